Background: an optimization exercise with open tools, aiming at small area, a short achievable clock period and few clock cycles per item. Do not read the settings as production practice.
At most, simulation tests tie the RTL to the original design; equivalence was not proved.
Runs are listed by start time; runs that overlapped did not see each other's results, and the first one shown may already differ from the original design.
The series may have gaps, and a smaller design here may also do less where the tests do not look.
No functional check of the RTL was part of runs 2 to 13.
The flow treats the clock pin as an ideal source, which a real chip does not have.
Power and IR drop assume default switching activity.

### design/flow/run.sh
#!/bin/bash
# synth_recipe.tcl (not shown) runs the flow's synth.tcl, then flattens the netlist and writes it again
# the make line also repeats each setting of config.mk as NAME=value (left out here)
make -C /OpenROAD-flow-scripts/flow DESIGN_CONFIG=/design/flow/config.mk WORK_HOME=/design/flow/orfs CLKGATE_MAP_FILE= SYNTH_SCRIPT=/design/flow/synth_recipe.tcl finish
### design/flow/config.mk
export PLATFORM = sky130hd
export DESIGN_NAME = top
export DESIGN_NICKNAME = top
export VERILOG_FILES = /design/flow/design.v
export SDC_FILE = /design/flow/constraint.sdc
export NUM_CORES = 4
export LEC_CHECK = 0
export CAP_MARGIN = 20
export CORE_MARGIN = 2
export CORE_UTILIZATION = 40
export PLACE_DENSITY = 0.6
export SLEW_MARGIN = 20
### design/flow/constraint.sdc
create_clock -name core_clock -period 13.0 [get_ports {clk}]
set_input_delay 2.6000 -clock core_clock [delete_from_list [all_inputs] [get_ports {clk}]]
set_output_delay 2.6000 -clock core_clock [all_outputs]
set_load 0.01 [all_outputs]
### design/flow/design.v
module divider(
    input logic [15:0]  dividend,
    output logic [15:0] quotient,
    output logic [15:0] remainder
);
    localparam logic[15:0] MAGIC = 16'h000047AF;
    logic [31:0]           temp;
    logic [31:0]           q;
    logic [15:0]           diff, t;
    assign temp = MAGIC * dividend[14:0];
    assign q = temp[31:16];
    assign diff = (dividend[14:0] - q) >> 1;
    assign t = diff + q;
    assign quotient = t >> 6;
    assign remainder[14:0] = dividend[14:0] - ((quotient << 6) + (quotient << 5) + (quotient << 2));
    assign remainder[15] = dividend[15];
endmodule
module input_circuit(
    input logic clk,
    input logic rst_n,
    input logic init_i,
    input logic stop_i,
    input logic [15:0] data_i,
    input logic valid_1,
    output logic ready_1,
    output logic [15:0] data_o,
    output logic valid_2,
    input  logic ready_2,
    output logic[15:0] total_num_turns_o
);
    logic[15:0] skid_buffer;
    logic       skid_buffer_empty;
    logic       r_init;
    logic       t1_done, t2_done;
    assign t1_done = ready_1 && valid_1;
    assign t2_done = ready_2 && valid_2;
    always_ff @(posedge clk) begin
        if(!rst_n) begin
            ready_1 <= 0;
        end
        else begin
            if(r_init)
              ready_1 <= !t1_done;
            else begin
                if(!stop_i) begin
                    if(skid_buffer_empty) begin
                        if((!valid_2) || t2_done)
                          ready_1 <= 1;
                        else ready_1 <= 0;
                    end else ready_1 <= 0;
                end
                else
                    ready_1 <= 0;
            end
        end
    end
    always_ff @(posedge clk) begin
        if(!rst_n) begin
            valid_2 <= 0;
        end
        else begin
            if(r_init)
              valid_2 <= 0;
            else begin
                if(t2_done) begin
                    if(skid_buffer_empty) begin
                        if(t1_done) begin
                            data_o <= data_i;
                            valid_2 <= 1;
                        end
                        else begin
                            valid_2 <= 0;
                        end
                    end
                    else begin
                        data_o <= skid_buffer;
                        valid_2 <= 1;
                    end
                end
                else if(!valid_2) begin
                    if(t1_done) begin
                        data_o <= data_i;
                        valid_2 <= 1;
                    end
                end
            end
        end
    end
    always_ff @(posedge clk) begin
        if(!rst_n) begin
            r_init <= 0;
            skid_buffer_empty <= 1;
        end
        else begin
            if(r_init) begin
                if(t1_done) begin
                    r_init <= 0;
                    total_num_turns_o <= data_i;
                end
            end
            else begin
                if(init_i)
                    r_init <= 1;
                if(t1_done && valid_2 && !t2_done) begin
                    skid_buffer <= data_i;
                    skid_buffer_empty <= 0;
                end
                else if(!t1_done && t2_done && !skid_buffer_empty) begin
                    skid_buffer_empty <= 1;
                end
            end
        end
    end
endmodule
module dial_solver(
        input logic [15:0] val,
        input logic        valid_i,
        input logic        clk,
        input logic        rst_n,
        input logic [15:0] full_turns,
        output logic       ready,
        output logic       valid,
        output logic [31:0] password
);
    logic signed[31:0] dial;
    logic signed[31:0] old_dial;
    logic [15:0] rval;
    typedef enum logic {
        LEFT = 0,
        RIGHT = 1
    } turn_t;
    typedef enum logic[2:0]{
        IDLE,
        READY,
        CHECK_TURN,
        R_END,
        L_END
    }state_t;
    logic turn;
    state_t state;
    assign turn = rval[15];
    always_ff @(posedge clk) begin
        if(!rst_n) begin
            ready <= 0;
            password <= 0;
            dial <= 50;
            state <= IDLE;
        end
        else begin
            unique case(state)
                IDLE: begin
                    ready <= 1;
                    state <= READY;
                end
                READY: begin
                    if(valid_i) begin
                      old_dial <= dial;
                      password <= password + full_turns;
                      rval <= val;
                      state <= CHECK_TURN;
                      ready <= 0;
                    end
                end
                CHECK_TURN: begin
                    if(turn == RIGHT) begin
                      dial <= dial + rval[14:0];
                      state <= R_END;
                    end
                    else begin
                      dial <= dial - rval[14:0];
                      state <= L_END;
                    end
                end
                R_END: begin
                    if(dial > 99) begin
                        dial <= dial - 100;
                        password <= password + 1;
                    end
                    state <= READY;
                    ready <= 1;
                end
                L_END: begin
                    if(dial < 0) begin
                      dial <= dial + 100;
                    end
                    if((dial < 0 || dial == 0) && old_dial != 0)
                        password <= password + 1;
                    state <= READY;
                    ready <= 1;
                end
            endcase
        end
    end
endmodule
module top(input logic [15:0]  data_i,
           input logic         valid_i,
           input logic         clk,
           input logic         rst_n,
           output logic        ready_o,
           output logic valid_o,
           output logic [31:0] password_o);
    logic [15:0] dividend;
    logic [15:0] quotient;
    logic [15:0] remainder;
    logic        init;
    logic        stop;
    logic [31:0] turns;
    logic        ready1;
    logic        valid2, ready2;
    logic        valid3;
    logic [15:0] cnt;
    logic [15:0] total_num_turns;
    typedef enum logic[2:0] {
        IDLE,
        CHECK_TOTAL_CNT,
        ACTIVE,
        WAIT1,
        WAIT2,
        DONE
    }state_t;
    state_t state;
    always_ff @(posedge clk) begin
        if(!rst_n) begin
            state <= IDLE;
            valid_o <= 0;
            init <= 1;
            stop <= 1;
            cnt <= 0;
        end
        else begin
            unique case(state)
                IDLE: begin
                    if(valid_i && ready_o) begin
                        init <= 0;
                        state <= CHECK_TOTAL_CNT;
                    end
                end
                CHECK_TOTAL_CNT: begin
                    if(cnt == total_num_turns) begin
                        state <= DONE;
                    end
                    else begin
                        state <= ACTIVE;
                        stop <= 0;
                        init <= 0;
                    end
                end
                ACTIVE:begin
                    if(ready_o && valid_i) begin
                        cnt <= cnt + 1;
                        if(cnt + 1 == total_num_turns) begin
                            state <= WAIT1;
                            stop <= 1;
                        end
                    end
                end
                WAIT1: begin
                    state <= WAIT2;
                end
                WAIT2: begin
                    if(ready2 && !valid2) begin
                        valid_o <= 1;
                        state <= DONE;
                    end
                end
                DONE:begin
                    valid_o <= 0;
                    stop <= 1;
                    init <= 1;
                    state <= IDLE;
                end
            endcase
        end
    end
    input_circuit ic (
        .clk (clk),
        .rst_n (rst_n),
        .data_i (data_i),
        .valid_1 (valid_i),
        .ready_1 (ready_o),
        .data_o (dividend),
        .valid_2 (valid2),
        .ready_2 (ready2),
        .total_num_turns_o (total_num_turns),
        .init_i (init),
        .stop_i (stop));
    divider d(.dividend (dividend),
              .quotient (quotient),
              .remainder (remainder));
    dial_solver ds(.val (remainder),
                  .valid_i (valid2),
                  .clk (clk),
                  .rst_n (rst_n),
                  .ready (ready2),
                  .valid (valid_3),
                  .password (password_o),
                  .full_turns (quotient));
endmodule
==> flow_summary.ini, run 1 <==
[setup_path]
startpoint_type = register
reg2reg_depth = 49
arrival_ns = 12.49
worst_setup_path_end_kind = register
r2r_end = ds.rval[14]
worst-setup-path-type = reg2reg
crit_path_frequent_cell = fa_1
ff2ff_setup_slack_ns = 0.70
cp.required_ns = 13.18
r2r-start = ic.data_o[1]
cp_slowest_cell = fa_1
slowest_delay_ns = 0.53
path_max_fanout = 6

[logic_synthesis]
synth_top_cells_by_count = ha_1, inv_1, nor2_1
synthSimpleGateAreaFrac = 0.1511
synth.most_common_cell = ha_1
synth_top_area_cell = edfxtp_1
synthTopCellsByArea = edfxtp_1, ha_1, dfxtp_1
synth_top_family_by_area = adder cells
seq_area_frac_synth = 0.2678
synth_xor_area_frac = 0.09423
synth_top_area_frac = 0.1620
syn_area_sq_um = 17790
ys_seq_elements = 190
ys_warn_count = 4
synth_ff_type = edfxtp_1
async_flop_share = 0
synth_cell_types = 90
synthAdderAreaFrac = 0.2603
synthMuxAreaShare = 0.01512
avgSynthCellArea_sq_um = 9.124
synth_edf_count = 96
synthCells = 1950
synth_compound_area_frac = 0.1611

[global_routing]
track_usage = 0.1877
grt_pass1_wl_mm = 71.17
antenna_found_initial = 0
grt_max_degree = 70
grt_pass1_vias = 14120
grt-ovfl-total = 0

[place]
hpwl_mm = 33.94
place_congestion = 0.8703
io_buffers = 52
dp_slack_ns = 0.3798

[detailed_routing]
finalWirelength_mm = 42.28
routedWlPerCell_microns = 16.10
dr.pass1.iters = 5
num_vias = 13930
drtAntennaViolNets = 0
vias_per_cell = 5.305
drt_iter0_drc = 694
drc_errors = 0

[min_path]
hold_depth = 0
holdCritStartpoint = ic.data_o[15]
worstHoldPathType = reg2reg
min_to = ds.rval[15]

[clock_tree]
cts_tree = done
cts-buffers-inserted = 17
root_buffer = clkbuf_16
holdBufCountCts = 0
htree_levels = 4
cts.path.max_buffers = 2
clk_pin_slew_ns = 0.08
numClockSinks = 190
clkLatencyLatePin_ns = 0.45

[timing]
finClkSkew_ns = 0.01367
fin_ws_ns = 0.6968
relSlewSlack = 0.2734
clock.fmax_mhz = 81.28
final.period_utilization = 0.9464
min_period_ns = 12.30
drv_slew = 0
tightest_slew_ns = 1.082
setup_viol = 0
hold_viol = 0

[die]
core_sq_um = 44030
start_util = 0.4041
ios = 53
die_width_microns = 214.9
die_area_sq_um = 46180
num_rows = 77
fp.dieH_microns = 214.9

[layout]
fillers = 4268
drive_above_1_share = 0.06883
n_antenna_cell = 0
syn2layout_area_growth_pct = 11.68
post-route-util = 0.4513
layout.nets = 2350
multi_input_area_sq_um = 12210
regArea_sq_um = 4765

[status]
status = timing/DRC/antenna clean

[job]
maxCapViolCount = 0
==> cell usage in the layout, fill, tap and decap left out, types with 17 or more instances in the layout <==
master / synthesis / layout
o21bai_1: 19 / 19
clkbuf_16: 0 / 17
xor2_1: 83 / 81
nand2b_1: 23 / 23
o211ai_1: 21 / 21
nor3_1: 50 / 50
nor2_1: 185 / 184
ha_1: 221 / 221
and3_1: 21 / 21
nand2_1: 106 / 104
buf_4: 1 / 43
xnor2_1: 101 / 99
nand3_1: 33 / 33
nand4_1: 22 / 22
nor4_1: 22 / 21
mux2i_1: 21 / 21
a21o_1: 29 / 29
a21oi_1: 148 / 145
edfxtp_1: 96 / 96
o21a_1: 20 / 20
and2_1: 23 / 23
inv_1: 190 / 188
clkdlybuf4s50_1: 0 / 52
dfxtp_1: 94 / 94
o21ai_0: 85 / 84
fa_1: 89 / 88
nor2b_1: 17 / 17
==> registers in the layout, summed over array words and instances, names as in the netlist, 16 cells and up <==
register / flops
cnt: 16
ds.dial: 32
ds.old_dial: 32
ds.password: 32
ds.rval: 16
ic.data_o: 16
ic.skid_buffer: 16
ic.total_num_turns_o: 16
==> layout make-up <==
class | instances | area share
Inverter | 192 | 0.03627
Tap cell | 592 | 0.03728
Multi-Input combinational cell | 1525 | 0.6145
Clock inverter | 14 | 0.008123
Sequential cell | 190 | 0.2398
Clock buffer | 18 | 0.02160
Timing Repair Buffer | 95 | 0.04244
==> worst max-delay path by stage <==
stage	startpoint	to	slack, ns	cells past startpoint
global route	ic.data_o[1]	ds.rval[14]	-0.03	48
detailed placement	ic.data_o[1]	ds.rval[14]	0.38	48
global placement	ic.data_o[1]	ds.rval[14]	0.56	48
CTS	ic.data_o[1]	ds.rval[14]	0.31	48
floorplan	ic.data_o[5]	ds.rval[14]	1.13	47
finish	ic.data_o[1]	ds.rval[14]	0.70	49
==> repair_timing <==
item,4_1_cts,5_1_grt
endpoints found under the setup margin,0,11
buffers inserted,0,12
gates resized for setup,0,13
hold endpoints to repair,0,0
==> metrics by stage <==
step | setup TNS (ns) | instance area, sq um | instances | hold WS [ns]
final | 0 | 19870 | 2626 | 0.4726
after global routing | -0.02680 | 19870 | 2626 | 0.4895
after CTS | 0 | 19730 | 2614 | 0.4741
after detailed placement | 0 | 19140 | 2582 | 0.4557
after global placement | 0 | 19140 | 2582 | 0.4452
after floorplan | 0 | 17790 | 1950 | 0.4261
==> cell families (layout without fill, tap and decap cells) <==
kind of cell	Yosys count	count (layout)
xor+xnor	188	188
buf+inv	235	319
flops	190	190
fa+ha+maj	318	318
mux	26	26
simple gates	554	554
compound gates	439	439
==> per-layer routing <==
layer	up-vias	global-route usage	wire, microns
met5	-	0	0
met4	0	0.05301	876
met3	55	0.02166	994
met2	175	0.3351	21010
met1	6661	0.2384	19400
li1	7040	-	-
==> worst max-delay path: cells and delay by family, from the launching register on <==
kind                       cells  cell delay [ns]
xor gates and xnor gates       6             0.98
adders and majority gates     16             6.50
buffers and inverters          5             0.48
and+or+nand+nor               11             1.46
DFF                            1             0.49
AOI/OAI and AO/OA             11             2.15
Testbench counts, summed over its fixed seeds: cycles 33,144, items 10,920.
Power of run 1 is left out: the tool's default activity adds up to more than one toggle a clock period on the data nets, which glitch-free logic cannot reach.
==> inputs of run 2 (changes only) <==
==> design/flow/design.v (replaced) <==
module top(input  logic [15:0] data_i,
           input  logic        valid_i,
           input  logic        clk,
           input  logic        rst_n,
           output logic        ready_o,
           output logic        valid_o,
           output logic [31:0] password_o);
    localparam int PW = 25;
    logic        got_n;    
    logic        pend;     
    logic [15:0] cnt;      
    logic        drain;    
    logic        mv;       
    logic        big;      
    assign ready_o = !pend;
    assign mv  = valid_i & got_n & !pend & rst_n;
    assign big = (data_i[14:12] != 3'd0) || (data_i[11:0] >= 12'd3200);
    logic [11:0] x;
    logic        xv;       
    logic        xdir;
    logic [4:0]  low;      
    logic [4:0]  q_h;
    logic [6:0]  r_h;
    always_comb begin
        logic [11:0] t;
        t = x;
        for (int i = 4; i >= 0; i--) begin
            q_h[i] = t >= (12'd100 << i);
            if (q_h[i]) t = t - (12'd100 << i);
        end
        r_h = t[6:0];
    end
    always_ff @(posedge clk) begin
        got_n <= rst_n & (got_n | valid_i);
        pend  <= mv & big;
        xv    <= (mv & !big) | (rst_n & pend);
        if (pend)     x <= {r_h, low};
        else if (big) x <= {2'd0, data_i[14:5]};
        else          x <= data_i[11:0];
        if (!pend) xdir <= data_i[15];
        low <= data_i[4:0];
    end
    logic [4:0] q1;
    logic [6:0] r1;
    logic       d1, v1, h1;
    always_ff @(posedge clk) begin
        q1 <= q_h;
        r1 <= r_h;
        d1 <= xdir;
        v1 <= rst_n & xv;
        h1 <= rst_n & pend;
    end
    logic [6:0] dial;
    logic [6:0] r;
    logic [7:0] sr, sl;
    logic       hit, hit1;
    logic [6:0] ndial;
    assign r  = v1 ? r1 : 7'd0;
    assign sr = {1'b0, dial} + {1'b0, r};
    assign sl = {1'b0, dial} - {1'b0, r};
    always_comb begin
        if (d1) begin
            hit   = sr >= 8'd100;
            ndial = hit ? 7'(sr - 8'd100) : sr[6:0];
        end else begin
            hit   = (sl[7] || sl == 8'd0) && dial != 7'd0;
            ndial = sl[7] ? 7'(sl + 8'd100) : sl[6:0];
        end
    end
    logic [PW-1:0] pw;
    logic [9:0]    addend;
    assign addend = v1 ? {5'd0, q1} : h1 ? {q1, 5'd0} : 10'd0;
    always_ff @(posedge clk) begin
        if (!got_n) begin
            dial <= 7'd50;
            hit1 <= 1'b0;
            pw   <= '0;
        end else begin
            dial <= ndial;
            hit1 <= hit;
            pw   <= pw + PW'(addend) + PW'(hit1);
        end
    end
    always_ff @(posedge clk) begin
        if (!got_n) cnt <= data_i;
        else        cnt <= cnt - {15'd0, mv | drain};
        drain   <= got_n & (drain | (cnt == 16'd0 && !pend));
        valid_o <= rst_n & got_n & drain & (cnt[1:0] == 2'd3);
    end
    assign password_o = {{(32 - PW){1'b0}}, pw};
endmodule
--- a/design/flow/config.mk
+++ b/design/flow/config.mk
@@ -7,2 +7,3 @@
 export LEC_CHECK = 0
+export ABC_AREA = 1
 export CAP_MARGIN = 20
==> flow_summary.ini, run 2 <==
[layout]
post-route-util = 0.4651
final_common_cell = nand2_1
drive_above_1_share = 0.08611
n_antenna_cell = 0
layout.nets = 927
largest_register_ffs = 25
fillers = 1463
largestRegisters = pw x25, cnt x16, x x12
final_cell_mix = nand2_1, inv_1, dfxtp_1
syn2layout_area_growth_pct = 15.11
regMostFlops = pw

[logic_synthesis]
synth_top_area_cell = dfxtp_1
synth_ff_type = dfxtp_1
synth_top_area_frac = 0.2966
synth_cell_types = 47
avgSynthCellArea_sq_um = 7.037
synthCells = 825
synthTopCellsByArea = dfxtp_1, nand2_1, ha_1
seq_area_frac_synth = 0.3017
synth.most_common_cell = nand2_1
async_flop_share = 0
ys_warn_count = 1
synth_edf_count = 1
syn_area_sq_um = 5806
synth_top_cells_by_count = nand2_1, inv_1, dfxtp_1
ys_seq_elements = 87

[clock_tree]
holdBufCountCts = 0
numClockSinks = 87
clkLatencyLatePin_ns = 0.33
cts_setup_buffers = 0
cts-buffers-inserted = 9
root_buffer = clkbuf_16
post_cts_resized = 0
clk_pin_slew_ns = 0.06
cts.path.max_buffers = 2
htree_levels = 3
cts_tree = done

[setup_path]
reg2reg_depth = 39
worst_setup_path_end_kind = register
arrival_ns = 5.16
path_max_fanout = 5
r2r-start = x[6]
startpoint_type = input pin
r2r_end = x[10]
ff2ff_setup_slack_ns = 8.29
worst-setup-path-type = in2reg
cp.required_ns = 13.27

[min_path]
hold_depth = 0
min_to = d1
holdCritStartpoint = xdir
worstHoldPathType = reg2reg

[global_routing]
track_usage = 0.1659
met3_usage = 0.03265
grt_pass1_vias = 4551
grt-ovfl-total = 0
antenna_found_initial = 0
grt_pass1_wl_mm = 21.74
grt_busiest_layer = met2
grt_max_degree = 39
grt_use_met2 = 0.2674
met1_usage = 0.2337

[place]
dp_slack_ns = 7.806
hpwl_mm = 10.09
io_buffers = 45
place_congestion = 0.7893

[detailed_routing]
num_vias = 5094
dr.pass1.iters = 4
drtAntennaViolNets = 0
drc_errors = 0
drt_iter0_drc = 181
routedWlPerCell_microns = 12.26
vias_per_cell = 4.828
finalWirelength_mm = 12.93

[timing]
hold_viol = 0
min_period_ns = 4.884
final.period_utilization = 0.3757
finClkSkew_ns = 0.005918
holdWs_ns = 0.3478
tightest_slew_ns = 1.010
clock.fmax_mhz = 204.7
rsz0062_at_grt = no
drv_slew = 0
setup_tns_ns = 0
fin_ws_ns = 8.116
relSlewSlack = 0.3227
setup_viol = 0

[job]
maxCapViolCount = 0

[die]
die_area_sq_um = 15490
num_rows = 44
start_util = 0.4040
core_sq_um = 14370
die_width_microns = 124.5
ios = 53
fp.dieH_microns = 124.5

[status]
status = timing/DRC/antenna clean
-- run 2: metal layers --
metal | part of all wire | vias up
li1 | - | 2748
met1 | 0.51 | 2267
met2 | 0.45 | 69
met3 | 0.028 | 10
met4 | 0.0099 | 0
met5 | 0 | -
-- run 2: layout make-up --
type | instances | area (sq um) | share of cell area
tap | 184 | 230.2 | 0.03445
clock buffer | 11 | 232.7 | 0.03482
multi-input combinational | 612 | 3546 | 0.5306
inverter | 111 | 416.7 | 0.06235
timing repair buffer | 46 | 457.9 | 0.06853
clock inverter | 4 | 47.55 | 0.007115
sequential | 87 | 1752 | 0.2621
-- run 2: through the flow --
step / cell area, sq um / cells
after floorplan: 5828 / 831
after global placement: 6402 / 1040
after detailed placement: 6402 / 1040
after CTS: 6683 / 1055
after global routing: 6683 / 1055
final: 6683 / 1055
-- run 2: cells by family after synthesis --
| logic type | count (synthesis) | synth area share |
|---|---|---|
| AOI/OAI and AO/OA | 125 | 0.1196 |
| xor gates and xnor gates | 28 | 0.04224 |
| adders and majority gates | 41 | 0.09353 |
| buffers and inverters | 132 | 0.09138 |
| DFF | 87 | 0.3017 |
| other | 1 | 0.0006459 |
| and+or+nand+nor | 411 | 0.3509 |
-- run 2: how the worst max path moves through the flow --
stage,start,to,slack [ns],cells past startpoint
6_report,rst_n,cnt[15],8.12,12
2_1_floorplan,rst_n,cnt[15],8.60,11
4_1_cts,rst_n,cnt[15],8.15,12
3_5_place_dp,rst_n,cnt[15],7.81,12
5_1_grt,x[6],x[10],7.73,39
3_3_place_gp,rst_n,cnt[15],7.85,12
-- run 2: critical path: stages --
cell and delay [ns]:
clkdlybuf4s50_1 0.56, nand4_1 0.16, nand2_1 0.11, ha_1 0.16, nand3_1 0.13, nor4_1 0.34
nand2_1 0.17, or3_1 0.39, nor4_1 0.25, xor2_1 0.17, nand2_1 0.06, nand2_1 0.06
Power of run 2 is not shown: the default activity estimate is doubtful for this run.
==> inputs of run 3 (changes only) <==
==> design/flow/design.v (replaced) <==
module top(input  logic [15:0] data_i,
           input  logic        valid_i,
           input  logic        clk,
           input  logic        rst_n,
           output logic        ready_o,
           output logic        valid_o,
           output logic [31:0] password_o);
    localparam int PW = 25;
    localparam int LO = 6;
    logic        got_n;    
    logic        rdy;      
    logic        tk;       
    logic [15:0] cnt;      
    logic        drain;    
    logic [15:0] x;        
    logic        xv;       
    logic        mv;       
    logic        big;      
    logic        big_in;   
    logic        big_nx;   
    assign ready_o = rdy;
    assign mv      = valid_i & got_n & rdy & rst_n;
    assign big     = xv & ((x[14:12] != 3'd0) || (x[11:0] >= 12'd3200));
    assign big_in  = (data_i[14:12] != 3'd0) || (data_i[11:0] >= 12'd3200);
    assign big_nx  = x[14:0] >= 15'd6400;
    always_ff @(posedge clk) begin
        got_n <= rst_n & (got_n | valid_i);
        tk    <= mv;
        if (big) begin
            x[14:7] <= x[14:7] - 8'd25;
        end else begin
            x  <= data_i;
        end
        xv  <= rst_n & (big | mv);
        rdy <= !rst_n | (big ? !big_nx : !(mv & big_in));
    end
    logic [4:0]  q_h;
    logic [6:0]  r_h;
    always_comb begin
        logic [11:0] t;
        t = x[11:0];
        for (int i = 4; i >= 0; i--) begin
            q_h[i] = t >= (12'd100 << i);
            if (q_h[i]) t = t - (12'd100 << i);
        end
        r_h = t[6:0];
    end
    logic [4:0] q1;
    logic [6:0] r1;
    logic       d1, v1, i1;
    always_ff @(posedge clk) begin
        q1 <= q_h;
        r1 <= r_h;
        d1 <= x[15];
        v1 <= rst_n & xv & !big;
        i1 <= rst_n & big;
    end
    logic [6:0] dial;
    logic [6:0] r;
    logic [7:0] sr, sl;
    logic       hit, hit1;
    logic [6:0] ndial;
    assign r  = v1 ? r1 : 7'd0;
    assign sr = {1'b0, dial} + {1'b0, r};
    assign sl = {1'b0, dial} - {1'b0, r};
    always_comb begin
        if (d1) begin
            hit   = sr >= 8'd100;
            ndial = hit ? 7'(sr - 8'd100) : sr[6:0];
        end else begin
            hit   = (sl[7] || sl == 8'd0) && dial != 7'd0;
            ndial = sl[7] ? 7'(sl + 8'd100) : sl[6:0];
        end
    end
    logic [PW-1:0] pw;
    logic [LO:0]   lo;
    logic          cy;
    logic [PW-LO-1:0] hi_n;
    assign lo = {1'b0, pw[LO-1:0]} + (LO+1)'({i1, v1 ? q1 : 5'd0}) + (LO+1)'(hit1);
    always_comb
        for (int i = 0; i < PW - LO; i++)
            hi_n[i] = pw[LO + i] ^ (cy & &(pw[PW-1:LO] | ~((PW-LO)'((1 << i) - 1))));
    always_ff @(posedge clk) begin
        if (!got_n) begin
            dial <= 7'd50;
            hit1 <= 1'b0;
            cy   <= 1'b0;
            pw   <= '0;
        end else begin
            dial <= ndial;
            hit1 <= hit;
            cy   <= lo[LO];
            pw   <= {hi_n, lo[LO-1:0]};
        end
    end
    always_ff @(posedge clk) begin
        if (!got_n) cnt <= data_i;
        else        cnt <= cnt - {15'd0, tk | drain};
        drain   <= got_n & (drain | (cnt == 16'd0 && !xv));
        valid_o <= rst_n & got_n & drain & (cnt[1:0] == 2'd3);
    end
    assign password_o = {{(32 - PW){1'b0}}, pw};
endmodule
==> flow_summary.ini, run 3 <==
[setup_path]
r2r_end = r1[2]
cp_slowest_cell = edfxtp_1
crit_path_frequent_cell = nand2_1
worst-setup-path-type = reg2reg
ff2ff_setup_slack_ns = 8.56
path_max_fanout = 9
r2r-start = x[6]
reg2reg_depth = 36
worst_setup_path_end_kind = register
arrival_ns = 4.67
cp.required_ns = 13.23
slowest_delay_ns = 0.45
startpoint_type = register

[clock_tree]
post_cts_resized = 0
htree_levels = 3
cts-buffers-inserted = 9
root_buffer = clkbuf_16
cts_setup_buffers = 0
clkLatencyLatePin_ns = 0.34
numClockSinks = 87
cts_tree = done
clk_pin_slew_ns = 0.06
cts.path.max_buffers = 2
holdBufCountCts = 0

[logic_synthesis]
synth_edf_count = 8
synth_cell_types = 47
avgSynthCellArea_sq_um = 7.219
syn_area_sq_um = 5739
synthTopCellsByArea = dfxtp_1, nand2_1, ha_1
ys_seq_elements = 87
seq_area_frac_synth = 0.3174
ys_warn_count = 1
synth_top_area_cell = dfxtp_1
synth_top_area_frac = 0.2756
synthCells = 795
synth.most_common_cell = nand2_1
synth_ff_type = dfxtp_1
synth_top_cells_by_count = nand2_1, inv_1, dfxtp_1
async_flop_share = 0

[layout]
post-route-cell-area_sq_um = 6636
drive_above_1_share = 0.1019
layout.nets = 900
fillers = 1425
largestRegisters = pw x25, cnt x16, x x16
n_antenna_cell = 0
final_common_cell = nand2_1
regArea_sq_um = 1822
final_cell_mix = nand2_1, inv_1, dfxtp_1
largest_register_ffs = 25
post-route-util = 0.4763
multi_input_area_sq_um = 3372
fin_cells = 1024
regMostFlops = pw
syn2layout_area_growth_pct = 15.63

[timing]
final.period_utilization = 0.3413
drv_slew = 0
rsz0062_at_grt = no
setup_tns_ns = 0
hold_viol = 0
tightest_slew_ns = 0.7327
finClkSkew_ns = 0.009150
setup_viol = 0
relSlewSlack = 0.5085
min_period_ns = 4.437
clock.fmax_mhz = 225.4
fin_ws_ns = 8.563

[global_routing]
track_usage = 0.1652
grt_pass1_vias = 4433
grt_max_degree = 43
grt_pass1_wl_mm = 20.38
antenna_found_initial = 0
grt-ovfl-total = 0

[place]
post-place-cells = 1008
io_buffers = 45
place_congestion = 0.8013
hpwl_mm = 9.264
dp_slack_ns = 8.588
post_dp_cell_area_sq_um = 6345

[pwr]
ir_drop_uv = 73.42
total_leakage_power_nw = 3.193
powerDensity_nw_per_um2 = 194.2

[die]
die_area_sq_um = 15320
num_rows = 43
die_width_microns = 123.8
fp.dieH_microns = 123.8
ios = 53
core_sq_um = 13930
start_util = 0.4119

[status]
status = timing/DRC/antenna clean

[detailed_routing]
drt_iter0_drc = 193
drc_errors = 0
top_layer = met4
routedWlPerCell_microns = 11.57
drtAntennaViolNets = 0
met1Wirelength_mm = 5.876
dr.pass1.iters = 5
wl_met3_microns = 273
vias_per_cell = 4.679
num_vias = 4791
wl_met2_mm = 5.600
finalWirelength_mm = 11.84

[min_path]
hold_depth = 0
worstHoldPathType = reg2reg
min_to = r1[0]
holdCritStartpoint = x[0]

[job]
maxCapViolCount = 0
[run 3: worst max-delay path, delay by kind of cell (launching register included)]
family | cells | cell delay [ns]
compound gates | 1 | 0.18
fa+ha+maj | 4 | 0.76
buf+inv | 5 | 0.44
flops | 1 | 0.45
simple gates | 26 | 2.49
[run 3: power breakdown]
group	leakage, nW	total [mW]	internal (mW)	switching (mW)
sequential	0.735	0.337	0.311	0.0262
combinational	2.31	0.702	0.242	0.460
clock	0.148	0.250	0.142	0.108
[run 3: cell families (layout without fill, tap and decap cells)]
family / count (synthesis) / after routing / share of synthesized area
buf+inv: 142 / 185 / 0.09898
simple gates: 375 / 375 / 0.3242
fa+ha+maj: 42 / 42 / 0.09680
flops: 87 / 87 / 0.3174
other cells: 1 / 7 / 0.0006534
compound gates: 117 / 117 / 0.1147
xor+xnor: 31 / 31 / 0.04731
[run 3: cell type report]
| type | count | area share |
|---|---|---|
| clock buffers | 11 | 0.03808 |
| clock inverters | 5 | 0.005845 |
| repair buffers | 47 | 0.07014 |
| flip-flops and latches | 87 | 0.2745 |
| inverters | 122 | 0.06938 |
| well taps | 180 | 0.03394 |
| multi-input cells | 572 | 0.5081 |
[run 3: worst max-delay path by stage]
stage               endpoint  start  cells after the start  slack (ns)
CTS                    r1[2]   x[6]                     36        8.55
global route           r1[3]   x[6]                     36        8.07
floorplan              r1[4]   x[6]                     36        9.01
global placement       r1[6]   x[6]                     36        8.69
detailed placement     r1[3]   x[6]                     36        8.59
finish                 r1[2]   x[6]                     36        8.56
[run 3: metal layers]
| metal | vias up | global-route usage |
|---|---|---|
| met3 | 9 | 0.03205 |
| met5 | - | 0 |
| met2 | 51 | 0.2709 |
| li1 | 2627 | - |
| met4 | 0 | 0.03835 |
| met1 | 2104 | 0.2245 |
[run 3: stage by stage]
stage          total power, mW  hold WS [ns]
6_report                 1.289        0.3663
5_1_grt                  1.412        0.3877
4_1_cts                  1.301        0.3681
3_5_place_dp             1.047        0.3538
3_3_place_gp             1.042        0.3538
2_1_floorplan           0.9194        0.3233
==> inputs of run 4 (changes only) <==
--- a/design/flow/design.v
+++ b/design/flow/design.v
@@ -8,3 +8,3 @@
     localparam int PW = 25;
-    localparam int LO = 6;
+    localparam int LO = 5;
     logic        got_n;    
@@ -22,5 +22,5 @@
     assign mv      = valid_i & got_n & rdy & rst_n;
-    assign big     = xv & ((x[14:12] != 3'd0) || (x[11:0] >= 12'd3200));
-    assign big_in  = (data_i[14:12] != 3'd0) || (data_i[11:0] >= 12'd3200);
-    assign big_nx  = x[14:0] >= 15'd6400;
+    assign big     = xv & ((x[14:11] != 4'd0) || (x[10:0] >= 11'd1600));
+    assign big_in  = (data_i[14:11] != 4'd0) || (data_i[10:0] >= 11'd1600);
+    assign big_nx  = x[14:0] >= 15'd3200;
     always_ff @(posedge clk) begin
@@ -29,3 +29,3 @@
         if (big) begin
-            x[14:7] <= x[14:7] - 8'd25;
+            x[14:6] <= x[14:6] - 9'd25;
         end else begin
@@ -36,10 +36,10 @@
     end
-    logic [4:0]  q_h;
+    logic [3:0]  q_h;
     logic [6:0]  r_h;
     always_comb begin
-        logic [11:0] t;
-        t = x[11:0];
-        for (int i = 4; i >= 0; i--) begin
-            q_h[i] = t >= (12'd100 << i);
-            if (q_h[i]) t = t - (12'd100 << i);
+        logic [10:0] t;
+        t = x[10:0];
+        for (int i = 3; i >= 0; i--) begin
+            q_h[i] = t >= (11'd100 << i);
+            if (q_h[i]) t = t - (11'd100 << i);
         end
@@ -47,3 +47,3 @@
     end
-    logic [4:0] q1;
+    logic [3:0] q1;
     logic [6:0] r1;
@@ -78,3 +78,3 @@
     logic [PW-LO-1:0] hi_n;
-    assign lo = {1'b0, pw[LO-1:0]} + (LO+1)'({i1, v1 ? q1 : 5'd0}) + (LO+1)'(hit1);
+    assign lo = {1'b0, pw[LO-1:0]} + (LO+1)'({i1, v1 ? q1 : 4'd0}) + (LO+1)'(hit1);
     always_comb
==> flow_summary.ini, run 4 <==
[logic_synthesis]
synthTopCellsByArea = dfxtp_1, nand2_1, ha_1
synth_cell_types = 43
async_flop_share = 0
avgSynthCellArea_sq_um = 7.408
synth_ff_type = dfxtp_1
synth_top_cells_by_count = nand2_1, inv_1, dfxtp_1
ys_seq_elements = 86
syn_area_sq_um = 5067
seq_area_frac_synth = 0.3536
synth_top_area_cell = dfxtp_1
synthCells = 684
synth_top_area_frac = 0.3121
ys_warn_count = 1
synth.most_common_cell = nand2_1
synth_edf_count = 7

[layout]
regMostFlops = pw
layout.nets = 785
syn2layout_area_growth_pct = 18.20
drive_above_1_share = 0.08856
final_common_cell = nand2_1
fin_cells = 906
post-route-util = 0.4785
final_cell_mix = nand2_1, inv_1, dfxtp_1
post-route-cell-area_sq_um = 5989
largest_register_ffs = 25
largestRegisters = pw x25, cnt x16, x x16
n_antenna_cell = 0

[die]
die_area_sq_um = 13590
start_util = 0.4048
fp.dieH_microns = 116.6
core_sq_um = 12520
ios = 53
die_width_microns = 116.6
num_rows = 41

[place]
dp_slack_ns = 9.299
post_dp_cell_area_sq_um = 5673
post-place-cells = 890
hpwl_mm = 8.467
io_buffers = 45
place_congestion = 0.8653

[pwr]
ir_drop_uv = 74.39
powerDensity_nw_per_um2 = 147.2
total_leakage_power_nw = 2.759
power.total_mw = 0.8816

[clock_tree]
numClockSinks = 86
root_buffer = clkbuf_16
post_cts_resized = 0
cts_tree = done
cts-buffers-inserted = 9
htree_levels = 3
cts.path.max_buffers = 2
cts_setup_buffers = 0
holdBufCountCts = 0
clkLatencyLatePin_ns = 0.34
clk_pin_slew_ns = 0.06

[job]
maxCapViolCount = 0

[timing]
setup_viol = 0
relSlewSlack = 0.5801
holdWs_ns = 0.3454
clock.fmax_mhz = 257.7
hold_viol = 0
tightest_slew_ns = 0.6284
rsz0062_at_grt = no
fin_ws_ns = 9.119
final.period_utilization = 0.2985
drv_slew = 0
setup_tns_ns = 0
min_period_ns = 3.881
finClkSkew_ns = 0.009680

[status]
status = timing/DRC/antenna clean

[setup_path]
crit_chain = clkdlybuf4s50_1
worst_setup_path_end_kind = output port
worst-setup-path-type = reg2out
crit_family = buffers and inverters
cp.required_ns = 10.40
path_max_fanout = 3
arrival_ns = 1.28
cp_num_buf_inv = 1
cp_slowest_cell = clkdlybuf4s50_1
startpoint_type = register
ff2ff_setup_slack_ns = 9.71
slowest_delay_ns = 0.56

[global_routing]
grt_pass1_wl_mm = 18.17
antenna_found_initial = 0
grt_max_degree = 31
grt_pass1_vias = 4025
track_usage = 0.1683
grt-ovfl-total = 0

[min_path]
worstHoldPathType = reg2reg

[detailed_routing]
num_vias = 4255
drtAntennaViolNets = 0
vias_per_cell = 4.696
dr.pass1.iters = 4
finalWirelength_mm = 10.76
drc_errors = 0
routedWlPerCell_microns = 11.88
drt_iter0_drc = 190
[run 4: changes by cell type after synthesis, moves of 5 or more]
cell     before  now
a31oi_1      10    3
nand2_2      23   12
ha_1         38   33
o21ai_0      52   43
nand4_1      13    7
nor3_1       10   16
nor2_1       76   66
nand3_1      44   37
inv_1       108   93
nand3_2       5    0
nand2_1     165  139
[run 4: logic make-up after synthesis]
family | Yosys count | share of synthesized area
compound gates | 101 | 0.1158
xor+xnor | 30 | 0.05185
fa+ha+maj | 37 | 0.09729
buf+inv | 120 | 0.09407
flops | 86 | 0.3536
other cells | 1 | 0.0007400
simple gates | 309 | 0.2867
[run 4: path summary, 6_finish.rpt]
path | from | end | cells past startpoint
hold reg to reg | x[15] | d1 | 0
setup reg to reg | x[5] | r1[4] | 23
hold / removal | x[15] | d1 | 0
setup / recovery | pw[1] | password_o[1] | 1
[run 4: cell type report]
class                      count  area, sq um
fill                        1261         6528
clock inverter                 5        62.56
multi-input combinational    484         2821
tap                          172        215.2
clock buffer                  11        254.0
timing repair buffer          47        465.4
sequential                    86         1792
inverter                     101        379.1
[run 4: routing by layer]
layer	track usage	wire length [microns]	vias up
met4	0.03451	109	0
met2	0.2957	5216	66
li1	-	-	2269
met5	0	0	-
met3	0.04411	396	9
met1	0.2089	5036	1911
[run 4: power by group]
group	total, mW	internal, mW	switching, mW
Sequential	0.323	0.300	0.0224
Clock	0.270	0.162	0.108
Combinational	0.289	0.105	0.184
Total	0.882	0.567	0.314
==> inputs of run 5 (changes only) <==
--- a/design/flow/design.v
+++ b/design/flow/design.v
@@ -48,9 +48,10 @@
     logic [3:0] q1;
-    logic [6:0] r1;
-    logic       d1, v1, i1;
+    logic [6:0] a1;
+    logic       d1, i1;
+    logic       xm;        
+    assign xm = rst_n & xv & !big;
     always_ff @(posedge clk) begin
-        q1 <= q_h;
-        r1 <= r_h;
-        d1 <= x[15];
-        v1 <= rst_n & xv & !big;
+        q1 <= xm ? q_h : 4'd0;
+        a1 <= !xm ? 7'd0 : x[15] ? r_h : 7'(7'd100 - r_h);
+        d1 <= x[15] | !xm;
         i1 <= rst_n & big;
@@ -58,18 +59,20 @@
     logic [6:0] dial;
-    logic [6:0] r;
-    logic [7:0] sr, sl;
-    logic       hit, hit1;
+    logic [7:0] a;
+    logic       ge, le, hit, hit1;
     logic [6:0] ndial;
-    assign r  = v1 ? r1 : 7'd0;
-    assign sr = {1'b0, dial} + {1'b0, r};
-    assign sl = {1'b0, dial} - {1'b0, r};
     always_comb begin
-        if (d1) begin
-            hit   = sr >= 8'd100;
-            ndial = hit ? 7'(sr - 8'd100) : sr[6:0];
-        end else begin
-            hit   = (sl[7] || sl == 8'd0) && dial != 7'd0;
-            ndial = sl[7] ? 7'(sl + 8'd100) : sl[6:0];
+        logic       c;
+        logic [6:0] b;
+        b = a1;
+        c = 1'b0;
+        for (int i = 0; i < 7; i++) begin
+            a[i] = dial[i] ^ b[i] ^ c;
+            c = (dial[i] & b[i]) | (c & (dial[i] ^ b[i]));
         end
+        a[7] = c;
     end
+    assign ge    = a[7] | (a[6] & a[5] & (a[4] | a[3] | a[2]));
+    assign le    = !ge | (a == 8'd100);
+    assign hit   = d1 ? ge : (le && dial != 7'd0);
+    assign ndial = ge ? 7'(a - 8'd100) : a[6:0];
     logic [PW-1:0] pw;
@@ -78,3 +81,3 @@
     logic [PW-LO-1:0] hi_n;
-    assign lo = {1'b0, pw[LO-1:0]} + (LO+1)'({i1, v1 ? q1 : 4'd0}) + (LO+1)'(hit1);
+    assign lo = {1'b0, pw[LO-1:0]} + (LO+1)'({i1, q1}) + (LO+1)'(hit1);
     always_comb
==> flow_summary.ini, run 5 <==
[layout]
final_common_cell = nand2_1
syn2layout_area_growth_pct = 17.74
final_cell_mix = nand2_1, inv_1, nor2_1
fillers = 1187
n_antenna_cell = 0
largest_register_ffs = 25
post-route-cell-area_sq_um = 5729
regMostFlops = pw
drive_above_1_share = 0.08815
multi_input_area_sq_um = 2635
layout.nets = 767
largestRegisters = pw x25, cnt x16, x x16
regArea_sq_um = 1772

[global_routing]
grt_pass1_vias = 4015
grt_pass1_wl_mm = 18.02
antenna_found_initial = 0
grt_max_degree = 40
track_usage = 0.1707
grt-ovfl-total = 0

[logic_synthesis]
synth_top_cells_by_count = nand2_1, inv_1, nor2_1
synth_ff_type = dfxtp_1
async_flop_share = 0
synthTopCellsByArea = dfxtp_1, nand2_1, inv_1
synth_top_area_frac = 0.3209
synth_edf_count = 7
syn_area_sq_um = 4866
synth_cell_types = 38
synth.most_common_cell = nand2_1
synth_top_area_cell = dfxtp_1
ys_seq_elements = 85
ys_warn_count = 1
synthCells = 676
avgSynthCellArea_sq_um = 7.198
seq_area_frac_synth = 0.3641

[timing]
rsz0062_at_grt = no
min_period_ns = 4.002
holdWs_ns = 0.4614
hold_viol = 0
relSlewSlack = 0.3554
tightest_slew_ns = 0.9659
drv_slew = 0
final.period_utilization = 0.3079
finClkSkew_ns = 0.009752
setup_tns_ns = 0
setup_viol = 0
clock.fmax_mhz = 249.9

[clock_tree]
clk_pin_slew_ns = 0.06
numClockSinks = 85
holdBufCountCts = 0
cts_setup_buffers = 0
cts-buffers-inserted = 9
htree_levels = 3
post_cts_resized = 0
root_buffer = clkbuf_16
cts.path.max_buffers = 2
cts_tree = done
clkLatencyLatePin_ns = 0.33

[detailed_routing]
num_vias = 4221
vias_per_cell = 4.835
dr.pass1.iters = 5
finalWirelength_mm = 10.56
drt_iter0_drc = 158
drtAntennaViolNets = 0
drc_errors = 0
routedWlPerCell_microns = 12.09

[pwr]
switching_power_mw = 0.3797
total_leakage_power_nw = 2.546
powerDensity_nw_per_um2 = 169.5
comb_power_share = 0.423
seq_power_share = 0.316
pwr-share-clk = 0.262
p_int_mw = 0.5914
switching_share = 0.3910
ir_drop_uv = 78.64

[place]
io_buffers = 45
post_dp_cell_area_sq_um = 5431
place_congestion = 0.8514
hpwl_mm = 8.200

[setup_path]
crit_path_frequent_cell = nand2_1
arrival_ns = 4.22
startpoint_type = register
cp.required_ns = 13.22
cp_slowest_cell = edfxtp_1
worst_setup_path_end_kind = register
slowest_delay_ns = 0.35
path_max_fanout = 7
worst-setup-path-type = reg2reg

[min_path]
worstHoldPathType = reg2reg

[die]
ios = 53
core_sq_um = 11960
fp.dieH_microns = 114.3
num_rows = 40
die_area_sq_um = 13060
start_util = 0.4068
die_width_microns = 114.3

[status]
status = timing/DRC/antenna clean

[job]
maxCapViolCount = 0
[run 5: cell count changes in the layout (fill, tap and decap cells not counted), sizes merged, moves of 5 or more]
| cell | change |
|---|---|
| o21ai | -9 |
| a21oi | -5 |
| nand2 | +8 |
| ha | -14 |
| xor2 | -7 |
| a31oi | +5 |
| nand3 | +16 |
| nor3 | -6 |
| xnor2 | -6 |
| nor2 | +21 |
[run 5: worst max-delay path: cells and delay by family, from the launching register on]
| kind | cells | cell delay [ns] |
|---|---|---|
| buffers and inverters | 3 | 0.41 |
| and+or+nand+nor | 22 | 2.39 |
| adders and majority gates | 2 | 0.47 |
| AOI/OAI and AO/OA | 1 | 0.26 |
| DFF | 1 | 0.35 |
[run 5: layout make-up]
type                    instances  area share
clock buffers                  15     0.04674
clock inverters                 1    0.005241
inverters                     102     0.06683
multi-input cells             477      0.4599
flip-flops and latches         85      0.3092
well taps                     147     0.03210
repair buffers                 46     0.07993
[run 5: power by group through the flow]
stage	Combinational (mW)	Clock (mW)	Sequential, mW
6_report	0.410	0.254	0.307
5_1_grt	0.468	0.271	0.310
4_1_cts	0.410	0.261	0.307
3_5_place_dp	0.408	0	0.313
3_3_place_gp	0.397	0	0.312
2_1_floorplan	0.332	0	0.308
[run 5: routing by layer]
layer | wire [microns] | global-route usage | vias up | share of wire
li1 | - | - | 2232 | -
met1 | 5001 | 0.2177 | 1921 | 0.47
met2 | 5142 | 0.2940 | 58 | 0.49
met3 | 316 | 0.03441 | 10 | 0.030
met4 | 95 | 0.04715 | 0 | 0.0090
met5 | 0 | 0 | - | 0
[run 5: cell families (layout without fill, tap and decap cells)]
logic type | count (synthesis) | after routing | synth area share
AO/OA/AOI/OAI | 87 | 87 | 0.09822
XOR/XNOR | 17 | 17 | 0.03060
adder cells (fa/ha/maj) | 27 | 27 | 0.08177
buffers and inverters | 120 | 164 | 0.09900
AND/OR/NAND/NOR | 339 | 339 | 0.3255
flip-flops | 85 | 85 | 0.3641
other | 1 | 7 | 0.0007707
[run 5: metrics by stage]
| step | utilization | setup slack [ns] | power [mW] | std cells |
|---|---|---|---|---|
| after floorplan | - | 9.535 | 0.6397 | 682 |
| after CTS | 0.4790 | 9.017 | 0.9783 | 873 |
| final | 0.4790 | 8.998 | 0.9711 | 873 |
| after global routing | 0.4790 | 8.574 | 1.050 | 873 |
| after global placement | 0.4541 | 8.923 | 0.7095 | 857 |
| after detailed placement | 0.4541 | 8.870 | 0.7204 | 857 |
[run 5: path summary, 6_finish.rpt]
| kind | start | endpoint | slack [ns] | cells after the start |
|---|---|---|---|---|
| max | x[1] | a1[6] | 9.00 | 28 |
| min | pw[15] | pw[15] | 0.46 | 2 |
| max reg2reg | x[1] | a1[6] | 9.00 | 28 |
| min reg2reg | pw[15] | pw[15] | 0.46 | 2 |
==> inputs of run 6 (changes only) <==
--- a/design/flow/design.v
+++ b/design/flow/design.v
@@ -48,10 +48,9 @@
     logic [3:0] q1;
-    logic [6:0] a1;
-    logic       d1, i1;
-    logic       xm;        
-    assign xm = rst_n & xv & !big;
+    logic [6:0] r1;
+    logic       d1, v1, i1;
     always_ff @(posedge clk) begin
-        q1 <= xm ? q_h : 4'd0;
-        a1 <= !xm ? 7'd0 : x[15] ? r_h : 7'(7'd100 - r_h);
-        d1 <= x[15] | !xm;
+        q1 <= q_h;
+        r1 <= r_h;
+        d1 <= x[15];
+        v1 <= rst_n & xv & !big;
         i1 <= rst_n & big;
@@ -59,20 +58,18 @@
     logic [6:0] dial;
-    logic [7:0] a;
-    logic       ge, le, hit, hit1;
+    logic [6:0] r;
+    logic [7:0] sr, sl;
+    logic       hit, hit1;
     logic [6:0] ndial;
+    assign r  = v1 ? r1 : 7'd0;
+    assign sr = {1'b0, dial} + {1'b0, r};
+    assign sl = {1'b0, dial} - {1'b0, r};
     always_comb begin
-        logic       c;
-        logic [6:0] b;
-        b = a1;
-        c = 1'b0;
-        for (int i = 0; i < 7; i++) begin
-            a[i] = dial[i] ^ b[i] ^ c;
-            c = (dial[i] & b[i]) | (c & (dial[i] ^ b[i]));
+        if (d1) begin
+            hit   = sr >= 8'd100;
+            ndial = hit ? 7'(sr - 8'd100) : sr[6:0];
+        end else begin
+            hit   = (sl[7] || sl == 8'd0) && dial != 7'd0;
+            ndial = sl[7] ? 7'(sl + 8'd100) : sl[6:0];
         end
-        a[7] = c;
     end
-    assign ge    = a[7] | (a[6] & a[5] & (a[4] | a[3] | a[2]));
-    assign le    = !ge | (a == 8'd100);
-    assign hit   = d1 ? ge : (le && dial != 7'd0);
-    assign ndial = ge ? 7'(a - 8'd100) : a[6:0];
     logic [PW-1:0] pw;
@@ -81,3 +78,3 @@
     logic [PW-LO-1:0] hi_n;
-    assign lo = {1'b0, pw[LO-1:0]} + (LO+1)'({i1, q1}) + (LO+1)'(hit1);
+    assign lo = {1'b0, pw[LO-1:0]} + (LO+1)'({i1, v1 ? q1 : 4'd0}) + (LO+1)'(hit1);
     always_comb
--- a/design/flow/config.mk
+++ b/design/flow/config.mk
@@ -11,2 +11,4 @@
 export CORE_UTILIZATION = 40
+export CTS_CLUSTER_DIAMETER = 100
+export CTS_CLUSTER_SIZE = 30
 export PLACE_DENSITY = 0.6
==> flow_summary.ini, run 6 <==
[setup_path]
cp_slowest_cell = clkdlybuf4s50_1
cp_num_buf_inv = 1
crit_family = buffers and inverters
path_max_fanout = 3
worst_setup_path_end_kind = output port
crit_chain = clkdlybuf4s50_1
worst-setup-path-type = reg2out
startpoint_type = register
cp.required_ns = 10.40
arrival_ns = 1.28
slowest_delay_ns = 0.56

[global_routing]
track_usage = 0.1683
grt_pass1_wl_mm = 18.17
antenna_found_initial = 0
grt_pass1_vias = 4025
grt-ovfl-total = 0
grt_max_degree = 31

[layout]
post-route-util = 0.4785
regMostFlops = pw
fillers = 1261
fin_cells = 906
post-route-cell-area_sq_um = 5989
largest_register_ffs = 25
regArea_sq_um = 1792
final_common_cell = nand2_1
drive_above_1_share = 0.08856
final_cell_mix = nand2_1, inv_1, dfxtp_1
n_antenna_cell = 0
largestRegisters = pw x25, cnt x16, x x16
layout.nets = 785
syn2layout_area_growth_pct = 18.20
multi_input_area_sq_um = 2821

[clock_tree]
post_cts_resized = 0
htree_levels = 3
holdBufCountCts = 0
clk_pin_slew_ns = 0.06
clkLatencyLatePin_ns = 0.34
cts_tree = done
cts.path.max_buffers = 2
numClockSinks = 86
root_buffer = clkbuf_16
cts_setup_buffers = 0
cts-buffers-inserted = 9

[status]
status = timing/DRC/antenna clean

[logic_synthesis]
synth_edf_count = 7
synth_ff_type = dfxtp_1
synth_cell_types = 43
synth_top_area_cell = dfxtp_1
synth_top_area_frac = 0.3121
ys_warn_count = 1
seq_area_frac_synth = 0.3536
synth.most_common_cell = nand2_1
ys_seq_elements = 86
syn_area_sq_um = 5067
synthCells = 684
synth_top_cells_by_count = nand2_1, inv_1, dfxtp_1
avgSynthCellArea_sq_um = 7.408
synthTopCellsByArea = dfxtp_1, nand2_1, ha_1
async_flop_share = 0

[timing]
setup_viol = 0
rsz0062_at_grt = no
fin_ws_ns = 9.119
finClkSkew_ns = 0.009680
holdWs_ns = 0.3454
drv_slew = 0
tightest_slew_ns = 0.6284
hold_viol = 0
relSlewSlack = 0.5801
setup_tns_ns = 0
clock.fmax_mhz = 257.7
min_period_ns = 3.881
final.period_utilization = 0.2985

[pwr]
powerDensity_nw_per_um2 = 147.2
total_leakage_power_nw = 2.759
ir_drop_uv = 74.39
power.total_mw = 0.8816

[die]
num_rows = 41
start_util = 0.4048
die_width_microns = 116.6
fp.dieH_microns = 116.6
core_sq_um = 12520
die_area_sq_um = 13590
ios = 53

[detailed_routing]
routedWlPerCell_microns = 11.88
wl_met3_microns = 396
num_vias = 4255
finalWirelength_mm = 10.76
dr.pass1.iters = 4
vias_per_cell = 4.696
drtAntennaViolNets = 0
met1Wirelength_mm = 5.036
wl_met2_mm = 5.216
drt_iter0_drc = 190
top_layer = met4
drc_errors = 0

[place]
dp_slack_ns = 9.299
post-place-cells = 890
post_dp_cell_area_sq_um = 5673
place_congestion = 0.8653
io_buffers = 45
hpwl_mm = 8.467

[job]
maxCapViolCount = 0

[min_path]
worstHoldPathType = reg2reg
run 6: cell types whose count changed after synthesis, sizes merged, moves of 7 or more:
cell	change
nand3	-16
nor2	-21
nand2	-8
o21ai	+9
xor2	+7
ha	+14
run 6: logic make-up after synthesis:
logic type	Yosys count	synth area share
AO/OA/AOI/OAI	101	0.1158
XOR/XNOR	30	0.05185
adder cells (fa/ha/maj)	37	0.09729
buffers and inverters	120	0.09407
flip-flops	86	0.3536
other	1	0.0007400
AND/OR/NAND/NOR	309	0.2867
run 6: worst paths after layout:
path	startpoint	endpoint	slack (ns)	cells past startpoint
worst max-delay path	pw[1]	password_o[1]	9.12	1
worst max register to register	x[5]	r1[4]	9.71	23
worst min register to register	x[15]	d1	0.35	0
worst min-delay path	x[15]	d1	0.35	0
run 6: per-layer routing:
layer,up-vias,track usage
met3,9,0.04411
met5,-,0
met4,0,0.03451
met2,66,0.2957
met1,1911,0.2089
li1,2269,-
run 6: power by group:
part           internal (mW)  switching, mW
Sequential             0.300         0.0224
Clock                  0.162          0.108
Combinational          0.105          0.184
run 6: layout make-up:
cell class,count,share of cell area
Clock buffer,11,0.04241
Clock inverter,5,0.01044
Inverter,101,0.06330
Multi-Input combinational cell,484,0.4711
Sequential cell,86,0.2991
Tap cell,172,0.03593
Timing Repair Buffer,47,0.07771
==> inputs of run 7 (changes only) <==
--- a/design/flow/design.v
+++ b/design/flow/design.v
@@ -22,3 +22,3 @@
     assign mv      = valid_i & got_n & rdy & rst_n;
-    assign big     = xv & ((x[14:11] != 4'd0) || (x[10:0] >= 11'd1600));
+    assign big     = xv & !rdy;
     assign big_in  = (data_i[14:11] != 4'd0) || (data_i[10:0] >= 11'd1600);
@@ -48,9 +48,10 @@
     logic [3:0] q1;
-    logic [6:0] r1;
-    logic       d1, v1, i1;
+    logic [6:0] a1;
+    logic       d1, i1;
+    logic       xm;        
+    assign xm = rst_n & xv & rdy;
     always_ff @(posedge clk) begin
-        q1 <= q_h;
-        r1 <= r_h;
-        d1 <= x[15];
-        v1 <= rst_n & xv & !big;
+        q1 <= xm ? q_h : 4'd0;
+        a1 <= !xm ? 7'd0 : x[15] ? r_h : 7'(7'd100 - r_h);
+        d1 <= x[15] | !xm;
         i1 <= rst_n & big;
@@ -58,18 +59,20 @@
     logic [6:0] dial;
-    logic [6:0] r;
-    logic [7:0] sr, sl;
-    logic       hit, hit1;
+    logic [7:0] a;
+    logic       ge, le, hit, hit1;
     logic [6:0] ndial;
-    assign r  = v1 ? r1 : 7'd0;
-    assign sr = {1'b0, dial} + {1'b0, r};
-    assign sl = {1'b0, dial} - {1'b0, r};
     always_comb begin
-        if (d1) begin
-            hit   = sr >= 8'd100;
-            ndial = hit ? 7'(sr - 8'd100) : sr[6:0];
-        end else begin
-            hit   = (sl[7] || sl == 8'd0) && dial != 7'd0;
-            ndial = sl[7] ? 7'(sl + 8'd100) : sl[6:0];
+        logic       c;
+        logic [6:0] b;
+        b = a1;
+        c = 1'b0;
+        for (int i = 0; i < 7; i++) begin
+            a[i] = dial[i] ^ b[i] ^ c;
+            c = (dial[i] & b[i]) | (c & (dial[i] ^ b[i]));
         end
+        a[7] = c;
     end
+    assign ge    = a[7] | (a[6] & a[5] & (a[4] | a[3] | a[2]));
+    assign le    = !ge | (a == 8'd100);
+    assign hit   = d1 ? ge : (le && dial != 7'd0);
+    assign ndial = ge ? 7'(a - 8'd100) : a[6:0];
     logic [PW-1:0] pw;
@@ -78,3 +81,3 @@
     logic [PW-LO-1:0] hi_n;
-    assign lo = {1'b0, pw[LO-1:0]} + (LO+1)'({i1, v1 ? q1 : 4'd0}) + (LO+1)'(hit1);
+    assign lo = {1'b0, pw[LO-1:0]} + (LO+1)'({i1, q1}) + (LO+1)'(hit1);
     always_comb
--- a/design/flow/config.mk
+++ b/design/flow/config.mk
@@ -11,4 +11,2 @@
 export CORE_UTILIZATION = 40
-export CTS_CLUSTER_DIAMETER = 100
-export CTS_CLUSTER_SIZE = 30
 export PLACE_DENSITY = 0.6
==> flow_summary.ini, run 7 <==
[status]
status = timing/DRC/antenna clean

[global_routing]
grt_max_degree = 41
grt-ovfl-total = 0
grt_pass1_vias = 3810
grt_pass1_wl_mm = 16.96
track_usage = 0.1658
antenna_found_initial = 0

[clock_tree]
cts.path.max_buffers = 2
post_cts_resized = 0
root_buffer = clkbuf_16
cts_setup_buffers = 0
clk_pin_slew_ns = 0.06
cts_tree = done
holdBufCountCts = 0
htree_levels = 3
clkLatencyLatePin_ns = 0.34
cts-buffers-inserted = 9
numClockSinks = 85

[place]
io_buffers = 45
place_congestion = 0.8079
hpwl_mm = 7.591
post_dp_cell_area_sq_um = 5230
dp_slack_ns = 8.679

[layout]
regMostFlops = pw
fillers = 1124
largest_register_ffs = 25
drive_above_1_share = 0.1187
n_antenna_cell = 0
final_common_cell = nand2_1
layout.nets = 714
regArea_sq_um = 1772
largestRegisters = pw x25, cnt x16, x x16
multi_input_area_sq_um = 2446
final_cell_mix = nand2_1, inv_1, dfxtp_1
post-route-cell-area_sq_um = 5489
syn2layout_area_growth_pct = 17.96

[logic_synthesis]
synth_top_area_cell = dfxtp_1
synthAdderAreaFrac = 0.08282
synthTopCellsByArea = dfxtp_1, nand2_1, inv_1
ys_warn_count = 1
synth_top_cells_by_count = nand2_1, inv_1, dfxtp_1
synth.most_common_cell = nand2_1
synth_cell_types = 42
synthMuxAreaShare = 0
syn_area_sq_um = 4653
synth_compound_area_frac = 0.1199
synth_xor_area_frac = 0.02823
async_flop_share = 0
synth_top_area_frac = 0.3356
seq_area_frac_synth = 0.3807
ys_seq_elements = 85
synthSimpleGateAreaFrac = 0.2891
synth_edf_count = 7
synthCells = 621
synth_ff_type = dfxtp_1
synth_top_family_by_area = simple AND/OR/NAND/NOR gates
avgSynthCellArea_sq_um = 7.493

[timing]
drv_slew = 0
rsz0062_at_grt = no
finClkSkew_ns = 0.005033
clock.fmax_mhz = 250.5
fin_ws_ns = 9.007
final.period_utilization = 0.3071
hold_viol = 0
min_period_ns = 3.993
setup_viol = 0
relSlewSlack = 0.3637
setup_tns_ns = 0
tightest_slew_ns = 0.9533

[detailed_routing]
dr.pass1.iters = 4
drt_iter0_drc = 106
drc_errors = 0
routedWlPerCell_microns = 11.82
num_vias = 3906
finalWirelength_mm = 9.657
drtAntennaViolNets = 0
vias_per_cell = 4.781

[setup_path]
cp_slowest_cell = nor3_1
cp.required_ns = 13.25
crit_chain = clkdlybuf4s50_1 > inv_1 > nor3_1 > inv_1 > nor3_1
worst_setup_path_end_kind = register
worst-setup-path-type = in2reg
startpoint_type = input pin
cp_num_buf_inv = 3
path_max_fanout = 7
crit_family = buffers and inverters
slowest_delay_ns = 0.56
arrival_ns = 4.24

[die]
die_area_sq_um = 12510
fp.dieH_microns = 111.9
start_util = 0.4093
die_width_microns = 111.9
core_sq_um = 11370
num_rows = 39
ios = 53

[min_path]
worstHoldPathType = reg2reg

[pwr]
power.total_mw = 0.7049
total_leakage_power_nw = 2.445
ir_drop_uv = 59.90
powerDensity_nw_per_um2 = 128.4

[job]
maxCapViolCount = 0
run 7: kinds of logic (layout without fill, tap and decap cells):
kind of cell,count (synthesis),after routing
XOR/XNOR,15,15
flip-flops,85,85
AND/OR/NAND/NOR,279,279
AO/OA/AOI/OAI,100,100
other,1,7
adder cells (fa/ha/maj),26,26
buffers and inverters,115,162
run 7: worst paths after layout:
check	start	slack, ns	depth (start not counted)	end
worst max-delay path	rst_n	9.01	5	a1[2]
worst min-delay path	d1	0.46	2	hit1
worst max register to register	x[5]	9.12	28	a1[6]
worst min register to register	d1	0.46	2	hit1
run 7: through the flow:
stage	utilization	instances	hold WS (ns)
after floorplan	-	627	0.4289
after global placement	0.4600	801	0.4530
after detailed placement	0.4600	801	0.4624
after CTS	0.4828	817	0.4701
after global routing	0.4828	817	0.4916
final	0.4828	817	0.4641
run 7: power breakdown:
| part | internal (mW) | switching, mW | leakage (nW) |
|---|---|---|---|
| registers | 0.279 | 0.0109 | 0.713 |
| clock network | 0.127 | 0.0975 | 0.136 |
| logic | 0.0675 | 0.122 | 1.60 |
run 7: layer usage:
metal  GRT usage  vias up  wire length (microns)  share of wire
met5           0        -                      0              0
met4     0.06831        0                    206          0.021
met3     0.04083       18                    301          0.031
met2      0.2873       52                   4848           0.50
met1      0.1965     1774                   4301           0.45
li1            -     2062                      -              -
run 7: worst reg2reg max path: cells and delay by family (launching register included):
family | cells | cell delay (ns)
AO/OA/AOI/OAI | 3 | 0.67
adder cells (fa/ha/maj) | 2 | 0.38
buffers and inverters | 3 | 0.28
AND/OR/NAND/NOR | 19 | 1.85
flip-flops | 1 | 0.43
XOR/XNOR | 1 | 0.16
run 7: cell type report:
| class | instances | area share |
|---|---|---|
| inverters | 100 | 0.06838 |
| repair buffers | 46 | 0.08343 |
| clock inverters | 6 | 0.005471 |
| clock buffers | 10 | 0.04171 |
| well taps | 143 | 0.03260 |
| flip-flops and latches | 85 | 0.3228 |
| multi-input cells | 427 | 0.4456 |
==> inputs of run 8 (changes only) <==
--- a/design/flow/design.v
+++ b/design/flow/design.v
@@ -36,13 +36,42 @@
     end
+    logic [3:0]  qh;
+    logic [6:0]  rh;
+    always_comb begin
+        case (x[10:6])
+            5'd0: begin qh = 4'd0; rh = 7'd0; end
+            5'd1: begin qh = 4'd0; rh = 7'd64; end
+            5'd2: begin qh = 4'd1; rh = 7'd28; end
+            5'd3: begin qh = 4'd1; rh = 7'd92; end
+            5'd4: begin qh = 4'd2; rh = 7'd56; end
+            5'd5: begin qh = 4'd3; rh = 7'd20; end
+            5'd6: begin qh = 4'd3; rh = 7'd84; end
+            5'd7: begin qh = 4'd4; rh = 7'd48; end
+            5'd8: begin qh = 4'd5; rh = 7'd12; end
+            5'd9: begin qh = 4'd5; rh = 7'd76; end
+            5'd10: begin qh = 4'd6; rh = 7'd40; end
+            5'd11: begin qh = 4'd7; rh = 7'd4; end
+            5'd12: begin qh = 4'd7; rh = 7'd68; end
+            5'd13: begin qh = 4'd8; rh = 7'd32; end
+            5'd14: begin qh = 4'd8; rh = 7'd96; end
+            5'd15: begin qh = 4'd9; rh = 7'd60; end
+            5'd16: begin qh = 4'd10; rh = 7'd24; end
+            5'd17: begin qh = 4'd10; rh = 7'd88; end
+            5'd18: begin qh = 4'd11; rh = 7'd52; end
+            5'd19: begin qh = 4'd12; rh = 7'd16; end
+            5'd20: begin qh = 4'd12; rh = 7'd80; end
+            5'd21: begin qh = 4'd13; rh = 7'd44; end
+            5'd22: begin qh = 4'd14; rh = 7'd8; end
+            5'd23: begin qh = 4'd14; rh = 7'd72; end
+            5'd24: begin qh = 4'd15; rh = 7'd36; end
+            default: begin qh = 4'd0; rh = 7'd0; end
+        endcase
+    end
+    logic [7:0]  hs;
+    logic        hge;
     logic [3:0]  q_h;
     logic [6:0]  r_h;
-    always_comb begin
-        logic [10:0] t;
-        t = x[10:0];
-        for (int i = 3; i >= 0; i--) begin
-            q_h[i] = t >= (11'd100 << i);
-            if (q_h[i]) t = t - (11'd100 << i);
-        end
-        r_h = t[6:0];
-    end
+    assign hs  = {1'b0, rh} + {2'b0, x[5:0]};
+    assign hge = hs >= 8'd100;
+    assign r_h = hge ? 7'(hs - 8'd100) : hs[6:0];
+    assign q_h = qh + {3'd0, hge};
     logic [3:0] q1;
==> flow_summary.ini, run 8 <==
[clock_tree]
holdBufCountCts = 0
cts-buffers-inserted = 9
post_cts_resized = 0
htree_levels = 3
clk_pin_slew_ns = 0.06
clkLatencyLatePin_ns = 0.34
cts.path.max_buffers = 2
numClockSinks = 93
cts_setup_buffers = 0
cts_tree = done
root_buffer = clkbuf_16

[timing]
drv_slew = 0
setup_tns_ns = 0
rsz0062_at_grt = no
setup_viol = 0
final.period_utilization = 0.3391
holdWs_ns = 0.4551
hold_viol = 0
finClkSkew_ns = 0.006743
tightest_slew_ns = 0.8630
relSlewSlack = 0.4186
clock.fmax_mhz = 226.8
min_period_ns = 4.409

[layout]
regMostFlops = pw
post-route-cell-area_sq_um = 5704
layout.nets = 728
largest_register_ffs = 25
post-route-util = 0.4932
final_common_cell = nand2_1
n_antenna_cell = 0
syn2layout_area_growth_pct = 19.22
final_cell_mix = nand2_1, inv_1, dfxtp_1
drive_above_1_share = 0.05605
largestRegisters = pw x25, cnt x16, x x16

[setup_path]
worst_setup_path_end_kind = register
arrival_ns = 4.63
r2r-start = dial[0]
crit_start = data_i[7]
path_max_fanout = 8
startpoint_type = input pin
cp.required_ns = 13.22
reg2reg_depth = 16
worst-setup-path-type = in2reg

[detailed_routing]
routedWlPerCell_microns = 11.95
num_vias = 3913
vias_per_cell = 4.766
dr.pass1.iters = 4
drt_iter0_drc = 249
finalWirelength_mm = 9.813
drc_errors = 0
drtAntennaViolNets = 0

[global_routing]
grt-ovfl-total = 0
met3_usage = 0.03401
grt_pass1_wl_mm = 17.24
met1_usage = 0.2003
grt_busiest_layer = met2
grt_use_met2 = 0.2890
track_usage = 0.1644
grt_max_degree = 36
grt_pass1_vias = 3920
antenna_found_initial = 0

[logic_synthesis]
synth_top_area_frac = 0.3598
avgSynthCellArea_sq_um = 7.655
async_flop_share = 0
synth_ff_type = dfxtp_1
synthCells = 625
ys_seq_elements = 93
synth_edf_count = 7
synth.most_common_cell = nand2_1
synth_cell_types = 38
synthTopCellsByArea = dfxtp_1, nand2_1, inv_1
seq_area_frac_synth = 0.4038
syn_area_sq_um = 4785
synth_top_cells_by_count = nand2_1, inv_1, dfxtp_1
ys_warn_count = 1
synth_top_area_cell = dfxtp_1

[die]
die_area_sq_um = 12850
fp.dieH_microns = 113.4
core_sq_um = 11560
die_width_microns = 113.4
num_rows = 39
ios = 53
start_util = 0.4137

[place]
io_buffers = 45
hpwl_mm = 7.454
place_congestion = 0.8635
post_dp_cell_area_sq_um = 5365

[job]
maxCapViolCount = 0

[pwr]
powerDensity_nw_per_um2 = 129.2
total_leakage_power_nw = 2.522
ir_drop_uv = 59.74

[min_path]
hold_depth = 2
worstHoldPathType = reg2reg
holdCritStartpoint = d1

[status]
status = timing/DRC/antenna clean
[run 8: cell types whose count changed after synthesis, moves of 5 or more]
| cell | change |
|---|---|
| dfxtp_1 | +8 |
| ha_1 | +9 |
| inv_2 | -10 |
| nand2_2 | -21 |
| nand2_4 | -7 |
| nor2_1 | +6 |
| nor2_4 | -6 |
| or2_2 | +5 |
| xnor2_1 | +6 |
[run 8: worst max-delay path, stage by stage]
cell and delay (ns):
clkdlybuf4s50_1 0.51, nand2_1 0.06, o21ai_0 0.36, inv_1 0.21, ha_1 0.28, inv_1 0.06, nor2_1 0.03, o21ai_0 0.25
inv_1 0.09, o21ai_0 0.11, nand2_1 0.08
[run 8: final cells by class]
type                            count  area [sq um]
Clock buffer                       10         229.0
Clock inverter                      6         110.1
Fill cell                        1169          5861
Inverter                           95         356.6
Multi-Input combinational cell    427          2432
Sequential cell                    93          1932
Tap cell                          143         178.9
Timing Repair Buffer               47         465.4
[run 8: per-layer routing]
metal / vias up / wire length, microns
met5: - / 0
met1: 1743 / 4527
met2: 63 / 4818
li1: 2098 / -
met3: 9 / 360
met4: 0 / 106
[run 8: cell families after synthesis]
group,synth area share
buffers and inverters,0.09257
AND/OR/NAND/NOR,0.2479
other,0.0007838
XOR/XNOR,0.03635
AO/OA/AOI/OAI,0.1104
adder cells (fa/ha/maj),0.1083
flip-flops,0.4038
[run 8: final timing paths]
| kind | to | slack [ns] |
|---|---|---|
| min | hit1 | 0.46 |
| min reg2reg | hit1 | 0.46 |
| max | rh[5] | 8.59 |
| max reg2reg | dial[6] | 9.52 |
[run 8: stage by stage]
stage                     worst slack, ns  cells  total power, mW
after global placement              8.104    805           0.4428
after floorplan                     9.077    631           0.4165
final                               8.591    821           0.7369
after CTS                           8.367    821           0.7453
after detailed placement            8.003    805           0.4458
after global routing                8.357    821           0.7786
[run 8: power by group]
group / internal (mW) / leakage [nW] / switching [mW]
Clock: 0.188 / 0.161 / 0.109
Sequential: 0.305 / 0.781 / 0.0121
Combinational: 0.0480 / 1.58 / 0.0745
Total: 0.541 / 2.52 / 0.196
==> inputs of run 9 (changes only) <==
--- a/design/flow/design.v
+++ b/design/flow/design.v
@@ -38,32 +38,13 @@
     logic [6:0]  rh;
-    always_comb begin
-        case (x[10:6])
-            5'd0: begin qh = 4'd0; rh = 7'd0; end
-            5'd1: begin qh = 4'd0; rh = 7'd64; end
-            5'd2: begin qh = 4'd1; rh = 7'd28; end
-            5'd3: begin qh = 4'd1; rh = 7'd92; end
-            5'd4: begin qh = 4'd2; rh = 7'd56; end
-            5'd5: begin qh = 4'd3; rh = 7'd20; end
-            5'd6: begin qh = 4'd3; rh = 7'd84; end
-            5'd7: begin qh = 4'd4; rh = 7'd48; end
-            5'd8: begin qh = 4'd5; rh = 7'd12; end
-            5'd9: begin qh = 4'd5; rh = 7'd76; end
-            5'd10: begin qh = 4'd6; rh = 7'd40; end
-            5'd11: begin qh = 4'd7; rh = 7'd4; end
-            5'd12: begin qh = 4'd7; rh = 7'd68; end
-            5'd13: begin qh = 4'd8; rh = 7'd32; end
-            5'd14: begin qh = 4'd8; rh = 7'd96; end
-            5'd15: begin qh = 4'd9; rh = 7'd60; end
-            5'd16: begin qh = 4'd10; rh = 7'd24; end
-            5'd17: begin qh = 4'd10; rh = 7'd88; end
-            5'd18: begin qh = 4'd11; rh = 7'd52; end
-            5'd19: begin qh = 4'd12; rh = 7'd16; end
-            5'd20: begin qh = 4'd12; rh = 7'd80; end
-            5'd21: begin qh = 4'd13; rh = 7'd44; end
-            5'd22: begin qh = 4'd14; rh = 7'd8; end
-            5'd23: begin qh = 4'd14; rh = 7'd72; end
-            5'd24: begin qh = 4'd15; rh = 7'd36; end
-            default: begin qh = 4'd0; rh = 7'd0; end
-        endcase
-    end
+    assign qh[0] = (x[10:6] == 5'd2) | (x[10:6] == 5'd3) | (x[10:6] == 5'd5) | (x[10:6] == 5'd6) | (x[10:6] == 5'd8) | (x[10:6] == 5'd9) | (x[10:6] == 5'd11) | (x[10:6] == 5'd12) | (x[10:6] == 5'd15) | (x[10:6] == 5'd18) | (x[10:6] == 5'd21) | (x[10:6] == 5'd24);
+    assign qh[1] = (x[10:6] == 5'd4) | (x[10:6] == 5'd5) | (x[10:6] == 5'd6) | (x[10:6] == 5'd10) | (x[10:6] == 5'd11) | (x[10:6] == 5'd12) | (x[10:6] == 5'd16) | (x[10:6] == 5'd17) | (x[10:6] == 5'd18) | (x[10:6] == 5'd22) | (x[10:6] == 5'd23) | (x[10:6] == 5'd24);
+    assign qh[2] = (x[10:6] == 5'd7) | (x[10:6] == 5'd8) | (x[10:6] == 5'd9) | (x[10:6] == 5'd10) | (x[10:6] == 5'd11) | (x[10:6] == 5'd12) | (x[10:6] == 5'd19) | (x[10:6] == 5'd20) | (x[10:6] == 5'd21) | (x[10:6] == 5'd22) | (x[10:6] == 5'd23) | (x[10:6] == 5'd24);
+    assign qh[3] = (x[10:6] == 5'd13) | (x[10:6] == 5'd14) | (x[10:6] == 5'd15) | (x[10:6] == 5'd16) | (x[10:6] == 5'd17) | (x[10:6] == 5'd18) | (x[10:6] == 5'd19) | (x[10:6] == 5'd20) | (x[10:6] == 5'd21) | (x[10:6] == 5'd22) | (x[10:6] == 5'd23) | (x[10:6] == 5'd24);
+    assign rh[0] = 1'b0;
+    assign rh[1] = 1'b0;
+    assign rh[2] = (x[10:6] == 5'd2) | (x[10:6] == 5'd3) | (x[10:6] == 5'd5) | (x[10:6] == 5'd6) | (x[10:6] == 5'd8) | (x[10:6] == 5'd9) | (x[10:6] == 5'd11) | (x[10:6] == 5'd12) | (x[10:6] == 5'd15) | (x[10:6] == 5'd18) | (x[10:6] == 5'd21) | (x[10:6] == 5'd24);
+    assign rh[3] = (x[10:6] == 5'd2) | (x[10:6] == 5'd3) | (x[10:6] == 5'd4) | (x[10:6] == 5'd8) | (x[10:6] == 5'd9) | (x[10:6] == 5'd10) | (x[10:6] == 5'd15) | (x[10:6] == 5'd16) | (x[10:6] == 5'd17) | (x[10:6] == 5'd21) | (x[10:6] == 5'd22) | (x[10:6] == 5'd23);
+    assign rh[4] = (x[10:6] == 5'd2) | (x[10:6] == 5'd3) | (x[10:6] == 5'd4) | (x[10:6] == 5'd5) | (x[10:6] == 5'd6) | (x[10:6] == 5'd7) | (x[10:6] == 5'd15) | (x[10:6] == 5'd16) | (x[10:6] == 5'd17) | (x[10:6] == 5'd18) | (x[10:6] == 5'd19) | (x[10:6] == 5'd20);
+    assign rh[5] = (x[10:6] == 5'd4) | (x[10:6] == 5'd7) | (x[10:6] == 5'd10) | (x[10:6] == 5'd13) | (x[10:6] == 5'd14) | (x[10:6] == 5'd15) | (x[10:6] == 5'd18) | (x[10:6] == 5'd21) | (x[10:6] == 5'd24);
+    assign rh[6] = (x[10:6] == 5'd1) | (x[10:6] == 5'd3) | (x[10:6] == 5'd6) | (x[10:6] == 5'd9) | (x[10:6] == 5'd12) | (x[10:6] == 5'd14) | (x[10:6] == 5'd17) | (x[10:6] == 5'd20) | (x[10:6] == 5'd23);
     logic [7:0]  hs;
@@ -72,2 +53,3 @@
     logic [6:0]  r_h;
+    logic [6:0]  a_h;      
     assign hs  = {1'b0, rh} + {2'b0, x[5:0]};
@@ -76,2 +58,3 @@
     assign q_h = qh + {3'd0, hge};
+    assign a_h = x[15] ? r_h : 7'(7'd100 - r_h);
     logic [3:0] q1;
@@ -80,8 +63,8 @@
     logic       xm;        
-    assign xm = rst_n & xv & rdy;
+    assign xm = xv & rdy;
     always_ff @(posedge clk) begin
         q1 <= xm ? q_h : 4'd0;
-        a1 <= !xm ? 7'd0 : x[15] ? r_h : 7'(7'd100 - r_h);
+        a1 <= xm ? a_h : 7'd0;
         d1 <= x[15] | !xm;
-        i1 <= rst_n & big;
+        i1 <= big;
     end
@@ -91,13 +74,3 @@
     logic [6:0] ndial;
-    always_comb begin
-        logic       c;
-        logic [6:0] b;
-        b = a1;
-        c = 1'b0;
-        for (int i = 0; i < 7; i++) begin
-            a[i] = dial[i] ^ b[i] ^ c;
-            c = (dial[i] & b[i]) | (c & (dial[i] ^ b[i]));
-        end
-        a[7] = c;
-    end
+    assign a = {1'b0, dial} + {1'b0, a1};
     assign ge    = a[7] | (a[6] & a[5] & (a[4] | a[3] | a[2]));
==> design/flow/flow/run.sh (new file) <==
#!/bin/bash
# The standard layout (standard.sh: ORFS synthesis to final layout),
# with: port buffers of sky130_fd_sc_hd__buf_2 cells instead of the slower
# delay buffers buffer_ports picks on its own; a clock tree of clkbuf_8 cells
# without dummy loads; and ORFS's timing repair aiming for 9.25 ns of setup
# slack (a 3.75 ns cycle) instead of 0.
set -euo pipefail
bash standard.sh BUFFER_PORTS_ARGS="-buffer_cell sky130_fd_sc_hd__buf_2" \
    CTS_ARGS="-sink_clustering_enable -repair_clock_nets -dont_use_dummy_load -buf_list sky130_fd_sc_hd__clkbuf_8 -sink_clustering_size 30 -sink_clustering_max_diameter 100" \
    SETUP_SLACK_MARGIN=9.25 \
    finish > standard.log 2>&1
==> design/flow/standard.sh (new file) <==
#!/bin/bash
# synth_recipe.tcl (not shown) runs the flow's synth.tcl, then flattens the netlist and writes it again
# the make line also repeats each setting of config.mk as NAME=value (left out here)
make -C /OpenROAD-flow-scripts/flow DESIGN_CONFIG=/design/flow/config.mk WORK_HOME=/design/flow/orfs CLKGATE_MAP_FILE= SYNTH_SCRIPT=/design/flow/synth_recipe.tcl "${@:-finish}"
removed: design/flow/run.sh
==> flow_summary.ini, run 9 <==
[pwr]
seq_power_share = 0.489
comb_power_share = 0.271
pwr-share-clk = 0.240
switching_share = 0.3336
ir_drop_uv = 53.10
powerDensity_nw_per_um2 = 113.5
p_int_mw = 0.4041
power.total_mw = 0.6064
total_leakage_power_nw = 2.595
switching_power_mw = 0.2023

[logic_synthesis]
synthCells = 657
ys_warn_count = 1
synth_top_area_cell = dfxtp_1
synthAdderAreaFrac = 0.09737
synthTopCellsByArea = dfxtp_1, nand2_1, ha_1
synth.most_common_cell = nand2_1
synth_compound_area_frac = 0.1244
synth_cell_types = 40
seq_area_frac_synth = 0.3687
synth_xor_area_frac = 0.03463
synth_edf_count = 7
ys_seq_elements = 85
synth_top_family_by_area = simple AND/OR/NAND/NOR gates
synth_top_cells_by_count = nand2_1, inv_1, dfxtp_1, nor2_1, a21oi_1
async_flop_share = 0
syn_area_sq_um = 4806
synthSimpleGateAreaFrac = 0.2773
synthMuxAreaShare = 0
synth_ff_type = dfxtp_1
avgSynthCellArea_sq_um = 7.315
synth_top_area_frac = 0.3249

[layout]
regArea_sq_um = 1777
multi_input_area_sq_um = 2649
largest_register_ffs = 25
largestRegisters = pw x25, cnt x16, x x16
layout.nets = 758
fillers = 1218
final_cell_mix = nand2_1, inv_1, nor2_1
post-route-cell-area_sq_um = 5341
drive_above_1_share = 0.1396
final_common_cell = nand2_1
fin_cells = 849
regMostFlops = pw
syn2layout_area_growth_pct = 11.14
n_antenna_cell = 0

[detailed_routing]
finalWirelength_mm = 10.86
met1Wirelength_mm = 4.978
dr.pass1.iters = 4
num_vias = 4234
wl_met2_mm = 5.493
routedWlPerCell_microns = 12.80
drtAntennaViolNets = 0
vias_per_cell = 4.987
drc_errors = 0
top_layer = met4
drt_iter0_drc = 214
wl_met3_microns = 243

[place]
dp_slack_ns = 9.368
io_buffers = 45
post-place-cells = 839
place_congestion = 0.8146
hpwl_mm = 8.573
post_dp_cell_area_sq_um = 5147

[timing]
hold_viol = 0
setup_tns_ns = 0
tightest_slew_ns = 1.027
clock.fmax_mhz = 278.7
setup_viol = 0
fin_ws_ns = 9.412
rsz0062_at_grt = no
finClkSkew_ns = 0.01649
final.period_utilization = 0.2760
relSlewSlack = 0.3143
drv_slew = 0
min_period_ns = 3.588

[min_path]
holdCritStartpoint = pw[20]
worstHoldPathType = reg2reg

[setup_path]
cp.required_ns = 10.40
ff2ff_setup_slack_ns = 9.51
worst-setup-path-type = reg2out
cp.depth = 1
startpoint_type = register
path_max_fanout = 5
cp_slowest_cell = dfxtp_1
arrival_ns = 0.99
crit_chain = buf_2
crit_family = flip-flops
worst_setup_path_end_kind = output port
cp_num_buf_inv = 1
critPathCapture = password_o[15]
reg2reg_depth = 22
slowest_delay_ns = 0.44
r2r_end = a1[3]
r2r-start = x[6]
crit_start = pw[15]

[global_routing]
track_usage = 0.1786
grt_pass1_wl_mm = 18.56
antenna_found_initial = 0
grt-ovfl-total = 0
grt_pass1_vias = 4084
grt_max_degree = 39

[die]
core_sq_um = 11860
ios = 53
num_rows = 40
start_util = 0.4052
die_width_microns = 113.6
fp.dieH_microns = 113.6
die_area_sq_um = 12910

[clock_tree]
cts-buffers-inserted = 9
cts.path.max_buffers = 2
cts_tree = done
clkLatencyLatePin_ns = 0.37
holdBufCountCts = 0
clk_pin_slew_ns = 0.09
htree_levels = 3
root_buffer = clkbuf_8
numClockSinks = 85

[status]
status = timing/DRC/antenna clean

[job]
maxCapViolCount = 0
-- run 9: cell count changes in the layout (fill, tap and decap cells not counted), moves of 5 or more --
| cell | before | now |
|---|---|---|
| buf_2 | 0 | 45 |
| clkdlybuf4s50_1 | 45 | 0 |
| a21oi_1 | 31 | 46 |
| dfxtp_1 | 86 | 74 |
| clkbuf_16 | 9 | 0 |
| clkbuf_8 | 0 | 9 |
| nand2_1 | 112 | 119 |
| nor2_4 | 0 | 6 |
| fa_1 | 9 | 4 |
-- run 9: what timing repair did --
| action | 4_1_cts | 5_1_grt |
|---|---|---|
| setup endpoints to repair | 0 | 7 |
| buffers inserted | 0 | 1 |
| gates resized for setup | 0 | 17 |
-- run 9: kinds of logic (layout without fill, tap and decap cells) --
family,count (synthesis),in the layout
and+or+nand+nor,290,290
other,1,7
buffers and inverters,115,154
DFF,85,85
AOI/OAI and AO/OA,112,112
adders and majority gates,35,35
xor gates and xnor gates,19,19
-- run 9: area by class of cell --
class	count	share of cell area
Clock buffer	9	0.02319
Inverter	98	0.06887
Multi-Input combinational cell	463	0.4959
Sequential cell	85	0.3326
Tap cell	147	0.03443
Timing Repair Buffer	47	0.04498
-- run 9: routing by layer --
| metal | GRT usage | vias to the layer above |
|---|---|---|
| li1 | - | 2210 |
| met1 | 0.2190 | 1967 |
| met2 | 0.3170 | 46 |
| met3 | 0.03348 | 11 |
| met4 | 0.05691 | 0 |
| met5 | 0 | - |
-- run 9: power groups by stage --
stage	registers [mW]	clock network, mW	logic (mW)
after floorplan	0.297	0	0.128
after global placement	0.301	0	0.154
after detailed placement	0.302	0	0.159
after CTS	0.296	0.151	0.160
after global routing	0.298	0.162	0.191
final	0.296	0.146	0.164
-- run 9: through the flow --
stage / util / hold WS, ns
finish: 0.4503 / 0.4823
global route: 0.4503 / 0.5030
CTS: 0.4444 / 0.4841
detailed placement: 0.4340 / 0.4690
global placement: 0.4340 / 0.4579
floorplan: - / 0.4302
-- run 9: worst min path at each step --
stage                          to  slack, ns  cells after the start
after floorplan           valid_o       0.43                      2
after global placement    valid_o       0.46                      2
after detailed placement  valid_o       0.47                      2
after CTS                 valid_o       0.48                      2
after global routing       pw[24]       0.50                      2
final                      pw[20]       0.48                      2
==> inputs of run 10 (changes only) <==
--- a/design/flow/design.v
+++ b/design/flow/design.v
@@ -11,5 +11,5 @@
     logic        rdy;      
-    logic        tk;       
     logic [15:0] cnt;      
-    logic        drain;    
+    logic        z;        
+    logic        z1;       
     logic [15:0] x;        
@@ -27,3 +27,2 @@
         got_n <= rst_n & (got_n | valid_i);
-        tk    <= mv;
         if (big) begin
@@ -81,3 +80,2 @@
     logic [LO:0]   lo;
-    logic          cy;
     logic [PW-LO-1:0] hi_n;
@@ -86,3 +84,3 @@
         for (int i = 0; i < PW - LO; i++)
-            hi_n[i] = pw[LO + i] ^ (cy & &(pw[PW-1:LO] | ~((PW-LO)'((1 << i) - 1))));
+            hi_n[i] = pw[LO + i] ^ (lo[LO] & &(pw[PW-1:LO] | ~((PW-LO)'((1 << i) - 1))));
     always_ff @(posedge clk) begin
@@ -91,3 +89,2 @@
             hit1 <= 1'b0;
-            cy   <= 1'b0;
             pw   <= '0;
@@ -96,3 +93,2 @@
             hit1 <= hit;
-            cy   <= lo[LO];
             pw   <= {hi_n, lo[LO-1:0]};
@@ -100,7 +96,8 @@
     end
+    assign z = got_n & (cnt == 16'd0) & !xv;
     always_ff @(posedge clk) begin
         if (!got_n) cnt <= data_i;
-        else        cnt <= cnt - {15'd0, tk | drain};
-        drain   <= got_n & (drain | (cnt == 16'd0 && !xv));
-        valid_o <= rst_n & got_n & drain & (cnt[1:0] == 2'd3);
+        else        cnt <= cnt - {15'd0, xv & !i1};
+        z1      <= z;
+        valid_o <= rst_n & z & z1;
     end
==> design/flow/flow/run.sh (replaced) <==
#!/bin/bash
# The standard layout (standard.sh: ORFS synthesis to final layout),
# with: port buffers of sky130_fd_sc_hd__buf_2 cells instead of the slower
# delay buffers buffer_ports picks on its own; a clock tree of clkbuf_4 and clkbuf_8 cells
# without dummy loads; and ORFS's timing repair aiming for 9.25 ns of setup
# slack (a 3.75 ns cycle) instead of 0.
set -euo pipefail
bash standard.sh BUFFER_PORTS_ARGS="-buffer_cell sky130_fd_sc_hd__buf_2" \
    CTS_ARGS="-sink_clustering_enable -repair_clock_nets -dont_use_dummy_load -buf_list \"sky130_fd_sc_hd__clkbuf_4 sky130_fd_sc_hd__clkbuf_8\" -sink_clustering_size 30 -sink_clustering_max_diameter 100" \
    SETUP_SLACK_MARGIN=9.25 \
    finish > standard.log 2>&1
==> flow_summary.ini, run 10 <==
[status]
status = stopped before the end
haltStage = clock tree synthesis (4_1_cts)
error_line = [ERROR STA-0564] clock_tree_synthesis positional arguments not supported.

[logic_synthesis]
synthTopCellsByArea = dfxtp_1, nand2_1, ha_1
synth_top_cells_by_count = nand2_1, inv_1, dfxtp_1
synth_top_area_cell = dfxtp_1
ys_seq_elements = 83
syn_area_sq_um = 4770
synth_ff_type = dfxtp_1
synthCells = 648
synth_edf_count = 7
seq_area_frac_synth = 0.3631
synth_top_area_frac = 0.3190
synth_cell_types = 44
ys_warn_count = 1
async_flop_share = 0
synth.most_common_cell = nand2_1
avgSynthCellArea_sq_um = 7.360

[place]
post_dp_cell_area_sq_um = 5124
dp_slack_ns = 9.249
place_congestion = 0.8176
hpwl_mm = 8.211
post-place-cells = 828
io_buffers = 45

[die]
die_width_microns = 113.2
fp.dieH_microns = 113.2
num_rows = 39
ios = 53
start_util = 0.4142
-- run 10: cells by family after synthesis --
family,count (synthesis),synth area share
fa+ha+maj,35,0.09811
other cells,1,0.0007862
compound gates,108,0.1220
simple gates,298,0.2920
buf+inv,103,0.08736
flops,83,0.3631
xor+xnor,20,0.03673
-- run 10: stage by stage --
step / hold WS (ns) / utilization
after floorplan: 0.4436 / -
after global placement: 0.4586 / 0.4449
after detailed placement: 0.4665 / 0.4449
-- run 10: how the worst max path moves through the flow --
stage / start / end / slack [ns]
floorplan: x[6] / q1[2] / 9.67
global placement: x[6] / q1[2] / 9.42
detailed placement: x[6] / q1[2] / 9.25
==> inputs of run 11 (changes only) <==
--- a/design/flow/design.v
+++ b/design/flow/design.v
@@ -73,3 +73,11 @@
     logic [6:0] ndial;
-    assign a = {1'b0, dial} + {1'b0, a1};
+    always_comb begin
+        logic c;
+        c = 1'b0;
+        for (int i = 0; i < 7; i++) begin
+            a[i] = dial[i] ^ a1[i] ^ c;
+            c = (dial[i] & a1[i]) | (c & (dial[i] ^ a1[i]));
+        end
+        a[7] = c;
+    end
     assign ge    = a[7] | (a[6] & a[5] & (a[4] | a[3] | a[2]));
==> design/flow/flow/run.sh (replaced) <==
#!/bin/bash
# The standard layout (standard.sh: ORFS synthesis to final layout),
# with: port buffers of sky130_fd_sc_hd__buf_2 cells instead of the slower
# delay buffers buffer_ports picks on its own; a clock tree of clkbuf_8 cells
# without dummy loads; and ORFS's timing repair aiming for 9.25 ns of setup
# slack (a 3.75 ns cycle) instead of 0.
set -euo pipefail
bash standard.sh BUFFER_PORTS_ARGS="-buffer_cell sky130_fd_sc_hd__buf_2" \
    CTS_ARGS="-sink_clustering_enable -repair_clock_nets -dont_use_dummy_load -buf_list sky130_fd_sc_hd__clkbuf_8 -sink_clustering_size 30 -sink_clustering_max_diameter 100" \
    SETUP_SLACK_MARGIN=9.25 \
    finish > standard.log 2>&1
==> flow_summary.ini, run 11 <==
[clock_tree]
cts.path.max_buffers = 2
clk_pin_slew_ns = 0.08
htree_levels = 3
cts-buffers-inserted = 9
root_buffer = clkbuf_8
cts_tree = done
clkLatencyLatePin_ns = 0.35
numClockSinks = 83

[layout]
syn2layout_area_growth_pct = 18.33
largestRegisters = pw x25, cnt x16, x x16
regMostFlops = pw
drive_above_1_share = 0.2602
post-route-cell-area_sq_um = 5614
post-route-util = 0.4875
n_antenna_cell = 0
largest_register_ffs = 25
layout.nets = 743
final_common_cell = nand2_1
fin_cells = 831
final_cell_mix = nand2_1, inv_1, dfxtp_1

[setup_path]
crit_family = buffers and inverters
cp.required_ns = 13.23
worst_setup_path_end_kind = register
slowest_delay_ns = 0.36
crit_chain = buf_4 > ha_2 > nand2_4 > a21boi_2 > a2111oi_2 > nand4_1 > buf_4 > buf_4 > buf_4 > buf_4 > buf_4 > buf_4 > buf_4 > buf_4 > buf_4 > buf_4 > buf_4 > buf_4 > ha_4 > ha_1 > o21ai_1 > a21oi_1
path_max_fanout = 5
cp_slowest_cell = a2111oi_2
arrival_ns = 3.85
worst-setup-path-type = reg2reg
crit_path_frequent_cell = buf_4
cp_num_buf_inv = 13
startpoint_type = register

[global_routing]
track_usage = 0.1741
grt_pass1_wl_mm = 18.13
grt_max_degree = 33
antenna_found_initial = 0
grt-ovfl-total = 0
grt_pass1_vias = 4091

[pwr]
ir_drop_uv = 62.64
seq_power_share = 0.457
total_leakage_power_nw = 2.624
p_int_mw = 0.4184
powerDensity_nw_per_um2 = 112.5
switching_share = 0.3376
power.total_mw = 0.6317
pwr-share-clk = 0.222
comb_power_share = 0.321
switching_power_mw = 0.2132

[min_path]
worstHoldPathType = reg2reg

[logic_synthesis]
ys_seq_elements = 83
synth.most_common_cell = nand2_1
seq_area_frac_synth = 0.3650
synth_top_cells_by_count = nand2_1, inv_1, dfxtp_1
async_flop_share = 0
syn_area_sq_um = 4745
synth_top_area_cell = dfxtp_1
avgSynthCellArea_sq_um = 7.665
ys_warn_count = 1
synth_top_area_frac = 0.3207
synth_ff_type = dfxtp_1
synth_cell_types = 47
synthTopCellsByArea = dfxtp_1, nand2_1, inv_1
synth_edf_count = 7
synthCells = 619

[detailed_routing]
routedWlPerCell_microns = 13.06
num_vias = 4111
dr.pass1.iters = 17
drtAntennaViolNets = 0
vias_per_cell = 4.947
drc_errors = 0
drt_iter0_drc = 222
finalWirelength_mm = 10.86

[timing]
tightest_slew_ns = 0.6334
min_period_ns = 3.622
drv_slew = 0
hold_viol = 0
final.period_utilization = 0.2786
holdWs_ns = 0.4672
rsz0062_at_grt = yes
fin_ws_ns = 9.378
setup_tns_ns = 0
relSlewSlack = 0.5773
finClkSkew_ns = 0.01988
setup_viol = 0
clock.fmax_mhz = 276.1

[place]
io_buffers = 45
post_dp_cell_area_sq_um = 5089
dp_slack_ns = 8.834
post-place-cells = 799
place_congestion = 0.9066
hpwl_mm = 8.047

[die]
ios = 53
die_width_microns = 112.9
core_sq_um = 11520
start_util = 0.4120
die_area_sq_um = 12750
num_rows = 39
fp.dieH_microns = 112.9

[status]
status = timing/DRC/antenna clean

[job]
maxCapViolCount = 0
## run 11: cell types whose count changed after synthesis, sizes merged, moves of 3 or more
| cell | previous run | this run |
|---|---|---|
| a211oi | 0 | 3 |
| a21oi | 50 | 35 |
| fa | 4 | 9 |
| ha | 31 | 25 |
| inv | 85 | 90 |
| nand2 | 138 | 114 |
| nand3 | 32 | 28 |
| nor2 | 79 | 84 |
| nor3 | 11 | 19 |
| xnor2 | 8 | 5 |
## run 11: cell type report
cell class	count	area (sq um)
fillers	1151	5902
multi-input cells	432	2796
flip-flops and latches	83	1737
repair buffers	70	416.7
inverters	94	361.6
well taps	143	178.9
clock buffers	9	123.9
## run 11: power groups by stage
| stage | Combinational [mW] | Clock (mW) | Sequential [mW] |
|---|---|---|---|
| 6_report | 0.203 | 0.140 | 0.288 |
| 5_1_grt | 0.227 | 0.156 | 0.291 |
| 4_1_cts | 0.172 | 0.147 | 0.288 |
| 3_5_place_dp | 0.159 | 0 | 0.294 |
| 3_3_place_gp | 0.156 | 0 | 0.294 |
| 2_1_floorplan | 0.129 | 0 | 0.291 |
## run 11: final timing paths
kind | from | to | slack, ns | depth (start not counted)
worst min-delay path | d1 | hit1 | 0.47 | 2
worst max-delay path | x[6] | q1[2] | 9.38 | 22
worst min register to register | d1 | hit1 | 0.47 | 2
worst max register to register | x[6] | q1[2] | 9.38 | 22
## run 11: cell families (layout without fill, tap and decap cells)
| logic type | count (synthesis) | in the layout | synth area share |
|---|---|---|---|
| AOI/OAI and AO/OA | 99 | 99 | 0.1147 |
| xor gates and xnor gates | 17 | 17 | 0.03138 |
| adders and majority gates | 34 | 34 | 0.1039 |
| buffers and inverters | 110 | 173 | 0.09625 |
| DFF | 83 | 83 | 0.3650 |
| other | 1 | 7 | 0.0007904 |
| and+or+nand+nor | 275 | 275 | 0.2880 |
## run 11: repair_timing
action	4_1_cts	5_1_grt
resized for setup	16	48
setup endpoints to repair	9	15
pin swaps	7	19
setup buffers	17	6
hold buffers	0	0
## run 11: worst reg2reg max path: cells and delay by family (launching register included)
kind | cells | cell delay, ns
fa+ha+maj | 3 | 0.55
flops | 1 | 0.34
buf+inv | 13 | 1.67
compound gates | 4 | 0.62
simple gates | 2 | 0.30
## run 11: per-layer routing
metal,vias to the layer above,track usage,routed length (microns)
li1,2120,-,-
met1,1901,0.2054,4700
met2,72,0.3060,5522
met3,18,0.04499,381
met4,0,0.06341,252
met5,-,0,0
==> inputs of run 12 (changes only) <==
==> design/flow/design.v (replaced) <==
module top(input  logic [15:0] data_i,
           input  logic        valid_i,
           input  logic        clk,
           input  logic        rst_n,
           output logic        ready_o,
           output logic        valid_o,
           output logic [31:0] password_o);
    localparam int PW = 25;
    localparam int LO = 5;
    logic        got_n;    
    logic        rdy;      
    logic [15:0] cnt;      
    logic        z;        
    logic [15:0] x;        
    logic        xv;       
    logic        mv;       
    logic        big;      
    logic        big_in;   
    logic        big_nx;   
    assign ready_o = rdy;
    assign mv      = valid_i & got_n & rdy & rst_n;
    assign big     = xv & !rdy;
    assign big_in  = (data_i[14:11] != 4'd0) || (data_i[10:0] >= 11'd1600);
    assign big_nx  = x[14:0] >= 15'd3200;
    always_ff @(posedge clk) begin
        got_n <= rst_n & (got_n | valid_i);
        if (big) begin
            x[14:6] <= x[14:6] - 9'd25;
        end else begin
            x  <= data_i;
        end
        xv  <= rst_n & (big | mv);
        rdy <= !rst_n | (big ? !big_nx : !(mv & big_in));
    end
    logic [3:0]  qh;
    logic [6:0]  rh;
    assign qh[0] = (x[10:7] == 4'd1) | (x[10:7] == 4'd3) | (x[10:7] == 4'd4) | (x[10:7] == 4'd6) | (x[10:7] == 4'd9) | (x[10:7] == 4'd12);
    assign qh[1] = (x[10:7] == 4'd2) | (x[10:7] == 4'd3) | (x[10:7] == 4'd5) | (x[10:7] == 4'd6) | (x[10:7] == 4'd8) | (x[10:7] == 4'd9) | (x[10:7] == 4'd11) | (x[10:7] == 4'd12);
    assign qh[2] = (x[10:7] == 4'd4) | (x[10:7] == 4'd5) | (x[10:7] == 4'd6) | (x[10:7] == 4'd10) | (x[10:7] == 4'd11) | (x[10:7] == 4'd12);
    assign qh[3] = (x[10:7] == 4'd7) | (x[10:7] == 4'd8) | (x[10:7] == 4'd9) | (x[10:7] == 4'd10) | (x[10:7] == 4'd11) | (x[10:7] == 4'd12);
    assign rh[0] = 1'b0;
    assign rh[1] = 1'b0;
    assign rh[2] = (x[10:7] == 4'd1) | (x[10:7] == 4'd3) | (x[10:7] == 4'd4) | (x[10:7] == 4'd6) | (x[10:7] == 4'd9) | (x[10:7] == 4'd12);
    assign rh[3] = (x[10:7] == 4'd1) | (x[10:7] == 4'd2) | (x[10:7] == 4'd4) | (x[10:7] == 4'd5) | (x[10:7] == 4'd8) | (x[10:7] == 4'd11);
    assign rh[4] = (x[10:7] == 4'd1) | (x[10:7] == 4'd2) | (x[10:7] == 4'd3) | (x[10:7] == 4'd8) | (x[10:7] == 4'd9) | (x[10:7] == 4'd10);
    assign rh[5] = (x[10:7] == 4'd2) | (x[10:7] == 4'd5) | (x[10:7] == 4'd7) | (x[10:7] == 4'd9) | (x[10:7] == 4'd12);
    assign rh[6] = (x[10:7] == 4'd3) | (x[10:7] == 4'd6) | (x[10:7] == 4'd7) | (x[10:7] == 4'd10);
    logic [7:0]  hs;
    logic        hg1, hg2;
    logic [3:0]  q_h;
    logic [6:0]  r_h;
    logic [6:0]  a_h;      
    assign hs  = {1'b0, rh} + {1'b0, x[6:0]};
    assign hg2 = hs >= 8'd200;
    assign hg1 = hs >= 8'd100;
    assign r_h = hg2 ? 7'(hs - 8'd200) : hg1 ? 7'(hs - 8'd100) : hs[6:0];
    assign q_h = qh + {2'd0, hg2, hg1 & !hg2};
    assign a_h = x[15] ? r_h : 7'(7'd100 - r_h);
    logic [3:0] q1;
    logic [6:0] a1;
    logic       d1, i1;
    logic       xm;        
    assign xm = xv & rdy;
    always_ff @(posedge clk) begin
        q1 <= xm ? q_h : 4'd0;
        a1 <= xm ? a_h : 7'd0;
        d1 <= x[15] | !xm;
        i1 <= big;
    end
    logic [6:0] dial;
    logic [7:0] a;
    logic       ge, le, hit;
    logic [6:0] ndial;
    assign a = {1'b0, dial} + {1'b0, a1};
    assign ge    = a[7] | (a[6] & a[5] & (a[4] | a[3] | a[2]));
    assign le    = !ge | (a == 8'd100);
    assign hit   = d1 ? ge : (le && dial != 7'd0);
    assign ndial = ge ? 7'(a - 8'd100) : a[6:0];
    logic [PW-1:0] pw;
    logic [LO:0]   lo;
    logic [PW-LO-1:0] hi_n;
    assign lo = {1'b0, pw[LO-1:0]} + (LO+1)'({i1, q1}) + (LO+1)'(hit);
    always_comb
        for (int i = 0; i < PW - LO; i++)
            hi_n[i] = pw[LO + i] ^ (lo[LO] & &(pw[PW-1:LO] | ~((PW-LO)'((1 << i) - 1))));
    always_ff @(posedge clk) begin
        if (!got_n) begin
            dial <= 7'd50;
            pw   <= '0;
        end else begin
            dial <= ndial;
            pw   <= {hi_n, lo[LO-1:0]};
        end
    end
    assign z = got_n & (cnt == 16'd0) & !xv;
    always_ff @(posedge clk) begin
        if (!got_n) cnt <= data_i;
        else        cnt <= cnt - {15'd0, xv & !i1};
        valid_o <= rst_n & z;
    end
    assign password_o = {{(32 - PW){1'b0}}, pw};
endmodule
==> flow_summary.ini, run 12 <==
[layout]
layout.nets = 736
regMostFlops = pw
fillers = 1158
largest_register_ffs = 25
n_antenna_cell = 0
drive_above_1_share = 0.2080
largestRegisters = pw x25, cnt x16, x x16
final_cell_mix = nand2_1, inv_1, dfxtp_1
post-route-cell-area_sq_um = 5356
post-route-util = 0.4671
syn2layout_area_growth_pct = 13.68
final_common_cell = nand2_1

[setup_path]
crit_chain = buf_2
worst-setup-path-type = reg2out
arrival_ns = 1.06
path_max_fanout = 9
crit_family = flip-flops
cp.required_ns = 10.40
startpoint_type = register
slowest_delay_ns = 0.51
worst_setup_path_end_kind = output port
cp_slowest_cell = dfxtp_1
cp_num_buf_inv = 1

[die]
die_area_sq_um = 12660
start_util = 0.4109
ios = 53
fp.dieH_microns = 112.5
num_rows = 39
die_width_microns = 112.5
core_sq_um = 11470

[pwr]
pwr-share-clk = 0.220
ir_drop_uv = 75.36
seq_power_share = 0.443
comb_power_share = 0.337
total_leakage_power_nw = 2.578
powerDensity_nw_per_um2 = 120.0
switching_power_mw = 0.2245
switching_share = 0.3492
p_int_mw = 0.4183

[place]
post_dp_cell_area_sq_um = 5054
io_buffers = 45
place_congestion = 0.8944
hpwl_mm = 7.917

[detailed_routing]
num_vias = 4065
vias_per_cell = 4.951
drc_errors = 0
routedWlPerCell_microns = 12.56
dr.pass1.iters = 5
drtAntennaViolNets = 0
drt_iter0_drc = 203
finalWirelength_mm = 10.31

[logic_synthesis]
synth_top_area_cell = dfxtp_1
syn_area_sq_um = 4712
seq_area_frac_synth = 0.3590
synth_top_area_frac = 0.3144
avgSynthCellArea_sq_um = 7.539
synth_cell_types = 48
async_flop_share = 0
ys_warn_count = 1
synthCells = 625
ys_seq_elements = 81
synth_edf_count = 7
synth_top_cells_by_count = nand2_1, inv_1, dfxtp_1
synth_ff_type = dfxtp_1
synth.most_common_cell = nand2_1
synthTopCellsByArea = dfxtp_1, nand2_1, ha_1

[timing]
setup_tns_ns = 0
setup_viol = 0
min_period_ns = 3.659
holdWs_ns = 0.4750
finClkSkew_ns = 0.02664
tightest_slew_ns = 0.6478
final.period_utilization = 0.2815
relSlewSlack = 0.5677
rsz0062_at_grt = yes
hold_viol = 0
drv_slew = 0
clock.fmax_mhz = 273.3

[clock_tree]
numClockSinks = 81
cts_tree = done
clk_pin_slew_ns = 0.07
root_buffer = clkbuf_8
clkLatencyLatePin_ns = 0.36
cts.path.max_buffers = 2
cts-buffers-inserted = 9
htree_levels = 3

[global_routing]
grt_max_degree = 35
grt_busiest_layer = met2
met1_usage = 0.2140
grt_pass1_vias = 3843
met3_usage = 0.04806
grt_use_met2 = 0.2815
grt_pass1_wl_mm = 17.36
antenna_found_initial = 0
grt-ovfl-total = 0
track_usage = 0.1674

[job]
maxCapViolCount = 0

[status]
status = timing/DRC/antenna clean

[min_path]
worstHoldPathType = reg2reg
## run 12: cells by family after synthesis
logic type               after synthesis  share of synthesized area
AND/OR/NAND/NOR                      271                     0.2772
AO/OA/AOI/OAI                        109                     0.1272
buffers and inverters                106                    0.09081
flip-flops                            81                     0.3590
adder cells (fa/ha/maj)               37                     0.1062
XOR/XNOR                              20                    0.03877
other                                  1                  0.0007958
## run 12: layout make-up
cell class / count / area [sq um] / area share
Timing Repair Buffer: 55 / 300.3 / 0.05606
Tap cell: 143 / 178.9 / 0.03340
Clock buffer: 9 / 123.9 / 0.02313
Inverter: 89 / 336.6 / 0.06284
Sequential cell: 81 / 1697 / 0.3167
Multi-Input combinational cell: 444 / 2720 / 0.5078
## run 12: worst paths after layout
| kind | cells past startpoint | to | startpoint | slack [ns] |
|---|---|---|---|---|
| hold / removal | 2 | pw[24] | pw[24] | 0.48 |
| setup reg to reg | 19 | pw[4] | dial[0] | 9.42 |
| hold reg to reg | 2 | pw[24] | pw[24] | 0.48 |
| setup / recovery | 1 | password_o[16] | pw[16] | 9.34 |
## run 12: power by group through the flow
| stage | clock [mW] | sequential (mW) | combinational (mW) |
|---|---|---|---|
| after CTS | 0.146 | 0.284 | 0.192 |
| after global placement | 0 | 0.289 | 0.183 |
| after global routing | 0.157 | 0.287 | 0.246 |
| after floorplan | 0 | 0.286 | 0.152 |
| final | 0.141 | 0.285 | 0.217 |
| after detailed placement | 0 | 0.290 | 0.189 |
## run 12: metrics by stage
step | setup WS, ns | std cells | total power [mW]
floorplan | 9.591 | 631 | 0.4380
global placement | 9.384 | 803 | 0.4726
detailed placement | 9.259 | 803 | 0.4787
CTS | 9.269 | 812 | 0.6218
global route | 9.228 | 821 | 0.6906
finish | 9.341 | 821 | 0.6428
## run 12: routing by layer
metal	routed length, microns	share of wire	vias up
li1	-	-	2119
met1	4838	0.47	1860
met2	4963	0.48	78
met3	380	0.037	8
met4	127	0.012	0
met5	0	0	-
## run 12: what timing repair did
| item | in CTS | in global routing |
|---|---|---|
| pin swaps | 0 | 11 |
| setup endpoints to repair | 1 | 22 |
| gates resized for setup | 2 | 31 |
| setup buffers | 0 | 9 |
| hold buffers | 0 | 0 |
==> inputs of run 13 (changes only) <==
--- a/design/flow/design.v
+++ b/design/flow/design.v
@@ -13,2 +13,3 @@
     logic        z;        
+    logic        z1;       
     logic [15:0] x;        
@@ -71,3 +72,3 @@
     logic [7:0] a;
-    logic       ge, le, hit;
+    logic       ge, le, hit, hit1;
     logic [6:0] ndial;
@@ -81,3 +82,3 @@
     logic [PW-LO-1:0] hi_n;
-    assign lo = {1'b0, pw[LO-1:0]} + (LO+1)'({i1, q1}) + (LO+1)'(hit);
+    assign lo = {1'b0, pw[LO-1:0]} + (LO+1)'({i1, q1}) + (LO+1)'(hit1);
     always_comb
@@ -88,2 +89,3 @@
             dial <= 7'd50;
+            hit1 <= 1'b0;
             pw   <= '0;
@@ -91,2 +93,3 @@
             dial <= ndial;
+            hit1 <= hit;
             pw   <= {hi_n, lo[LO-1:0]};
@@ -98,3 +101,4 @@
         else        cnt <= cnt - {15'd0, xv & !i1};
-        valid_o <= rst_n & z;
+        z1      <= z;
+        valid_o <= rst_n & z & z1;
     end
==> design/flow/flow/run.sh (replaced) <==
#!/bin/bash
# The standard layout (standard.sh: ORFS synthesis to final layout),
# with: port buffers of sky130_fd_sc_hd__buf_2 cells instead of the slower
# delay buffers buffer_ports picks on its own; a clock tree of one clkbuf_16
# that drives every flip-flop (flow/one_buffer_cts.tcl, in place of the
# H-tree clock_tree_synthesis builds); and ORFS's timing repair aiming for
# 9.25 ns of setup slack (a 3.75 ns cycle) instead of 0.
set -euo pipefail
bash standard.sh BUFFER_PORTS_ARGS="-buffer_cell sky130_fd_sc_hd__buf_2" \
    PRE_CTS_TCL="$PWD/flow/one_buffer_cts.tcl" \
    SETUP_SLACK_MARGIN=9.25 \
    finish > standard.log 2>&1
==> design/flow/flow/one_buffer_cts.tcl (new file) <==
# Sourced by ORFS's cts.tcl just before it calls clock_tree_synthesis (as
# PRE_CTS_TCL).  The design has under a hundred flip-flops, close together:
# instead of an H-tree of clock buffers, one sky130_fd_sc_hd__clkbuf_16 at
# the centre of the flip-flops drives every clock pin, and the clock port
# drives only that buffer.
rename clock_tree_synthesis orfs_clock_tree_synthesis
proc clock_tree_synthesis { args } {
  set block [ord::get_db_block]
  set dbu [$block getDbUnitsPerMicron]
  set sx 0.0
  set sy 0.0
  set n 0
  foreach iterm [[$block findNet clk] getITerms] {
    set inst [$iterm getInst]
    set box [$inst getBBox]
    set sx [expr {$sx + ([$box xMin] + [$box xMax]) / 2.0}]
    set sy [expr {$sy + ([$box yMin] + [$box yMax]) / 2.0}]
    incr n
  }
  set x [expr {$sx / $n / $dbu}]
  set y [expr {$sy / $n / $dbu}]
  puts "one_buffer_cts: $n clock pins, buffer at ($x, $y) um"
  insert_buffer -buffer_cell sky130_fd_sc_hd__clkbuf_16 -net clk \
    -location [list $x $y] -buffer_name clkbuf_root -net_name clknet_root
  [$block findNet clknet_root] setSigType CLOCK
  [$block findNet clk] setSigType CLOCK
  set_propagated_clock [all_clocks]
}
==> flow_summary.ini, run 13 <==
[status]
status = stopped before the end
haltStage = clock tree synthesis (4_1_cts)
error_line = Error: cts.tcl, 36 invalid command name "NULL"

[logic_synthesis]
avgSynthCellArea_sq_um = 7.532
synthMuxAreaShare = 0.002986
async_flop_share = 0
ys_warn_count = 1
synth_top_cells_by_count = nand2_1, inv_1, dfxtp_1
synth.most_common_cell = nand2_1
synthSimpleGateAreaFrac = 0.2462
synthAdderAreaFrac = 0.1086
synthCells = 612
synth_edf_count = 7
synthTopCellsByArea = dfxtp_1, nand2_1, ha_1
syn_area_sq_um = 4609
synth_top_area_cell = dfxtp_1
seq_area_frac_synth = 0.3757
synth_ff_type = dfxtp_1
synth_xor_area_frac = 0.04723
ys_seq_elements = 83
synth_top_area_frac = 0.3301
synth_compound_area_frac = 0.1279
synth_cell_types = 44
synth_top_family_by_area = simple AND/OR/NAND/NOR gates

[place]
place_congestion = 0.8245
hpwl_mm = 7.339
post_dp_cell_area_sq_um = 4949
io_buffers = 45

[die]
die_width_microns = 111.3
fp.dieH_microns = 111.3
num_rows = 39
start_util = 0.4072
ios = 53
-- run 13: cell types whose count changed after synthesis, sizes merged, moves of 3 or more --
cell | previous run | this run
or2 | 8 | 5
nor2 | 77 | 70
nand2 | 121 | 127
a21oi | 48 | 44
nand3 | 32 | 25
nor3 | 11 | 8
-- run 13: how the worst min path moves through the flow --
stage | end | cells after the start | start | slack (ns)
after detailed placement | valid_o | 1 | z1 | 0.45
after global placement | pw[12] | 2 | pw[12] | 0.46
after floorplan | valid_o | 1 | z1 | 0.44
-- run 13: logic make-up after synthesis --
group / after synthesis
AOI/OAI and AO/OA: 108
xor gates and xnor gates: 24
adders and majority gates: 37
buffers and inverters: 104
DFF: 83
muxes: 1
other: 1
and+or+nand+nor: 254
-- run 13: through the flow --
stage          setup slack [ns]  instances  utilization
2_1_floorplan             9.797        618            -
3_3_place_gp              9.522        789       0.4371
3_5_place_dp              9.492        789       0.4371

what the ideal ports hide:
In the flow no input, the clock included, has a driving cell. The finished layouts below were timed again as built, in two steps.
Step 1, drivers: a clkbuf_16 drives clk and a buf_2 each remaining input, both assumed.
Step 2, shift: input delay + t, output delay - t, t = (earliest + latest rising clock arrival at the registers) / 2. This alone moves slack from input paths to output paths.
Three values: ideal, step 1, step 2; two values: the first two.
run	t, ns	slack for setup (ns)	clock arrival spread, ns	worst data-port slew with drivers (ns)
run 1	0.488	0.697 / 0.697 / 0.697	0.014 / 0.014	0.05
run 2	0.364	8.116 / 8.131 / 7.767	0.005 / 0.006	0.05
run 3	0.373	8.563 / 8.563 / 8.563	0.009 / 0.009	0.04
run 4	0.372	9.119 / 9.082 / 9.291	0.010 / 0.009	0.04
run 5	0.361	8.998 / 8.998 / 8.840	0.010 / 0.009	0.04
run 6	0.372	9.119 / 9.082 / 9.291	0.010 / 0.009	0.04
run 7	0.371	9.007 / 9.008 / 8.637	0.006 / 0.006	0.04
run 8	0.377	8.591 / 8.608 / 8.231	0.008 / 0.008	0.04
run 9	0.392	9.412 / 9.379 / 9.423	0.022 / 0.022	0.06
run 11	0.378	9.378 / 9.378 / 9.378	0.023 / 0.024	0.05
run 12	0.380	9.341 / 9.308 / 9.421	0.026 / 0.026	0.04
After both steps setup and hold are still met in every run listed. For run 7, which loses most, drivers alone change the setup slack by +0.001 ns; drivers and shift together by -0.370 ns.
